From an optimization exercise on the open Yosys and OpenROAD flow, aimed at a short achievable clock period and few clock cycles; shortcuts taken in it are not production practice. Where RTL was checked, it was by simulation tests only, not by an equivalence proof against the original. The runs stand in the order in which they began. Some may have run side by side, so a run need not build on the results above it, and the first need not be the original design. Not every run is shown, and edits may drop behaviour that the tests do not exercise. No functional check of the RTL was part of run 2. Power figures rest on the tool's default switching activity, not on a simulated workload.

$ cat flow/run.sh
#!/bin/bash
# synth_recipe.tcl (not shown) runs the flow's synth.tcl, then flattens the netlist and writes it again
# the make line also repeats each setting of config.mk as NAME=value (left out here)
make -C /OpenROAD-flow-scripts/flow DESIGN_CONFIG=/design/flow/config.mk WORK_HOME=/design/flow/orfs CLKGATE_MAP_FILE= SYNTH_SCRIPT=/design/flow/synth_recipe.tcl finish
$ cat flow/config.mk
export PLATFORM = sky130hd
export DESIGN_NAME = riscv_single_cycle
export DESIGN_NICKNAME = riscv_single_cycle
export VERILOG_FILES = /design/flow/design.v
export SDC_FILE = /design/flow/constraint.sdc
export NUM_CORES = 4
export LEC_CHECK = 0
export CAP_MARGIN = 20
export CORE_MARGIN = 2
export CORE_UTILIZATION = 40
export SETUP_SLACK_MARGIN = 0.3
export SLEW_MARGIN = 20
$ cat flow/constraint.sdc
create_clock -name core_clock -period 12.0 [get_ports {clk}]
set_input_delay 2.4000 -clock core_clock [delete_from_list [all_inputs] [get_ports {clk}]]
set_output_delay 2.4000 -clock core_clock [all_outputs]
set_load 0.01 [all_outputs]
$ cat flow/design.v
module ALU( A, B, ALUcontrol_In, ALUResult, zero);
input [31:0] A,B;
input [3:0] ALUcontrol_In;
output reg zero;
output reg [31:0] ALUResult;
always @ (ALUcontrol_In or A or B)
begin
    case (ALUcontrol_In)
        4'b0000: begin zero<=0; ALUResult<=A&B; end
        4'b0001: begin zero<=0; ALUResult<=A|B; end
        4'b0010: begin zero<=0; ALUResult<=A+B; end
        4'b0110: begin if(A==B) zero<=1; else zero<=0; ALUResult<=A-B; end
        default: begin zero<=0; ALUResult<=A; end
    endcase
end
endmodule
module ALU_Control(ALUOp, funct7, funct3, ALUControl_out);
    input [1:0] ALUOp;
    input funct7;
    input [2:0] funct3;
    output reg [3:0] ALUControl_out;
    always @(*) begin
        case ({ALUOp, funct7, funct3})
            6'b00_0_000 : ALUControl_out <= 4'b0010;  
            6'b01_0_000 : ALUControl_out <= 4'b0110;  
            6'b10_0_000 : ALUControl_out <= 4'b0010;  
            6'b10_1_000 : ALUControl_out <= 4'b0110;  
            6'b10_0_111 : ALUControl_out <= 4'b0000;  
            6'b10_0_110 : ALUControl_out <= 4'b0001;  
            default: ALUControl_out <= 4'b0000;  
        endcase
    end
endmodule 
module And(branch, zero, andout);
    input branch, zero;
    output andout;
    assign andout = branch & zero;
endmodule 
module Control_Unit ( Opcode,Branch,MemRead,MemtoReg,MemWrite,ALUSrc,RegWrite, ALUOp);
    input [6:0] Opcode;
    output reg Branch,MemRead,MemtoReg,MemWrite,ALUSrc,RegWrite;
    output reg [1:0] ALUOp;
    always @(*)
    begin
        case (Opcode)
            7'b0110011:  
            begin 
                ALUSrc <= 0;
                MemtoReg <= 0;
                RegWrite <= 1;
                MemRead <= 0;
                MemWrite <= 0;
                Branch <= 0;
                ALUOp <= 2'b10;
            end
            7'b0000011:  
            begin 
                ALUSrc <= 1;
                MemtoReg <= 1;
                RegWrite <= 1;
                MemRead <= 1;
                MemWrite <= 0;
                Branch <= 0;
                ALUOp <= 2'b00;
            end
            7'b0100011:  
            begin 
                ALUSrc <= 1;
                MemtoReg <= 0;
                RegWrite <= 0;
                MemRead <= 0;
                MemWrite <= 1;
                Branch <= 0;
                ALUOp <= 2'b00;
            end
            7'b1100011:  
            begin 
                ALUSrc <= 0;
                MemtoReg <= 0;
                RegWrite <= 0;
                MemRead <= 0;
                MemWrite <= 0;
                Branch <= 1;
                ALUOp <= 2'b01;
            end
				7'b0010011:  
            begin 
                ALUSrc <= 1;
                MemtoReg <= 0;
                RegWrite <= 1;
                MemRead <= 0;
                MemWrite <= 0;
                Branch <= 0;
                ALUOp <= 2'b10;
            end
            default:  
            begin 
                ALUSrc <= 0;
                MemtoReg <= 0;
                RegWrite <= 1;
                MemRead <= 0;
                MemWrite <= 0;
                Branch <= 0;
                ALUOp <= 2'b10;
            end
        endcase
    end
endmodule 
module Data_Memory(clk, reset, MemWrite, MemRead, address, Writedata, Data_out);
    input clk, reset, MemWrite, MemRead;
    input [31:0] address, Writedata;
    output [31:0] Data_out;
    reg [31:0] DataMemory [63:0];
    assign Data_out = (MemRead) ? DataMemory[address[5:0]] : 32'b0;
    integer k;
    always @(posedge clk)
    begin
        if (reset == 1'b1) begin
            for (k = 0; k < 64; k = k + 1)
                DataMemory[k] = 32'b0;
        end
        else if (MemWrite) begin
            DataMemory[address[5:0]] = Writedata;
        end
    end
endmodule 
module immediate_Generator (
    input [6:0] Opcode,
    input [31:0] instruction,
    output reg [31:0] ImmExt
);
always @* begin
    case (Opcode)
        7'b0010011: ImmExt = {{20{instruction[31]}}, instruction[31:20]};   
        7'b0100011: ImmExt = {{20{instruction[31]}}, instruction[31:25], instruction[11:7]};   
		  7'b1100011: ImmExt = {{19{instruction[31]}}, instruction[31], instruction[7], instruction[30:25], instruction[11:8], 1'b0};   
        default: ImmExt = {{22{instruction[29]}}, instruction[29:20]};   
    endcase
end
endmodule 
module Mux1(Sel, A1, B1, Mux1_out);
    input Sel;
    input [31:0] A1, B1;
    output [31:0] Mux1_out;
    assign Mux1_out = (Sel == 1'b0) ? A1 : B1;
endmodule 
module Mux2(Sel, A2, B2, Mux2_out);
    input Sel;
    input [31:0] A2, B2;
    output [31:0] Mux2_out;
    assign Mux2_out = (Sel == 1'b0) ? A2 : B2;
endmodule 
module Mux3(Sel, A3, B3, Mux3_out);
    input Sel;
    input [31:0] A3, B3;
    output [31:0] Mux3_out;
    assign Mux3_out = (Sel == 1'b0) ? A3 : B3;
endmodule 
module PCplus4(fromPC, NexttoPC);
	input  [31:0] fromPC;
	output [31:0] NexttoPC;
	assign NexttoPC = fromPC + 32'h00000001;
endmodule 
module Program_Counter (clk, reset, PC_in, PC_out);
input clk, reset;
input [31:0] PC_in;
output reg [31:0] PC_out;
always @ (posedge clk)
begin
    if(reset==1'b1)
        PC_out <= 32'h0;
    else
        PC_out <= PC_in;
end
endmodule
module Register_File(clk, reset, RegWrite, Rs1, Rs2, Rd, Write_data, Read_data1, Read_data2);
input clk, reset, RegWrite;
input [4:0] Rs1, Rs2, Rd;
input [31:0] Write_data;
output [31:0] Read_data1, Read_data2;
reg [31:0] Registers [31:0];
integer k;
always @(posedge clk) begin
    if (reset == 1'b1) begin
        for (k = 0; k < 32; k = k + 1) begin
            Registers[k] = 32'h0;
        end
    end
    else if (RegWrite == 1'b1) begin
        Registers[Rd] = Write_data;
    end
end
assign Read_data1 = Registers[Rs1];
assign Read_data2 = Registers[Rs2];
endmodule 
module seletor_bits (
    input [31:0] data_in,
    output [6:0] instruction_control,
	 output [4:0] intruction_r_register1,
	 output [4:0] intruction_r_register2,
	 output [4:0] instruction_w_register
);
assign instruction_control = data_in[6:0];
assign intruction_r_register1 = data_in[19:15];
assign intruction_r_register2 = data_in[24:20];
assign instruction_w_register = data_in[11:7];
endmodule 
module seletor_bits_2 (
    input [31:0] data_in,
	 output func7,
	 output [2:0] func3
);
assign func7 = data_in[30];
assign func3 = data_in[14:12];
endmodule 
module PC_Next(
    input [31:0] fromPC,
    input [31:0] Imediato,
    input jump,
    output [31:0] NexttoPC
);
    assign NexttoPC = jump ? (fromPC + Imediato) : (fromPC + 32'd1);
endmodule
module riscv_single_cycle (
    input         clk,
    input         reset,
    input  [31:0] instr,
    output [31:0] pc,
    output        rf_we,
    output [4:0]  rf_rd,
    output [31:0] rf_wdata,
    output        dm_we,
    output [5:0]  dm_addr,
    output [31:0] dm_wdata
);
    wire [31:0] pc_next;
    wire [6:0]  opcode;
    wire [4:0]  rs1, rs2, rd;
    wire        funct7;
    wire [2:0]  funct3;
    wire        Branch, MemRead, MemtoReg, MemWrite, ALUSrc, RegWrite;
    wire [1:0]  ALUOp;
    wire [3:0]  alu_ctl;
    wire [31:0] read_data1, read_data2, imm, alu_b, alu_result, mem_data, write_back;
    wire        zero, jump;
    Program_Counter u_pc (.clk(clk), .reset(reset), .PC_in(pc_next), .PC_out(pc));
    seletor_bits u_sel (.data_in(instr), .instruction_control(opcode),
        .intruction_r_register1(rs1), .intruction_r_register2(rs2),
        .instruction_w_register(rd));
    seletor_bits_2 u_sel2 (.data_in(instr), .func7(funct7), .func3(funct3));
    Control_Unit u_ctrl (.Opcode(opcode), .Branch(Branch), .MemRead(MemRead),
        .MemtoReg(MemtoReg), .MemWrite(MemWrite), .ALUSrc(ALUSrc),
        .RegWrite(RegWrite), .ALUOp(ALUOp));
    Register_File u_rf (.clk(clk), .reset(reset), .RegWrite(RegWrite),
        .Rs1(rs1), .Rs2(rs2), .Rd(rd), .Write_data(write_back),
        .Read_data1(read_data1), .Read_data2(read_data2));
    immediate_Generator u_imm (.Opcode(opcode), .instruction(instr), .ImmExt(imm));
    Mux1 u_alusrc (.Sel(ALUSrc), .A1(read_data2), .B1(imm), .Mux1_out(alu_b));
    ALU_Control u_aluctl (.ALUOp(ALUOp), .funct7(funct7), .funct3(funct3),
        .ALUControl_out(alu_ctl));
    ALU u_alu (.A(read_data1), .B(alu_b), .ALUcontrol_In(alu_ctl),
        .ALUResult(alu_result), .zero(zero));
    Data_Memory u_dmem (.clk(clk), .reset(reset), .MemWrite(MemWrite),
        .MemRead(MemRead), .address(alu_result), .Writedata(read_data2),
        .Data_out(mem_data));
    Mux3 u_wb (.Sel(MemtoReg), .A3(alu_result), .B3(mem_data), .Mux3_out(write_back));
    And u_and (.branch(Branch), .zero(zero), .andout(jump));
    PC_Next u_pcnext (.fromPC(pc), .Imediato(imm), .jump(jump), .NexttoPC(pc_next));
    assign rf_we    = RegWrite;
    assign rf_rd    = rd;
    assign rf_wdata = write_back;
    assign dm_we    = MemWrite;
    assign dm_addr  = alu_result[5:0];
    assign dm_wdata = read_data2;
endmodule
==> key figures, run 1 <==
Setup path
  • Critical path type: input pin to primary output
  • CP Capture Type: primary output
  • CP max FO: 32
  • CP startpoint kind: input pin
  • Worst path arrival time: 9.46 ns
  • Worst path required time: around 9.6 ns

Power and ir drop
  • Sequential share of power: 42.0%
  • VDD IR-drop max: 0.185 mV
  • Net Sw Power: 9.57 mW
  • Final Power: 29.6 mW
  • Comb pwr share: 23.9%
  • Pint: roughly 20 mW
  • Clock power frac: 34.0%
  • Leak: 61.8 nW
  • Switch share: 32.4%
  • Pwr Density: 171 nW/um^2

Clock tree
  • Worst skew pair latency: between 0.9 and 1 ns
  • Clk sink count: 3,104
  • CTS tree: done
  • Root Buffer: clkbuf_16
  • Htree depth: 5
  • Clock tree buffer depth: 4
  • Clock transition at path regs: 0.06 ns
  • TritonCTS Buffers: 330

Routing
  • Detail Route Antenna Nets: 0
  • DRC: 0
  • Vias: 110,000
  • Initial drt markers: around 18,000
  • Final Routed Wirelength: between 600,000 and 700,000 um
  • WL met2: 273,000 um
  • Pre-antenna DRT Iters: 8
  • Wire length per cell: 36.2 um
  • WL met1: 213,000 um
  • DR WL met3: ~81,000 um
  • DR top layer: met5
  • Vias per Instance: around 6.5

STA
  • Clk_skew: ~0.069 ns
  • Max Slew Vio Count: 0
  • Worst hold margin: 0.609 ns
  • Slew @ Worst Pin: 1.40 ns
  • Setup tns final: 0 ns
  • Setup ws final: 0.143 ns
  • Final hold violations: 0
  • F_max: 84.3 MHz
  • Part of the cycle the worst path needs: 98.8%
  • Max transition margin: ~6.7%
  • RSZ-0062 raised after global routing: false
  • Post-route minimum period: ~12 ns
  • Count of final setup violators: 0

Synth
  • Most used flip-flop cell after synthesis: edfxtp_1
  • Seq/Total Area, Yosys: 61.8%
  • Ys Warns: 7
  • Syn_area_per_cell: 13.1 um^2
  • Post-synth EDFFs: 3,072
  • Post-Syn Area: approximately 150,000 um^2
  • Async set-reset flop share out of synthesis: 0%
  • Cell taking the most area after synthesis: edfxtp_1
  • Netlist cell types: 108
  • Top-area cell type share of the netlist area: between 60% and 70%
  • Yosys reg bits: 3,104
  • Mapped Cells: roughly 11,000
  • Synth top area cells: edfxtp_1, mux4_2, nor2_1, clkbuf_1, nand2_1

Placed design
  • GP Congestion: 1.00
  • Worst slack, placed: -0.148 ns
  • DPL Wire Length: roughly 390,000 um
  • # port buffers: ~140

Final layout
  • Post-layout nets: around 12,000
  • Most frequent cells in the layout: edfxtp_1, nor2_1, buf_4, mux4_2, nand2_1
  • Commonest non-fill, non-tap cell in the layout: edfxtp_1
  • Share of layout cells above drive strength 1: around a fifth
  • Area delta synth->final: 15.1%

Floorplanning
  • Die Wd: 617 um
  • # IOs: about 140
  • Core area: 375,000 um^2
  • Die Area: around 380,000 um^2
  • Initial Util: between 40% and 50%
  • Die height: 617 um
  • Row cnt: 225

Global route
  • Global-route wire length before repair: 844,000 um
  • Total GRT Usage: 31.5%
  • Largest net degree at the start of global routing: 104
  • Vias in the first global route: 106,000
  • GRT Residual Overflow: 0
  • Initial antenna violation count: 44

Worst hold path
  • Hold Crit Class: flip-flop to flip-flop

Run status
  • Status: complete, no violations

Flow run
  • MaxCap Viol Count: 0
## layout make-up
cell class	instances	area [um^2]
inverters	154	619
multi-input cells	7052	53100
well taps	4994	6250
diodes	12	30.0
clock buffers	402	8570
flip-flops and latches	3104	92900
clock inverters	187	1670
repair buffers	1030	9840
fillers	33000	202000
## final timing paths
check	from	end	slack, ns	cells past startpoint
max	instr[20]	rf_wdata[15]	0.14	22
min	u_pc.PC_out[0]	u_pc.PC_out[0]	0.61	2
max reg2reg	u_rf.Registers[15][24]	u_pc.PC_out[30]	3.97	22
min reg2reg	u_pc.PC_out[0]	u_pc.PC_out[0]	0.61	2
## per-layer routing
layer | track usage (%) | up-vias
li1 | - | 43400
met1 | 39.7 | 56000
met2 | 47.8 | 8519
met3 | 8.81 | 1702
met4 | 20.2 | 32
met5 | 0 | -
## Yosys cell counts, types with 32 or more instances
cell	instances
and2_1	339
a311oi_1	59
clkbuf_1	719
nand2_1	619
o21ai_0	165
a31oi_1	95
a21o_1	33
o22ai_1	73
nor2_1	2743
a211oi_1	129
ha_1	126
a21oi_1	175
dfxtp_1	32
buf_4	53
a221oi_1	180
mux4_2	747
nor3b_1	34
buf_2	281
nor3_1	205
nand4_1	34
edfxtp_1	3072
inv_1	142
mux2i_1	189
a221o_1	54
and3_1	136
a22oi_1	123
nand3_1	156
buf_1	98
mux2_2	158
## flip-flops by register name (all words and copies together) (netlist names)
register and flops:
u_dmem.DataMemory 2048, u_pc.PC_out 32, u_rf.Registers 1024
## through the flow
| step | std cells | area [um^2] | utilization (%) |
|---|---|---|---|
| final | 16900 | 173000 | 46.2 |
| after global routing | 16900 | 173000 | 46.1 |
| after CTS | 16900 | 173000 | 46.1 |
| after detailed placement | 16300 | 162000 | 43.3 |
| after global placement | 16300 | 162000 | 43.2 |
| after floorplan | 11500 | 150000 | - |
## what timing repair did
action                     4_1_cts  5_1_grt
cloned                           2        3
pin swaps                        4        6
setup buffers                    7        4
setup endpoints to repair       27       27
gates resized for setup         31       22
hold buffers                     0        0
## power by group through the flow
stage / Combinational, mW / Sequential [mW] / Clock [mW]
3_3_place_gp: 6.73 / 12.6 / 0
3_5_place_dp: 6.74 / 12.6 / 0
4_1_cts: 6.80 / 12.4 / 10.1
2_1_floorplan: 3.19 / 12.6 / 0
6_report: 7.08 / 12.4 / 10.1
5_1_grt: 7.15 / 12.4 / 10.5
## kinds of logic after synthesis
logic type / count (synthesis) / share of synthesized area [%]
AOI/OAI and AO/OA: 1424 / 7.10
xor gates and xnor gates: 32 / 0.187
adders and majority gates: 129 / 1.09
buffers and inverters: 1315 / 3.70
DFF: 3104 / 61.8
muxes: 1098 / 13.7
other: 1 / 0.00250
and+or+nand+nor: 4368 / 12.4
## worst max-delay path, stage by stage
cell and delay (ns):
clkbuf_16 0.25, mux4_2 0.52, mux4_2 0.49, mux2i_4 0.26, a21oi_1 0.18, ha_1 0.27, fa_1 0.49, xor2_1 0.18
nand3_1 0.09, mux2i_1 0.10, nor3_2 0.31, buf_12 0.21, clkinv_8 0.24, nor2_2 0.76, buf_4 0.29, a22oi_1 0.09
o22ai_1 0.75, a22o_1 0.46, o31ai_4 0.17, buf_12 0.20, inv_2 0.09, clkdlybuf4s50_1 0.54
Testbench counts, summed over its fixed seeds: cycles 19,357.
==> run 2: changes to the inputs <==
==> flow/design.v (replaced) <==
module riscv_single_cycle (
    input         clk,
    input         reset,
    input  [31:0] instr,
    output [31:0] pc,
    output        rf_we,
    output [4:0]  rf_rd,
    output [31:0] rf_wdata,
    output        dm_we,
    output [5:0]  dm_addr,
    output [31:0] dm_wdata
);
    reg  [9:0]  pc_q;
    reg  [31:0] regs [0:31];
    reg  [31:0] mem  [0:63];
    reg         e_wr;         
    reg         e_ld;         
    reg         e_st;         
    reg  [4:0]  e_rd;
    reg  [31:0] e_a;          
    reg  [31:0] e_b;          
    reg  [31:0] e_s;          
    reg         e_fa, e_fb, e_fs;  
    reg         e_add, e_sub, e_or;  
    reg         o_rf_we;
    reg  [4:0]  o_rf_rd;
    reg  [31:0] o_rf_wdata;
    reg         o_dm_we;
    reg  [5:0]  o_dm_addr;
    reg  [31:0] o_dm_wdata;
    wire [6:0] op  = instr[6:0];
    wire [4:0] rd  = instr[11:7];
    wire [2:0] f3  = instr[14:12];
    wire [4:0] rs1 = instr[19:15];
    wire [4:0] rs2 = instr[24:20];
    wire       f7  = instr[30];
    wire is_ld = (op == 7'b0000011);
    wire is_st = (op == 7'b0100011);
    wire is_br = (op == 7'b1100011);
    wire is_i  = (op == 7'b0010011);
    wire is_r  = !(is_ld | is_st | is_br | is_i);
    wire f_base = !f7 && (f3 == 3'b000);
    wire [31:0] imm_i = {{20{instr[31]}}, instr[31:20]};
    wire [31:0] imm_l = {{22{instr[29]}}, instr[29:20]};
    wire [31:0] imm_s = {{20{instr[31]}}, instr[31:25], instr[11:7]};
    wire [9:0]  imm_b = {instr[29:25], instr[11:8], 1'b0};
    wire [31:0] r1 = regs[rs1];
    wire [31:0] r2 = regs[rs2];
    wire dep1 = e_wr && (e_rd == rs1);
    wire dep2 = e_wr && (e_rd == rs2);
    wire br_cond = is_br && f_base;
    wire br_same = (rs1 == rs2);
    wire stall   = br_cond && !br_same && (dep1 || dep2);
    wire taken   = br_cond && (br_same || (r1 == r2));
    wire [9:0] pc_next = stall ? pc_q : taken ? (pc_q + imm_b) : (pc_q + 10'd1);
    wire use_imm = is_i | is_ld | is_st;
    wire fn_add  = (is_r | is_i) ? (f3 == 3'b000 && !f7) : f_base;
    wire fn_sub  = (is_r | is_i) && (f3 == 3'b000 && f7);
    wire fn_or   = (is_r | is_i) && (f3 == 3'b110 && !f7);
    wire [31:0] f_imm = is_i ? imm_i : is_ld ? imm_l : imm_s;
    wire        f_go  = !stall && !is_br && !is_st;
    wire [31:0] a = e_fa ? o_rf_wdata : e_a;
    wire [31:0] b = e_fb ? o_rf_wdata : e_b;
    wire [31:0] s = e_fs ? o_rf_wdata : e_s;
    wire [31:0] sum  = a + (e_sub ? ~b : b) + {31'd0, e_sub};
    wire [31:0] alu  = (e_add | e_sub) ? sum : e_or ? (a | b) : (a & b);
    wire [5:0]  addr = alu[5:0];
    wire [31:0] ldata = mem[addr];
    wire [31:0] wdata = e_ld ? ldata : alu;
    integer k;
    always @(posedge clk) begin
        if (reset) begin
            pc_q <= 10'd0;
            e_wr <= 1'b0; e_ld <= 1'b0; e_st <= 1'b0;
            o_rf_we <= 1'b0; o_dm_we <= 1'b0;
            for (k = 0; k < 32; k = k + 1) regs[k] <= 32'd0;
            for (k = 0; k < 64; k = k + 1) mem[k] <= 32'd0;
        end else begin
            pc_q <= pc_next;
            e_wr  <= f_go;
            e_ld  <= !stall && is_ld;
            e_st  <= !stall && is_st;
            o_rf_we <= e_wr;
            o_dm_we <= e_st;
            if (e_wr) regs[e_rd] <= wdata;
            if (e_st) mem[addr] <= s;
        end
        e_rd  <= rd;
        e_a   <= r1;
        e_b   <= use_imm ? f_imm : r2;
        e_s   <= r2;
        e_fa  <= dep1;
        e_fb  <= dep2 && !use_imm;
        e_fs  <= dep2;
        e_add <= fn_add;
        e_sub <= fn_sub;
        e_or  <= fn_or;
        o_rf_rd    <= e_rd;
        o_rf_wdata <= wdata;
        o_dm_addr  <= addr;
        o_dm_wdata <= s;
    end
    assign pc       = {22'd0, pc_q};
    assign rf_we    = o_rf_we;
    assign rf_rd    = o_rf_rd;
    assign rf_wdata = o_rf_wdata;
    assign dm_we    = o_dm_we;
    assign dm_addr  = o_dm_addr;
    assign dm_wdata = o_dm_wdata;
endmodule
--- a/flow/config.mk
+++ b/flow/config.mk
@@ -6,7 +6,8 @@
 export NUM_CORES = 4
 export LEC_CHECK = 0
+export ABC_CLOCK_PERIOD_IN_PS = 3000
 export CAP_MARGIN = 20
 export CORE_MARGIN = 2
 export CORE_UTILIZATION = 40
-export SETUP_SLACK_MARGIN = 0.3
+export SETUP_SLACK_MARGIN = 5
 export SLEW_MARGIN = 20
==> run 2 against run 1 <==
Effect of this change: register-to-register slack better by 0.79 ns; critical path type is now flip-flop to flip-flop; fmax grew 64%; die area decreased by 0.57%; still clean on timing, DRC and antenna; global-route usage rose by 1.2 points; clock power grew 9.9%; sequential share of layout area is 3.3 points higher; non-clock buffer count is 477 lower; first-iteration DRC count grew 25%; clock skew grew 0.048 ns; synthesized cell count up 5.5%; total power about the same.
==> key figures, run 2 <==
STA
  • Part of the cycle the worst path needs: 60.4% (was 98.8%)
  • Clk_skew: 0.116 ns (was 0.0685 ns)
  • Setup tns final: 0 ns (unchanged)
  • Post-route minimum period: 7.24 ns (was 11.86 ns)
  • Slew @ Worst Pin: 1.35 ns (was 1.40 ns)
  • RSZ-0062 raised after global routing: true (was false)
  • Max Slew Vio Count: 0 (unchanged)
  • Count of final setup violators: 0 (unchanged)
  • Final hold violations: 0 (unchanged)
  • Max transition margin: 10.0% (was 6.72%)
  • F_max: 138 MHz (was 84.3 MHz)

Final layout
  • Max reg flops: 2,048 (unchanged)
  • Post-layout nets: 11,900 (was 11,800)
  • Post-route cell area: 169,000 um^2 (was 173,000 um^2)
  • Share of layout cells above drive strength 1: 13.7% (was 21.0%)
  • Commonest non-fill, non-tap cell in the layout: nor2_1 (was edfxtp_1)
  • Area delta synth->final: 13.0% (was 15.1%)
  • Most frequent cells in the layout: nor2_1, edfxtp_1, nand2_1, mux2i_1, a22oi_1 (was edfxtp_1, nor2_1, buf_4, mux4_2, nand2_1)

Floorplanning
  • Die height: 615 um (was 617 um)
  • Core area: 372,000 um^2 (was 375,000 um^2)
  • Die Area: 378,000 um^2 (was 380,000 um^2)
  • Row cnt: 224 (was 225)
  • Initial Util: 40.2% (was 40.1%)
  • Die Wd: 615 um (was 617 um)
  • # IOs: 143 (unchanged)

Routing
  • Detail Route Antenna Nets: 0 (unchanged)
  • Wire length per cell: 37.5 um (was 36.2 um)
  • DRC: 0 (unchanged)
  • Vias: 114,000 (was 110,000)
  • Pre-antenna DRT Iters: 9 (was 8)
  • Initial drt markers: 22,300 (was 17,800)
  • Final Routed Wirelength: 641,000 um (was 614,000 um)
  • Vias per Instance: 6.67 (was 6.47)

Clock tree
  • Htree depth: 5 (unchanged)
  • CTS tree: done (unchanged)
  • Worst skew pair latency: 1.01 ns (was 0.98 ns)
  • Clock tree buffer depth: 4 (unchanged)
  • Clk sink count: 3,269 (was 3,104)
  • Clock transition at path regs: 0.06 ns (about the same)
  • Root Buffer: clkbuf_16 (unchanged)
  • TritonCTS Buffers: 352 (was 330)

Synth
  • Post-synth EDFFs: 3,072 (unchanged)
  • Top cells by count, synth: nor2_1, edfxtp_1, clkbuf_1 (was edfxtp_1, nor2_1, mux4_2)
  • Top-area cell type share of the netlist area: 61.8% (was 61.4%)
  • Synth top area cells: edfxtp_1, nor2_1, mux4_2, mux2i_1, a22oi_1 (was edfxtp_1, mux4_2, nor2_1, clkbuf_1, nand2_1)
  • Syn_area_per_cell: 12.3 um^2 (was 13.1 um^2)
  • Seq/Total Area, Yosys: 64.4% (was 61.8%)
  • Async set-reset flop share out of synthesis: 0% (unchanged)
  • Ys Warns: 1 (was 7)
  • Mapped Cells: 12,100 (was 11,500)
  • Most numerous cell in the Yosys netlist: nor2_1 (was edfxtp_1)
  • Netlist cell types: 103 (was 108)
  • Yosys reg bits: 3,269 (was 3,104)
  • Cell taking the most area after synthesis: edfxtp_1 (unchanged)
  • Post-Syn Area: 149,000 um^2 (was 150,000 um^2)
  • Most used flip-flop cell after synthesis: edfxtp_1 (unchanged)

Placed design
  • Area after DPL: 156,000 um^2 (was 162,000 um^2)
  • GP Congestion: 0.952 (was 1.00)
  • # port buffers: 120 (was 142)
  • DPL Wire Length: 360,000 um (was 389,000 um)

Power and ir drop
  • Pwr Density: 175 nW/um^2 (was 171 nW/um^2)
  • VDD IR-drop max: 0.124 mV (was 0.185 mV)
  • Leak: 59.4 nW (was 61.8 nW)

Global route
  • Global-route wire length before repair: 872,000 um (was 844,000 um)
  • GR Util met3: 11.6% (was 8.81%)
  • GRT Residual Overflow: 0 (unchanged)
  • Initial antenna violation count: 31 (was 44)
  • Met1 Track Usage GR: 42.2% (was 39.7%)
  • M2 GR Usage: 46.3% (was 47.8%)
  • Largest net degree at the start of global routing: 118 (was 104)
  • Vias in the first global route: 108,000 (was 106,000)
  • Total GRT Usage: 32.7% (was 31.5%)
  • GR peak layer: met2 (unchanged)

Worst hold path
  • Hold Crit Class: flip-flop to flip-flop (unchanged)
  • Hold depth: 0 (was 2)

Flow run
  • MaxCap Viol Count: 0 (unchanged)

Setup path
  • CP max FO: 44 (was 32)
  • Critical path type: flip-flop to flip-flop (was input pin to primary output)
  • CP Capture Type: flip-flop (was primary output)
  • Cell depth of the worst flop-to-flop path: 17 (was 22)
  • CP startpoint kind: flip-flop (was input pin)
  • Worst path arrival time: 7.99 ns (was 9.46 ns)
  • Worst path required time: 12.75 ns (was 9.60 ns)

Run status
  • Status: complete, no violations (unchanged)
## run 2: cell types whose count changed after synthesis, sizes merged, moves of 93 or more
cell and delta:
nor2 +454, mux4 -424, a22oi +406, mux2i +383, and2 -333, dfxtp +165
a21oi +148, nor3 -130, and3 -115, mux2 -112, o21ai +111, nand2b +102
a222oi +95, a211oi -93
## run 2: critical path, cell delays in order, from the launching register on
cell     delay, ns
dfxtp_2       0.48
buf_6         0.46
mux2_2        0.40
ha_1          0.39
a21oi_1       0.29
o41ai_2       0.13
xor2_1        0.18
mux2i_4       0.50
inv_1         0.43
buf_4         0.35
nor2_1        0.51
nand2_1       0.44
buf_4         0.37
o21ai_1       0.86
and4b_1       0.46
or2_0         0.28
buf_4         0.23
nor2_1        0.16
## run 2: final timing paths
| path | startpoint | endpoint | slack, ns |
|---|---|---|---|
| worst min-delay path | e_rd[0] | o_rf_rd[0] | 0.46 |
| worst max register to register | e_fa | regs[10][24] | 4.76 |
| worst min register to register | e_rd[0] | o_rf_rd[0] | 0.46 |
| worst max-delay path | e_fa | regs[10][24] | 4.76 |
## run 2: metal layers
layer	wire length, um	part of all wire [%]	vias to the layer above
met2	266000	41	10800
met5	518	0.081	-
met4	50000	7.8	26
li1	-	-	44100
met3	105000	16	2218
met1	220000	34	56900
## run 2: what timing repair did
item,in CTS,in global routing
hold buffers,0,0
endpoints found under the setup margin,1059,785
pin swaps,9,3
setup buffers,12,8
gates resized for setup,63,25
cloned,5,2
## run 2: power breakdown
part,switching (mW),leakage [nW],internal [mW]
Sequential,0.294,33.4,12.9
Combinational,3.97,20.4,1.27
Clock,4.78,5.67,6.35
## run 2: cells by family after synthesis
logic type,share of synthesized area [%]
DFF,64.4
and+or+nand+nor,11.8
buffers and inverters,3.88
xor gates and xnor gates,0.762
other,0.00251
muxes,9.08
adders and majority gates,0.374
AOI/OAI and AO/OA,9.71
## run 2: per-stage QoR
stage,setup WS (ns),instances,utilization [%],power (mW),hold slack [ns]
6_report,4.76,17100,45.4,29.6,0.456
3_5_place_dp,3.90,16400,42.0,18.2,0.451
5_1_grt,4.98,17100,45.4,30.0,0.480
4_1_cts,4.99,17100,45.3,29.2,0.461
2_1_floorplan,6.18,12100,-,15.8,0.329
3_3_place_gp,3.89,16400,42.0,18.2,0.449
## run 2: final cells by class
type | count | area (um^2)
Inverter | 100 | 400
Clock buffer | 483 | 9850
Fill cell | 33000 | 203000
Clock inverter | 167 | 1750
Multi-Input combinational cell | 7531 | 49300
Antenna cell | 23 | 57.6
Tap cell | 4972 | 6220
Sequential cell | 3269 | 96200
Timing Repair Buffer | 553 | 5040
==> run 3: changes to the inputs <==
==> flow/design.v (replaced) <==
module riscv_single_cycle (
    input         clk,
    input         reset,
    input  [31:0] instr,
    output [31:0] pc,
    output        rf_we,
    output [4:0]  rf_rd,
    output [31:0] rf_wdata,
    output        dm_we,
    output [5:0]  dm_addr,
    output [31:0] dm_wdata
);
    reg  [9:0]  pc_q;
    reg  [31:0] regs [0:31];
    reg  [31:0] mem  [0:63];
    reg         clr;          
    reg         e_wr;         
    reg         e_ld;         
    reg         e_st;         
    reg         e_br;         
    reg  [4:0]  e_rd;
    reg  [31:0] e_a;          
    reg  [31:0] e_b;          
    reg  [31:0] e_s;          
    reg  [5:0]  e_addr;       
    reg  [9:0]  e_pc1;        
    reg         e_fa, e_fb, e_fs;  
    reg         e_add, e_sub, e_or;  
    reg         o_rf_we;
    reg  [4:0]  o_rf_rd;
    reg  [31:0] o_rf_wdata;
    reg         o_dm_we;
    reg  [5:0]  o_dm_addr;
    reg  [31:0] o_dm_wdata;
    wire [31:0] a = e_fa ? o_rf_wdata : e_a;
    wire [31:0] b = e_fb ? o_rf_wdata : e_b;
    wire [31:0] s = e_fs ? o_rf_wdata : e_s;
    wire [31:0] sum   = a + (e_sub ? ~b : b) + {31'd0, e_sub};
    wire [31:0] alu   = (e_add | e_sub) ? sum : e_or ? (a | b) : (a & b);
    wire [31:0] ldata = mem[e_addr];
    wire [31:0] wdata = e_ld ? ldata : alu;
    wire        miss  = e_br && (a != s);    
    wire [6:0] op  = instr[6:0];
    wire [4:0] rd  = instr[11:7];
    wire [2:0] f3  = instr[14:12];
    wire [4:0] rs1 = instr[19:15];
    wire [4:0] rs2 = instr[24:20];
    wire       f7  = instr[30];
    wire is_ld = (op == 7'b0000011);
    wire is_st = (op == 7'b0100011);
    wire is_br = (op == 7'b1100011);
    wire is_i  = (op == 7'b0010011);
    wire is_r  = !(is_ld | is_st | is_br | is_i);
    wire f_base = !f7 && (f3 == 3'b000);
    wire [31:0] imm_i = {{20{instr[31]}}, instr[31:20]};
    wire [31:0] imm_l = {{22{instr[29]}}, instr[29:20]};
    wire [31:0] imm_s = {{20{instr[31]}}, instr[31:25], instr[11:7]};
    wire [9:0]  imm_b = {instr[29:25], instr[11:8], 1'b0};
    wire [31:0] r1 = clr ? 32'd0 : regs[rs1];
    wire [31:0] r2 = clr ? 32'd0 : regs[rs2];
    wire dep1 = e_wr && (e_rd == rs1);
    wire dep2 = e_wr && (e_rd == rs2);
    wire br_take = is_br && f_base;
    wire stall   = (is_ld | is_st) && dep1;
    wire [5:0] f_imm6 = is_ld ? imm_l[5:0] : imm_s[5:0];
    wire [5:0] f_addr = f_base ? (r1[5:0] + f_imm6) : (r1[5:0] & f_imm6);
    wire [9:0] pc_seq  = pc_q + 10'd1;
    wire [9:0] pc_next = miss ? e_pc1 : stall ? pc_q : br_take ? (pc_q + imm_b) : pc_seq;
    wire use_imm = is_i;
    wire fn_add  = f3 == 3'b000 && !f7;
    wire fn_sub  = f3 == 3'b000 && f7;
    wire fn_or   = f3 == 3'b110 && !f7;
    wire go = !miss && !stall;
    integer k;
    always @(posedge clk) begin
        clr <= reset;
        if (reset) begin
            pc_q <= 10'd0;
            e_wr <= 1'b0; e_ld <= 1'b0; e_st <= 1'b0; e_br <= 1'b0;
            o_rf_we <= 1'b0; o_dm_we <= 1'b0;
        end else begin
            pc_q <= pc_next;
            e_wr  <= go && !is_br && !is_st;
            e_ld  <= go && is_ld;
            e_st  <= go && is_st;
            e_br  <= go && br_take && (rs1 != rs2);
            o_rf_we <= e_wr;
            o_dm_we <= e_st;
        end
        if (clr) begin
            for (k = 0; k < 32; k = k + 1) regs[k] <= 32'd0;
            for (k = 0; k < 64; k = k + 1) mem[k] <= 32'd0;
        end else begin
            if (e_wr) regs[e_rd] <= wdata;
            if (e_st) mem[e_addr] <= s;
        end
        e_rd   <= rd;
        e_a    <= r1;
        e_b    <= use_imm ? imm_i : r2;
        e_s    <= r2;
        e_addr <= f_addr;
        e_pc1  <= pc_seq;
        e_fa   <= dep1;
        e_fb   <= dep2 && !use_imm;
        e_fs   <= dep2;
        e_add  <= fn_add;
        e_sub  <= fn_sub;
        e_or   <= fn_or;
        o_rf_rd    <= e_rd;
        o_rf_wdata <= wdata;
        o_dm_addr  <= e_addr;
        o_dm_wdata <= s;
    end
    assign pc       = {22'd0, pc_q};
    assign rf_we    = o_rf_we;
    assign rf_rd    = o_rf_rd;
    assign rf_wdata = o_rf_wdata;
    assign dm_we    = o_dm_we;
    assign dm_addr  = o_dm_addr;
    assign dm_wdata = o_dm_wdata;
endmodule
==> flow/flow/run.sh (new file) <==
#!/bin/bash
# Standard ORFS layout, with timing repair aimed well below the 12 ns
# constraint: the SDC is unchanged, only repair_timing's setup margin is raised.
set -euo pipefail
MARGIN=$(cat flow/margin.txt)
bash standard.sh SETUP_SLACK_MARGIN=$MARGIN finish > flow_standard.log 2>&1
==> flow/flow/margin.txt (new file) <==
8
==> flow/standard.sh (new file) <==
#!/bin/bash
# synth_recipe.tcl (not shown) runs the flow's synth.tcl, then flattens the netlist and writes it again
# the make line also repeats each setting of config.mk as NAME=value (left out here)
make -C /OpenROAD-flow-scripts/flow DESIGN_CONFIG=/design/flow/config.mk WORK_HOME=/design/flow/orfs CLKGATE_MAP_FILE= SYNTH_SCRIPT=/design/flow/synth_recipe.tcl "${@:-finish}"
--- a/flow/config.mk
+++ b/flow/config.mk
@@ -10,4 +10,4 @@
 export CORE_MARGIN = 2
 export CORE_UTILIZATION = 40
-export SETUP_SLACK_MARGIN = 5
 export SLEW_MARGIN = 20
+export TNS_END_PERCENT = 5
removed: flow/run.sh
==> run 3 against run 2 <==
Effect of this change: final cell count decreased by 2.9%; fmax increased by 53%; via count decreased by 5.1%; clock power decreased by 4%; register-to-register slack improved by 2.5 ns; global-route usage decreased by 1.9 points; critical path depth decreased by 6; final area increased by 4.0%; sequential cell count increased by 18; count of clock-buffer cells in the layout decreased by 20; largest cell class unchanged.
==> key figures, run 3 <==
Final layout
  • Layout Utilization: 46.7% (was 45.4%)
  • Post-layout nets: 11,400 (was 11,900)
  • Most frequent cells in the layout: nor2_1, edfxtp_1, mux4_2, buf_4, clkbuf_16 (was nor2_1, edfxtp_1, nand2_1, mux2i_1, a22oi_1)
  • Max reg flops: 2,048 (unchanged)
  • Fill count: 32,900 (was 33,000)
  • Post-route cell area: 176,000 um^2 (was 169,000 um^2)
  • Area delta synth->final: 16.1% (was 13.0%)
  • Commonest non-fill, non-tap cell in the layout: nor2_1 (unchanged)
  • Non-Filler Instances: 16,600 (was 17,100)
  • Multi-input logic area: 52,100 um^2 (was 49,300 um^2)
  • Share of layout cells above drive strength 1: 22.1% (was 13.7%)
  • FF/Latch Area: 96,600 um^2 (was 96,200 um^2)

STA
  • Part of the cycle the worst path needs: 39.4% (was 60.4%)
  • Slew @ Worst Pin: 1.43 ns (was 1.35 ns)
  • Max transition margin: 4.99% (was 10.0%)
  • Count of final setup violators: 0 (unchanged)
  • RSZ-0062 raised after global routing: true (unchanged)
  • Setup ws final: 7.27 ns (was 4.76 ns)
  • Post-route minimum period: 4.73 ns (was 7.24 ns)
  • F_max: 212 MHz (was 138 MHz)
  • Worst hold margin: 0.443 ns (was 0.456 ns)
  • Setup tns final: 0 ns (unchanged)
  • Final hold violations: 0 (unchanged)
  • Max Slew Vio Count: 0 (unchanged)
  • Clk_skew: 0.105 ns (was 0.116 ns)

Setup path
  • Worst path arrival time: 5.36 ns (was 7.99 ns)
  • Cell chain of the critical path: buf_4 -> clkinv_4 -> nand2_1 -> or2_2 -> buf_4 -> a41oi_1 -> a21oi_2 -> o2111ai_1 -> o21ai_2 -> buf_4 -> nor2_1 (was buf_6 -> mux2_2 -> ha_1 -> a21oi_1 -> o41ai_2 -> xor2_1 -> mux2i_4 -> inv_1 -> buf_4 -> nor2_1 -> nand2_1 -> buf_4 -> o21ai_1 -> and4b_1 -> or2_0 -> buf_4 -> nor2_1)
  • Worst path required time: 12.63 ns (was 12.75 ns)
  • CP startpoint kind: flip-flop (unchanged)
  • Most frequent cell on the critical path: buf_4 (unchanged)
  • CP Capture Type: flip-flop (unchanged)
  • Slowest library cell on the worst path: buf_4 (was o21ai_1)
  • Critical path type: flip-flop to flip-flop (unchanged)
  • CP max FO: 33 (was 44)
  • CP peak stage delay: 0.53 ns (was 0.86 ns)

Clock tree
  • TritonCTS Buffers: 351 (was 352)
  • Htree depth: 5 (unchanged)
  • Clk sink count: 3,287 (was 3,269)
  • Clock tree buffer depth: 4 (unchanged)
  • Clock transition at path regs: 0.06 ns (about the same)
  • Worst skew pair latency: 1.01 ns (about the same)
  • CTS tree: done (unchanged)
  • Root Buffer: clkbuf_16 (unchanged)

Placed design
  • Worst slack, placed: 4.92 ns (was 3.90 ns)
  • # port buffers: 120 (unchanged)
  • DPL Wire Length: 338,000 um (was 360,000 um)
  • Area after DPL: 158,000 um^2 (was 156,000 um^2)
  • Dpl cells: 15,700 (was 16,400)
  • GP Congestion: 0.905 (was 0.952)

Synth
  • Mapped Cells: 11,300 (was 12,100)
  • Yosys reg bits: 3,287 (was 3,269)
  • Post-synth EDFFs: 3,072 (unchanged)
  • Async set-reset flop share out of synthesis: 0% (unchanged)
  • Seq/Total Area, Yosys: 63.8% (was 64.4%)
  • Ys Warns: 1 (unchanged)
  • Syn_area_per_cell: 13.4 um^2 (was 12.3 um^2)
  • Post-Syn Area: 151,000 um^2 (was 149,000 um^2)
  • Top-area cell type share of the netlist area: 61.0% (was 61.8%)
  • Most used flip-flop cell after synthesis: edfxtp_1 (unchanged)
  • Cell taking the most area after synthesis: edfxtp_1 (unchanged)
  • Synth top area cells: edfxtp_1, mux4_2, nor2_1, dfxtp_1, mux2i_1 (was edfxtp_1, nor2_1, mux4_2, mux2i_1, a22oi_1)
  • Top cells by count, synth: nor2_1, edfxtp_1, clkbuf_1 (unchanged)
  • Most numerous cell in the Yosys netlist: nor2_1 (unchanged)
  • Netlist cell types: 104 (was 103)

Routing
  • Vias: 108,000 (was 114,000)
  • Pre-antenna DRT Iters: 7 (was 9)
  • DRC: 0 (unchanged)
  • Wire length per cell: 36.7 um (was 37.5 um)
  • Initial drt markers: 19,100 (was 22,300)
  • Vias per Instance: 6.52 (was 6.67)
  • Final Routed Wirelength: 610,000 um (was 641,000 um)
  • Detail Route Antenna Nets: 0 (unchanged)

Global route
  • Largest net degree at the start of global routing: 106 (was 118)
  • Total GRT Usage: 30.8% (was 32.7%)
  • Global-route wire length before repair: 827,000 um (was 872,000 um)
  • Initial antenna violation count: 37 (was 31)
  • GRT Residual Overflow: 0 (unchanged)
  • Vias in the first global route: 104,000 (was 108,000)

Power and ir drop
  • Pint: 20.1 mW (was 20.5 mW)
  • Pwr Density: 156 nW/um^2 (was 175 nW/um^2)
  • VDD IR-drop max: 0.133 mV (was 0.124 mV)
  • Net Sw Power: 7.33 mW (was 9.05 mW)
  • Final Power: 27.4 mW (was 29.6 mW)
  • Comb pwr share: 12.8% (was 17.7%)
  • Switch share: 26.8% (was 30.6%)
  • Sequential share of power: 48.0% (was 44.6%)
  • Clock power frac: 39.2% (was 37.6%)
  • Leak: 59.2 nW (was 59.4 nW)

Floorplanning
  • Initial Util: 40.2% (about the same)
  • Die height: 619 um (was 615 um)
  • Die Wd: 619 um (was 615 um)
  • Die Area: 383,000 um^2 (was 378,000 um^2)
  • Core area: 376,000 um^2 (was 372,000 um^2)
  • # IOs: 143 (unchanged)
  • Row cnt: 225 (was 224)

Flow run
  • MaxCap Viol Count: 0 (unchanged)

Run status
  • Status: complete, no violations (unchanged)

Worst hold path
  • Hold Crit Class: flip-flop to flip-flop (unchanged)
## run 3: metal layers
metal  global-route usage, %  vias up  wire length, um
met5                   0.177        -              376
met4                    19.3       24            47000
met3                    9.54     1978            89300
met2                    47.3     9121           271000
met1                    38.0    55100           201000
li1                        -    42000                -
## run 3: kinds of logic (layout without fill, tap and decap cells)
logic type	after synthesis	in the layout	share of synthesized area, %
and+or+nand+nor	4032	4035	10.8
DFF	3287	3287	63.8
AOI/OAI and AO/OA	1295	1306	6.16
buffers and inverters	1253	1487	3.48
muxes	1226	1226	14.2
xor gates and xnor gates	161	161	0.937
adders and majority gates	65	65	0.522
other	1	37	0.00248
## run 3: what timing repair did
action                     4_1_cts  5_1_grt
setup endpoints to repair     2578     1511
gates cloned                    60       15
setup buffers                  157       30
resized for setup              452      102
pin swaps                       59       14
hold buffers                     0        0
## run 3: path summary, 6_finish.rpt
| check | startpoint | to | slack, ns | depth (start not counted) |
|---|---|---|---|---|
| worst max-delay path | e_addr[3] | regs[21][12] | 7.27 | 11 |
| worst max register to register | e_addr[3] | regs[21][12] | 7.27 | 11 |
| worst min-delay path | e_pc1[2] | pc_q[2] | 0.44 | 2 |
| worst min register to register | e_pc1[2] | pc_q[2] | 0.44 | 2 |
## run 3: power by group through the flow
stage | registers, mW | logic, mW | clock network [mW]
finish | 13.2 | 3.51 | 10.7
CTS | 13.2 | 3.32 | 10.7
detailed placement | 13.4 | 2.95 | 0
global route | 13.2 | 3.53 | 11.1
global placement | 13.4 | 2.92 | 0
floorplan | 13.3 | 1.71 | 0
## run 3: area by class of cell
class	count	share of cell area (%)
diodes	15	0.0214
clock buffers	463	5.44
clock inverters	176	0.860
inverters	97	0.222
multi-input cells	6815	29.7
flip-flops and latches	3287	55.0
well taps	4994	3.56
repair buffers	751	5.17
## run 3: critical path: cells and delay by family (launching register included)
family	cells	cell delay (ns)
simple gates	3	0.79
compound gates	4	1.48
buf+inv	4	1.72
flops	1	0.32
Testbench counts for the RTL of run 3, summed over its fixed seeds: cycles 20,532.
==> run 4: changes to the inputs <==
==> flow/design.v (replaced) <==
module ks_add #(parameter W = 32, parameter L = 5) (
    input  [W-1:0] a,
    input  [W-1:0] b,
    input          cin,
    output [W-1:0] s
);
    wire [W-1:0] p = a ^ b;
    wire [W-1:0] g [0:L];
    wire [W-1:0] t [0:L];
    assign g[0] = (a & b) | {{(W-1){1'b0}}, p[0] & cin};
    assign t[0] = p;
    genvar l, i;
    generate
        for (l = 0; l < L; l = l + 1) begin : lvl
            for (i = 0; i < W; i = i + 1) begin : bt
                if (i >= (1 << l)) begin : cb
                    assign g[l+1][i] = g[l][i] | (t[l][i] & g[l][i-(1<<l)]);
                    assign t[l+1][i] = t[l][i] & t[l][i-(1<<l)];
                end else begin : ps
                    assign g[l+1][i] = g[l][i];
                    assign t[l+1][i] = t[l][i];
                end
            end
        end
    endgenerate
    assign s = p ^ {g[L][W-2:0], cin};
endmodule
module riscv_single_cycle (
    input         clk,
    input         reset,
    input  [31:0] instr,
    output [31:0] pc,
    output        rf_we,
    output [4:0]  rf_rd,
    output [31:0] rf_wdata,
    output        dm_we,
    output [5:0]  dm_addr,
    output [31:0] dm_wdata
);
    reg  [9:0]  pc_q;
    reg  [31:0] regs [0:31];
    reg  [31:0] mem  [0:63];
    reg  [31:0] vld;          
    reg  [63:0] mvld;         
    reg         d_v;          
    reg  [31:0] ir;
    reg  [31:0] sel1, sel2;   
    reg  [9:0]  d_pc1;        
    reg         e_wr;         
    reg         e_ld;         
    reg         e_st;         
    reg  [4:0]  e_rd;
    reg  [31:0] e_a;          
    reg  [31:0] e_b;          
    reg  [31:0] e_s;          
    reg  [5:0]  e_addr;       
    reg  [63:0] e_asel;       
    reg         e_fa, e_fb, e_fs;  
    reg         e_add, e_sub, e_or;  
    reg         o_rf_we;
    reg  [4:0]  o_rf_rd;
    reg  [31:0] o_rf_wdata;
    reg         o_dm_we;
    reg  [5:0]  o_dm_addr;
    reg  [31:0] o_dm_wdata;
    reg  [4:0]  w_rd;         
    reg  [31:0] w_n;          
    wire [31:0] w_data = ~w_n;
    integer k;
    wire [31:0] a  = e_fa ? w_data : e_a;
    wire [31:0] bx = e_fb ? (w_data ^ {32{e_sub}}) : e_b;
    wire [31:0] s  = e_fs ? w_data : e_s;
    wire [31:0] sum;
    ks_add #(32, 5) u_add (.a(a), .b(bx), .cin(e_sub), .s(sum));
    wire [31:0] alu = (e_add | e_sub) ? sum : e_or ? (a | bx) : (a & bx);
    reg  [31:0] ldata;
    always @(*) begin
        ldata = 32'd0;
        for (k = 0; k < 64; k = k + 1)
            ldata = ldata | ({32{e_asel[k]}} & mem[k]);
    end
    wire mv = |(e_asel & mvld);
    wire [31:0] wdata = ({32{e_ld && mv}} & ldata) | ({32{!e_ld}} & alu);
    wire [6:0] op  = ir[6:0];
    wire [4:0] rd  = ir[11:7];
    wire [2:0] f3  = ir[14:12];
    wire [4:0] rs1 = ir[19:15];
    wire [4:0] rs2 = ir[24:20];
    wire       f7  = ir[30];
    wire is_ld = (op == 7'b0000011);
    wire is_st = (op == 7'b0100011);
    wire is_br = (op == 7'b1100011);
    wire is_i  = (op == 7'b0010011);
    wire f_base = !f7 && (f3 == 3'b000);
    wire [31:0] imm_i = {{20{ir[31]}}, ir[31:20]};
    wire [5:0]  imm6  = is_ld ? ir[25:20] : {ir[25], ir[11:7]};
    reg  [31:0] q1, q2;
    always @(*) begin
        q1 = 32'd0;
        q2 = 32'd0;
        for (k = 0; k < 32; k = k + 1) begin
            q1 = q1 | ({32{sel1[k]}} & regs[k]);
            q2 = q2 | ({32{sel2[k]}} & regs[k]);
        end
    end
    wire byp1 = o_rf_we && (w_rd == rs1);
    wire byp2 = o_rf_we && (w_rd == rs2);
    wire [31:0] g1 = |(sel1 & vld) ? q1 : 32'd0;
    wire [31:0] g2 = |(sel2 & vld) ? q2 : 32'd0;
    wire [31:0] r1 = byp1 ? w_data : g1;
    wire [31:0] r2 = byp2 ? w_data : g2;
    wire eq_qq = (g1 == g2);
    wire eq_wq = (w_data == g2);
    wire eq_qw = (g1 == w_data);
    wire eq    = byp1 ? (byp2 ? 1'b1 : eq_wq) : (byp2 ? eq_qw : eq_qq);
    wire dep1 = e_wr && (e_rd == rs1);
    wire dep2 = e_wr && (e_rd == rs2);
    wire br_cond = is_br && f_base && (rs1 != rs2);    
    wire stall   = d_v && (((is_ld | is_st) && dep1) || (br_cond && (dep1 || dep2)));
    wire miss    = d_v && !stall && br_cond && !eq;
    wire go      = d_v && !stall;
    wire [5:0] a_sum;
    ks_add #(6, 3) u_aadd (.a(r1[5:0]), .b(imm6), .cin(1'b0), .s(a_sum));
    wire [5:0] d_addr = f_base ? a_sum : (r1[5:0] & imm6);
    wire fn_add = f3 == 3'b000 && !f7;
    wire fn_sub = f3 == 3'b000 && f7;
    wire fn_or  = f3 == 3'b110 && !f7;
    wire [31:0] bval = is_i ? imm_i : r2;
    wire [9:0] imm_b   = {instr[29:25], instr[11:8], 1'b0};
    wire       predict = (instr[6:0] == 7'b1100011) && (instr[14:12] == 3'b000) && !instr[30];
    wire [9:0] pc_seq, pc_tgt;
    ks_add #(10, 4) u_inc (.a(pc_q), .b(10'd0), .cin(1'b1), .s(pc_seq));
    ks_add #(10, 4) u_tgt (.a(pc_q), .b(imm_b), .cin(1'b0), .s(pc_tgt));
    wire [9:0] pc_next = miss ? d_pc1 : stall ? pc_q : predict ? pc_tgt : pc_seq;
    always @(posedge clk) begin
        if (reset) begin
            vld  <= 32'd0;
            mvld <= 64'd0;
            pc_q <= 10'd0;
            d_v  <= 1'b0;
            e_wr <= 1'b0; e_ld <= 1'b0; e_st <= 1'b0;
            o_rf_we <= 1'b0; o_dm_we <= 1'b0;
        end else begin
            pc_q <= pc_next;
            if (!stall) d_v <= !miss;
            e_wr  <= go && !is_br && !is_st;
            e_ld  <= go && is_ld;
            e_st  <= go && is_st;
            o_rf_we <= e_wr;
            o_dm_we <= e_st;
            if (o_rf_we) vld[w_rd] <= 1'b1;
            if (e_st) mvld <= mvld | e_asel;
        end
        if (o_rf_we) regs[w_rd] <= w_data;
        for (k = 0; k < 64; k = k + 1)
            if (e_st && e_asel[k]) mem[k] <= s;
        if (!stall) begin
            ir    <= instr;
            d_pc1 <= pc_seq;
            for (k = 0; k < 32; k = k + 1) begin
                sel1[k] <= (instr[19:15] == k);
                sel2[k] <= (instr[24:20] == k);
            end
        end
        e_rd   <= rd;
        e_a    <= r1;
        e_b    <= fn_sub ? ~bval : bval;
        e_s    <= r2;
        e_addr <= d_addr;
        for (k = 0; k < 64; k = k + 1) e_asel[k] <= (d_addr == k);
        e_fa   <= dep1;
        e_fb   <= dep2 && !is_i;
        e_fs   <= dep2;
        e_add  <= fn_add;
        e_sub  <= fn_sub;
        e_or   <= fn_or;
        o_rf_rd    <= e_rd;
        o_rf_wdata <= wdata;
        o_dm_addr  <= e_addr;
        o_dm_wdata <= s;
        if (e_wr) w_rd <= e_rd;
        w_n <= ~wdata;
    end
    assign pc       = {22'd0, pc_q};
    assign rf_we    = o_rf_we;
    assign rf_rd    = o_rf_rd;
    assign rf_wdata = o_rf_wdata;
    assign dm_we    = o_dm_we;
    assign dm_addr  = o_dm_addr;
    assign dm_wdata = o_dm_wdata;
endmodule
==> flow/flow/run.sh (replaced) <==
#!/bin/bash
# Standard ORFS layout (standard.sh), with two changes to how it is
# made; the SDC is unchanged:
#  - timing repair aims well below the 12 ns constraint (a larger setup
#    margin than config.mk may set);
#  - ports are buffered with buf_4 instead of the smallest buffer.
# make's full output goes to flow_standard.log; each ORFS step also keeps its
# own log under orfs/logs/.
set -euo pipefail
MARGIN=$(cat flow/margin.txt)
bash standard.sh SETUP_SLACK_MARGIN=$MARGIN \
  "BUFFER_PORTS_ARGS=-buffer_cell sky130_fd_sc_hd__buf_4" finish > flow_standard.log 2>&1
--- a/flow/config.mk
+++ b/flow/config.mk
@@ -6,5 +6,4 @@
 export NUM_CORES = 4
 export LEC_CHECK = 0
-export ABC_CLOCK_PERIOD_IN_PS = 3000
 export CAP_MARGIN = 20
 export CORE_MARGIN = 2
==> run 4 against run 3 <==
Effect of this change: worst hold slack lost 0.11 ns; critical path depth up 4; final cell count down 16%; worst setup slack better by 0.33 ns; register-to-register slack improved by 0.33 ns; global-route usage up 5.7 points; total power down 5.7%; combinational power fell by 79%; die area fell by 9.0%; first-iteration DRC count grew 24%; critical endpoint is now pc_q[6]; largest cell class unchanged.
==> key figures, run 4 <==
Final layout
  • Post-layout nets: 9,248 (was 11,400)
  • Commonest non-fill, non-tap cell in the layout: edfxtp_1 (was nor2_1)
  • Post-route cell area: 161,000 um^2 (was 176,000 um^2)
  • Share of layout cells above drive strength 1: 17.9% (was 22.1%)
  • Max reg flops: 2,048 (unchanged)
  • Non-Filler Instances: 14,000 (was 16,600)
  • Area delta synth->final: 17.4% (was 16.1%)
  • Most frequent cells in the layout: edfxtp_1, a22oi_1, buf_4, a221oi_1, a22o_1 (was nor2_1, edfxtp_1, mux4_2, buf_4, clkbuf_16)

STA
  • F_max: 227 MHz (was 212 MHz)
  • Max transition margin: 13.1% (was 4.99%)
  • Part of the cycle the worst path needs: 36.6% (was 39.4%)
  • Setup tns final: 0 ns (unchanged)
  • Max Slew Vio Count: 0 (unchanged)
  • Clk_skew: 0.0907 ns (was 0.105 ns)
  • Slew @ Worst Pin: 1.30 ns (was 1.43 ns)
  • RSZ-0062 raised after global routing: true (unchanged)
  • Count of final setup violators: 0 (unchanged)
  • Post-route minimum period: 4.40 ns (was 4.73 ns)
  • Final hold violations: 0 (unchanged)

Routing
  • Detail Route Antenna Nets: 0 (unchanged)
  • Vias per Instance: 7.37 (was 6.52)
  • Final Routed Wirelength: 657,000 um (was 610,000 um)
  • Initial drt markers: 23,800 (was 19,100)
  • Vias: 103,000 (was 108,000)
  • Wire length per cell: 46.9 um (was 36.7 um)
  • Pre-antenna DRT Iters: 22 (was 7)
  • DRC: 0 (unchanged)

Clock tree
  • CTS tree: done (unchanged)
  • Clock tree buffer depth: 4 (unchanged)
  • TritonCTS Buffers: 362 (was 351)
  • Root Buffer: clkbuf_16 (unchanged)
  • Worst skew pair latency: 1.01 ns (about the same)
  • Htree depth: 5 (unchanged)
  • Cts hold-fix bufs: 0 (unchanged)
  • Clock transition at path regs: 0.06 ns (about the same)
  • Clk sink count: 3,579 (was 3,287)

Placed design
  • DPL Wire Length: 354,000 um (was 338,000 um)
  • GP Congestion: 1.03 (was 0.905)
  • Dpl cells: 13,200 (was 15,700)
  • Area after DPL: 145,000 um^2 (was 158,000 um^2)
  • # port buffers: 120 (unchanged)

Floorplanning
  • Die Wd: 590 um (was 619 um)
  • # IOs: 143 (unchanged)
  • Initial Util: 40.1% (was 40.2%)
  • Row cnt: 215 (was 225)
  • Core area: 343,000 um^2 (was 376,000 um^2)
  • Die Area: 349,000 um^2 (was 383,000 um^2)
  • Die height: 590 um (was 619 um)

Synth
  • Post-synth EDFFs: 3,183 (was 3,072)
  • Synth top area cells: edfxtp_1, a22oi_1, dfxtp_1, a221oi_1, a22o_1 (was edfxtp_1, mux4_2, nor2_1, dfxtp_1, mux2i_1)
  • Top cells by count, synth: edfxtp_1, a22oi_1, clkbuf_1 (was nor2_1, edfxtp_1, clkbuf_1)
  • Cell taking the most area after synthesis: edfxtp_1 (unchanged)
  • Simple-Gate Fraction of Synth Area: 5.25% (was 10.8%)
  • Most numerous cell in the Yosys netlist: edfxtp_1 (was nor2_1)
  • Proportion of synthesized area in mux cells: 0.938% (was 14.2%)
  • Most used flip-flop cell after synthesis: edfxtp_1 (unchanged)
  • Post-synthesis compound-gate area fraction: 14.4% (was 6.16%)
  • Ys Warns: 5 (was 1)
  • Top-area cell type share of the netlist area: 69.5% (was 61.0%)
  • Post-synthesis xor/xnor area fraction: 1.12% (was 0.937%)
  • Post-synthesis adder-cell area fraction: 0.813% (was 0.522%)
  • Yosys reg bits: 3,579 (was 3,287)
  • Async set-reset flop share out of synthesis: 0% (unchanged)
  • Netlist cell types: 82 (was 104)
  • Post-Syn Area: 138,000 um^2 (was 151,000 um^2)
  • Seq/Total Area, Yosys: 75.3% (was 63.8%)
  • Mapped Cells: 8,668 (was 11,300)
  • Syn_area_per_cell: 15.9 um^2 (was 13.4 um^2)
  • Largest family of logic cells by synthesized area: compound AO/OA/AOI/OAI gates (was multiplexers)

Setup path
  • CP max FO: 21 (was 33)
  • Worst path arrival time: 5.22 ns (was 5.36 ns)
  • Critical path type: flip-flop to flip-flop (unchanged)
  • CP Capture Type: flip-flop (unchanged)
  • Worst path required time: 12.82 ns (was 12.63 ns)
  • CP startpoint kind: flip-flop (unchanged)

Global route
  • GRT Residual Overflow: 0 (unchanged)
  • Total GRT Usage: 36.5% (was 30.8%)
  • Vias in the first global route: 95,300 (was 104,000)
  • Initial antenna violation count: 46 (was 37)
  • Largest net degree at the start of global routing: 78 (was 106)
  • Global-route wire length before repair: 858,000 um (was 827,000 um)

Flow run
  • MaxCap Viol Count: 0 (unchanged)

Power and ir drop
  • VDD IR-drop max: 0.146 mV (was 0.133 mV)
  • Pwr Density: 160 nW/um^2 (was 156 nW/um^2)
  • Leak: 55.4 nW (was 59.2 nW)

Worst hold path
  • Hold Crit Class: flip-flop to flip-flop (unchanged)

Run status
  • Status: complete, no violations (unchanged)
-- run 4: cell count changes after synthesis, sizes merged, moves of 138 or more --
cell / change
nor2: -2818
a22oi: +1002
mux4: -718
a22o: +381
nand4: +320
buf: -289
clkbuf: -258
mux2i: -250
dfxtp: +181
a221oi: +180
nand2: -145
mux2: -138
-- run 4: timing repair --
item                       4_1_cts  5_1_grt
setup buffers                  120       11
cloned                          35        2
gates resized for setup        394       50
setup endpoints to repair      160      127
pin swaps                       65       33
-- run 4: path summary, 6_finish.rpt --
path,from,to,slack [ns],cells past startpoint
max,sel1[24],pc_q[6],7.60,15
min,e_addr[4],o_dm_addr[4],0.33,0
max reg2reg,sel1[24],pc_q[6],7.60,15
min reg2reg,e_addr[4],o_dm_addr[4],0.33,0
-- run 4: report_power, final --
group	leakage (nW)	switching (mW)	internal [mW]
clock network	5.78	4.99	6.59
registers	34.6	0.0527	13.5
logic	15.0	0.524	0.229
-- run 4: final cells by class --
class / count / area, um^2
antenna: 33 / 82.6
clock inverter: 203 / 2120
tap: 4557 / 5700
inverter: 163 / 658
timing repair buffer: 669 / 6660
sequential: 3579 / 104000
multi-input combinational: 4341 / 32800
fill: 28900 / 181000
clock buffer: 462 / 9770
timing repair inverter: 11 / 55.1
-- run 4: routing by layer --
| layer | track usage [%] | vias to the layer above | part of all wire (%) |
|---|---|---|---|
| met3 | 15.0 | 3902 | 17 |
| met1 | 42.6 | 50800 | 31 |
| met5 | 0.848 | - | 0.090 |
| li1 | - | 36600 | - |
| met2 | 53.2 | 12000 | 41 |
| met4 | 28.7 | 44 | 11 |
-- run 4: cells by family after synthesis --
family                   after synthesis
flip-flops                          3579
AO/OA/AOI/OAI                       2535
AND/OR/NAND/NOR                     1398
buffers and inverters                772
XOR/XNOR                             176
multiplexers                         120
adder cells (fa/ha/maj)               87
other                                  1
-- run 4: stage by stage --
step	worst slack (ns)	hold slack, ns	power (mW)	utilization [%]
finish	7.60	0.329	25.8	47.1
global route	7.65	0.358	26.2	47.1
CTS	7.82	0.333	25.7	47.0
detailed placement	6.83	0.316	14.4	42.4
global placement	6.61	0.321	14.4	42.4
floorplan	7.84	0.310	14.1	-
-- run 4: worst max-delay path: stages (launching register included) --
cell and delay [ns]:
edfxtp_1 0.40, buf_4 0.29, buf_8 0.29, a22o_1 0.27
a221oi_1 0.22, nand4_1 0.18, nor3_4 0.59, nor2_2 0.19
xnor2_2 0.32, nand4_1 0.14, or4_4 0.56, o311ai_4 0.09
buf_12 0.18, buf_12 0.14, nor4b_4 0.05, a221o_1 0.29
Testbench counts for the RTL of run 4, summed over its fixed seeds: cycles 20,918.
==> run 5: changes to the inputs <==
==> flow/design.v: back to that of run 3 <==
==> flow/flow/run.sh (replaced) <==
#!/bin/bash
# Standard ORFS layout (standard.sh), with these changes to how it is
# made; the SDC is unchanged:
#  - synthesis is synth_recipe.tcl with ABC run on flow/abc_fast.script:
#    ORFS's abc_speed.script without area recovery in &nf (-p instead) and
#    without the final dnsize; registers are untouched;
#  - timing repair aims well below the 12 ns constraint (a larger setup
#    margin than config.mk may set);
#  - ports are buffered with buf_4 instead of the smallest buffer.
# make's full output goes to flow_standard.log; each ORFS step also keeps its
# own log under orfs/logs/.
set -euo pipefail
MARGIN=$(cat flow/margin.txt)
bash standard.sh SETUP_SLACK_MARGIN=$MARGIN \
  "BUFFER_PORTS_ARGS=-buffer_cell sky130_fd_sc_hd__buf_4" \
  SYNTH_SCRIPT=$PWD/flow/own_synth.tcl OWN_ABC_SCRIPT=$PWD/flow/abc_fast.script \
  finish > flow_standard.log 2>&1
==> flow/flow/abc_fast.script (new file) <==
&get -n
&st
&dch
&nf -p
&st
&syn2
&if -g -K 6
&synch2
&nf -p
&st
&syn2
&if -g -K 6
&synch2
&nf -p
&st
&syn2
&if -g -K 6
&synch2
&nf -p
&st
&syn2
&if -g -K 6
&synch2
&nf -p
&st
&syn2
&if -g -K 6
&synch2
&nf -p
&put
buffer -c
topo
stime -c
upsize -c
==> flow/flow/own_synth.tcl (new file) <==
proc synth {args} { yosys synth -nofsm -noshare {*}$args }
# Use our own ABC script in place of ORFS's abc_speed.script.
proc abc {args} {
  set i [lsearch -exact $args -script]
  if {$i >= 0} { lset args [expr {$i + 1}] $::env(OWN_ABC_SCRIPT) }
  yosys abc {*}$args
}
source $::env(SCRIPTS_DIR)/synth.tcl
# left out here: clear keep_hierarchy, flatten, clean up, hide names made inside functions, write 1_2_yosys.v
--- a/flow/config.mk
+++ b/flow/config.mk
@@ -6,4 +6,5 @@
 export NUM_CORES = 4
 export LEC_CHECK = 0
+export ABC_CLOCK_PERIOD_IN_PS = 3000
 export CAP_MARGIN = 20
 export CORE_MARGIN = 2
==> run 5 against run 4 <==
Effect of this change: sequential power decreased by 3%; sequential share of layout area decreased by 11 points; fmax decreased by 4.7%; final cell count increased by 22%; global-route usage decreased by 8.2 points; count of clock-buffer cells in the layout decreased by 20; clock skew increased by 0.0038 ns; highest routed layer unchanged.
==> key figures, run 5 <==
Floorplanning
  • Row cnt: 236 (was 215)
  • Die height: 647 um (was 590 um)
  • Die Area: 419,000 um^2 (was 349,000 um^2)
  • # IOs: 143 (unchanged)
  • Core area: 413,000 um^2 (was 343,000 um^2)
  • Initial Util: 40.1% (about the same)
  • Die Wd: 647 um (was 590 um)

Worst hold path
  • Hold depth: 2 (was 0)
  • WHS Endpoint: pc_q[2] (was o_dm_addr[4])
  • Hold Crit Class: flip-flop to flip-flop (unchanged)
  • Worst Hold Launch: e_pc1[2] (was e_addr[4])

Clock tree
  • Root Buffer: clkbuf_16 (unchanged)
  • Worst skew pair latency: 1.01 ns (about the same)
  • Clock transition at path regs: 0.06 ns (about the same)
  • Htree depth: 5 (unchanged)
  • Clk sink count: 3,287 (was 3,579)
  • TritonCTS Buffers: 351 (was 362)
  • Clock tree buffer depth: 4 (unchanged)
  • Cts hold-fix bufs: 0 (unchanged)
  • CTS tree: done (unchanged)

Flow run
  • MaxCap Viol Count: 0 (unchanged)

Setup path
  • Crit. path cell count: 15 (unchanged)
  • Worst path required time: 12.68 ns (was 12.82 ns)
  • Worst r2r src: e_addr[2] (was sel1[24])
  • CP Capture Type: flip-flop (unchanged)
  • Worst Path Buf+Inv: 6 (was 4)
  • Critical path type: flip-flop to flip-flop (unchanged)
  • Most frequent cell on the critical path: buf_4
  • Cell depth of the worst flop-to-flop path: 15 (unchanged)
  • Largest delay share family, worst path: compound AO/OA/AOI/OAI gates (was simple AND/OR/NAND/NOR gates)
  • CP max FO: 33 (was 21)
  • R2r endpoint: regs[26][16] (was pc_q[6])
  • CP peak stage delay: 0.56 ns (was 0.59 ns)
  • R2R Setup Slk: 7.39 ns (was 7.60 ns)
  • CP startpoint kind: flip-flop (unchanged)
  • Cell chain of the critical path: buf_6 -> buf_16 -> buf_16 -> buf_4 -> and2b_2 -> buf_4 -> a21oi_1 -> o22ai_1 -> a21oi_1 -> nor2_1 -> a21oi_2 -> o21ai_0 -> o21ai_2 -> buf_4 -> nor2_1 (was buf_4 -> buf_8 -> a22o_1 -> a221oi_1 -> nand4_1 -> nor3_4 -> nor2_2 -> xnor2_2 -> nand4_1 -> or4_4 -> o311ai_4 -> buf_12 -> buf_12 -> nor4b_4 -> a221o_1)
  • Slowest library cell on the worst path: a21oi_2 (was nor3_4)
  • Worst path arrival time: 5.30 ns (was 5.22 ns)

Routing
  • Wire length per cell: 36.6 um (was 46.9 um)
  • Pre-antenna DRT Iters: 9 (was 22)
  • Vias per Instance: 6.39 (was 7.37)
  • Detail Route Antenna Nets: 0 (unchanged)
  • Initial drt markers: 18,300 (was 23,800)
  • DRC: 0 (unchanged)
  • Vias: 109,000 (was 103,000)
  • Final Routed Wirelength: 625,000 um (was 657,000 um)

STA
  • Clk_skew: 0.0945 ns (was 0.0907 ns)
  • RSZ-0062 raised after global routing: true (unchanged)
  • Slew @ Worst Pin: 1.25 ns (was 1.30 ns)
  • F_max: 217 MHz (was 227 MHz)
  • Max Slew Vio Count: 0 (unchanged)
  • Final hold violations: 0 (unchanged)
  • Part of the cycle the worst path needs: 38.5% (was 36.6%)
  • Post-route minimum period: 4.61 ns (was 4.40 ns)
  • Max transition margin: 16.5% (was 13.1%)
  • Setup tns final: 0 ns (unchanged)
  • Count of final setup violators: 0 (unchanged)

Final layout
  • Commonest non-fill, non-tap cell in the layout: nor2_1 (was edfxtp_1)
  • Share of layout cells above drive strength 1: 21.5% (was 17.9%)
  • Non-Filler Instances: 17,100 (was 14,000)
  • Area delta synth->final: 9.13% (was 17.4%)
  • Max reg flops: 2,048 (unchanged)
  • Most frequent cells in the layout: nor2_1, edfxtp_1, mux4_1, buf_4, clkbuf_16 (was edfxtp_1, a22oi_1, buf_4, a221oi_1, a22o_1)
  • Post-layout nets: 11,400 (was 9,248)

Synth
  • Seq/Total Area, Yosys: 58.4% (was 75.3%)
  • Netlist cell types: 133 (was 82)
  • Ys Warns: 1 (was 5)
  • Yosys reg bits: 3,287 (was 3,579)
  • Cell taking the most area after synthesis: edfxtp_1 (unchanged)
  • Post-Syn Area: 165,000 um^2 (was 138,000 um^2)
  • Syn_area_per_cell: 14.6 um^2 (was 15.9 um^2)
  • Top-area cell type share of the netlist area: 55.7% (was 69.5%)
  • Mapped Cells: 11,300 (was 8,668)
  • Post-synth EDFFs: 3,072 (was 3,183)
  • Synth top area cells: edfxtp_1, mux4_1, clkbuf_8, nor2_1, dfxtp_1 (was edfxtp_1, a22oi_1, dfxtp_1, a221oi_1, a22o_1)
  • Most numerous cell in the Yosys netlist: nor2_1 (was edfxtp_1)
  • Top cells by count, synth: nor2_1, edfxtp_1, clkbuf_8 (was edfxtp_1, a22oi_1, clkbuf_1)
  • Most used flip-flop cell after synthesis: edfxtp_1 (unchanged)
  • Async set-reset flop share out of synthesis: 0% (unchanged)

Placed design
  • GP Congestion: 0.940 (was 1.03)
  • DPL Wire Length: 338,000 um (was 354,000 um)
  • Dpl cells: 16,100 (was 13,200)
  • # port buffers: 120 (unchanged)

Global route
  • Initial antenna violation count: 29 (was 46)
  • Vias in the first global route: 104,000 (was 95,300)
  • Global-route wire length before repair: 833,000 um (was 858,000 um)
  • Largest net degree at the start of global routing: 129 (was 78)
  • GRT Residual Overflow: 0 (unchanged)
  • Total GRT Usage: 28.4% (was 36.5%)

Power and ir drop
  • Final Power: 27.7 mW (was 25.8 mW)
  • VDD IR-drop max: 0.127 mV (was 0.146 mV)
  • Pwr Density: 153 nW/um^2 (was 160 nW/um^2)
  • Leak: 62.9 nW (was 55.4 nW)

Run status
  • Status: complete, no violations (unchanged)
==> run 5: tightest hold or removal path, cell delays in order (launching register included) <==
cell	delay, ns
dfxtp_1	0.30
nand2_1	0.05
a21oi_1	0.05
==> run 5: worst max-delay path by stage <==
| stage | start | end |
|---|---|---|
| floorplan | instr[15] | e_addr[5] |
| detailed placement | instr[16] | e_addr[2] |
| CTS | instr[15] | e_addr[4] |
| finish | e_addr[2] | regs[26][16] |
| global placement | instr[16] | e_addr[2] |
| global route | instr[15] | e_addr[4] |
==> run 5: per-stage QoR <==
| stage | hold slack (ns) | area, um^2 | utilization, % | setup slack (ns) |
|---|---|---|---|---|
| final | 0.440 | 181000 | 43.8 | 7.39 |
| after global routing | 0.460 | 181000 | 43.8 | 7.49 |
| after CTS | 0.442 | 177000 | 42.9 | 7.48 |
| after detailed placement | 0.434 | 161000 | 39.1 | 5.13 |
| after global placement | 0.422 | 161000 | 39.1 | 5.17 |
| after floorplan | 0.330 | 165000 | - | 6.91 |
==> run 5: timing repair <==
action	4_1_cts	5_1_grt
setup buffers	116	82
pin swaps	47	123
setup endpoints to repair	3527	2492
gates cloned	53	44
resized for setup	362	364
==> run 5: area by class of cell <==
cell class	instances	area (um^2)
antenna	17	42.5
fill	36300	232000
tap	5474	6850
inverter	94	385
clock inverter	204	1880
sequential	3287	96600
clock buffer	442	9360
timing repair buffer	773	9400
multi-input combinational	6803	56100
==> run 5: per-layer routing <==
metal	track usage (%)	wire [um]	vias up	part of all wire [%]
met1	34.3	210000	55500	34
met2	43.9	280000	9097	45
met3	8.78	88300	1930	14
met5	0	387	-	0.062
li1	-	-	42700	-
met4	18.4	47000	28	7.5
==> run 5: logic make-up after synthesis <==
| kind of cell | share of synthesized area (%) |
|---|---|
| AND/OR/NAND/NOR | 10.3 |
| other | 0.00227 |
| multiplexers | 14.6 |
| flip-flops | 58.4 |
| adder cells (fa/ha/maj) | 0.477 |
| buffers and inverters | 9.54 |
| XOR/XNOR | 0.871 |
| AO/OA/AOI/OAI | 5.82 |
==> run 5: report_power, final <==
part           internal [mW]  leakage, nW  total, mW  switching (mW)
clock network           6.11         5.48       10.9            4.78
logic                   1.19         23.9       3.64            2.45
registers               12.9         33.5       13.1           0.229
Testbench counts for the RTL of run 5, summed over its fixed seeds: cycles 20,532.

==> afterwards: timing with drivers on the ports <==
In the flow no input, the clock included, has a driving cell. The finished layouts below were timed again as built, in two steps. Step 1 assumes that a clkbuf_16 drives the clock port and a buf_2 every other input. Step 2 moves the port delays by t, midway between the first and last clock arrival at a register: inputs arrive t later, outputs are due t later. That takes back most of the time a late clock gives input paths. a / b / c = ideal ports / drivers / drivers and shift; a / b = the first two.
| run | t (ns) | slack for setup (ns) | worst hold slack (ns) | latest minus earliest clock arrival (ns) |
|---|---|---|---|---|
| run 1 | 1.069 | 0.143 / -0.145 / -0.145 | 0.609 / 0.609 / 0.609 | 0.070 / 0.070 |
| run 2 | 1.058 | 4.756 / 4.756 / 4.039 | 0.456 / 0.456 / 0.456 | 0.119 / 0.119 |
| run 3 | 1.049 | 7.274 / 7.274 / 6.285 | 0.443 / 0.443 / 0.443 | 0.143 / 0.144 |
| run 4 | 1.078 | 7.602 / 7.602 / 7.257 | 0.329 / 0.329 / 0.329 | 0.098 / 0.098 |
| run 5 | 1.056 | 7.385 / 7.319 / 6.262 | 0.440 / 0.440 / 0.440 | 0.097 / 0.097 |
With both steps, setup timing fails in run 1, where it was met with ideal ports. For run 5, which loses most, drivers alone change the setup slack by -0.066 ns; drivers and shift together by -1.123 ns.
